Context: an optimization exercise on an open-source flow, tuned for a short achievable clock period, few clock cycles and low power. The choices shown serve that exercise and are no tape-out recipe. RTL that was checked went through simulation tests only; none was proved equivalent to the original. Runs are listed by start time; runs that overlapped did not see each other's results, and the first one shown may already differ from the original design. Some runs may be left out. An edit can pass the tests and still lose a function that they never use. The RTL of runs 7 and 8 was laid out without a check of its function. Power is estimated from default activity; no workload was simulated.

$ cat config.mk
export PLATFORM = sky130hd
export DESIGN_NAME = mips
export DESIGN_NICKNAME = mips
export VERILOG_FILES = /design/flow/design.v
export SDC_FILE = /design/flow/constraint.sdc
export NUM_CORES = 4
export LEC_CHECK = 0
export CAP_MARGIN = 20
export CORE_MARGIN = 2
export CORE_UTILIZATION = 40
export SLEW_MARGIN = 20
$ cat constraint.sdc
create_clock -name core_clock -period 10.0 [get_ports {clk}]
set_input_delay 2.0000 -clock core_clock [delete_from_list [all_inputs] [get_ports {clk}]]
set_output_delay 2.0000 -clock core_clock [all_outputs]
set_load 0.01 [all_outputs]
$ cat design.v
module mips(input  logic       clk, reset,
            input  logic [7:0] memdata,
            output logic [7:0] adr,
            output logic       memread, memwrite,
            output logic [7:0] writedata);
  logic       alusrca, iord, memtoreg, hit, cachewrite, morc, morw, pcen, regdst;
  logic       regwrite, zero;
  logic [2:0] alucontrol;
  logic [1:0] alusrcb;
  logic [5:0] funct;
  logic [3:0] irwrite;
  logic [7:0] cachedata, dpdata, cacheout;
  logic [5:0] op;
  logic [1:0] pcsrc;
  cache cache_0(.address(adr), .clk(clk), .reset(reset), .data_in(cachedata),
                .we(cachewrite), .data_out(cacheout), .hit(hit));
  controller_plabased controll_0(clk, reset, hit, op, funct, zero, memread, memwrite,
                    cachewrite, morc, morw,
                    alusrca, memtoreg, iord, pcen, regwrite, regdst,
                    pcsrc, alusrcb, alucontrol, irwrite);
  datapath0 #(8, 3)
            dp(clk, reset, dpdata, alusrca, memtoreg, iord, pcen,
               regwrite, regdst, pcsrc, alusrcb, irwrite, alucontrol,
               zero, op, funct, adr, writedata);
  mux2 #(8) cachemux(memdata, writedata, morw, cachedata);
  mux2 #(8) dpmux(memdata, cacheout, morc, dpdata);
endmodule
module controller_plabased(input  logic       clk, reset, hit,
                           input  logic [5:0] op,
                           input  logic [5:0] funct,
                           input  logic       zero,
                           output logic       memread, memwrite, cachewrite, morc, morw, alusrca,
                           output logic       memtoreg, iord, pcen,
                           output logic       regwrite, regdst,
                           output logic [1:0] pcsrc, alusrcb,
                           output logic [2:0] alucontrol,
                           output logic [3:0] irwrite);
  logic            pcwrite, branch;
  logic     [1:0]  aluop;
  logic     [10:0] in;
  logic            cw, cr;
  logic     [26:0] out;
  logic     [4:0]  state;
  logic     [4:0]  nextstate;
  always_ff @(posedge clk)
     if(reset) state <= 5'b00000;
     else      state <= nextstate;
  assign in = {op,state};
  assign {aluop, branch, pcwrite, irwrite, alusrcb, pcsrc, regdst, regwrite,
          iord, memtoreg, alusrca, memwrite, memread, nextstate, cw, cr, morw} = out;
  assign cachewrite = cw | (cr & ~hit);
  assign morc       = cr & hit;
  aludec  ac(aluop, funct, alucontrol);
  assign pcen = pcwrite | (branch & zero);  
  always_comb
    casez(in)
      11'b??????00000: out = 27'b000000000000000000010000000;
      11'b??????10000: out = 27'b000100010100000000100001010;
      11'b??????00001: out = 27'b000000000000000000010001000;
      11'b??????10001: out = 27'b000100100100000000100010010;
      11'b??????00010: out = 27'b000000000000000000010010000;
      11'b??????10010: out = 27'b000101000100000000100011010;
      11'b??????00011: out = 27'b000000000000000000010011000;
      11'b??????10011: out = 27'b000110000100000000100100010;
      11'b10000000100: out = 27'b000000001100000000000101000;
      11'b10100000100: out = 27'b000000001100000000000101000;
      11'b00000000100: out = 27'b000000001100000000001001000;
      11'b00010000100: out = 27'b000000001100000000001011000;
      11'b00001000100: out = 27'b000000001100000000001100000;
      11'b10000000101: out = 27'b000000001000000010000110000;
      11'b10100000101: out = 27'b000000001000000010001000000;
      11'b??????00110: out = 27'b000000001000000010010110000;
      11'b??????10110: out = 27'b000000000000001000100111010;
      11'b??????00111: out = 27'b000000000000010100000000000;
      11'b??????01000: out = 27'b000000000000001001000000101;
      11'b??????01001: out = 27'b100000000000000010001010000;
      11'b??????01010: out = 27'b000000000000110000000000000;
      11'b??????01011: out = 27'b011000000001000010000000000;
      11'b??????01100: out = 27'b000100000010000000000000000;
      default:          out = 27'b000000000000000000000000000;
    endcase
endmodule
module aludec(input  logic [1:0] aluop,
              input  logic [5:0] funct,
              output logic [2:0] alucontrol);
  localparam logic [5:0] ADD = 6'b100000,
                         SUB = 6'b100010,
                         AND = 6'b100100,
                         OR  = 6'b100101,
                         SLT = 6'b101010;
  always_comb
    case (aluop)
      2'b00: alucontrol = 3'b010;   
      2'b01: alucontrol = 3'b110;   
      default: case(funct)       
                 ADD: alucontrol = 3'b010;
                 SUB: alucontrol = 3'b110;
                 AND: alucontrol = 3'b000;
                 OR:  alucontrol = 3'b001;
                 SLT: alucontrol = 3'b111;
                 default:   alucontrol = 3'b101;  
               endcase
    endcase
endmodule
module datapath0 #(parameter WIDTH = 8, REGBITS = 3)
                 (input  logic             clk, reset,
                  input  logic [WIDTH-1:0] memdata,
                  input  logic             alusrca, memtoreg, iord,
                  input  logic             pcen, regwrite, regdst,
                  input  logic [1:0]       pcsrc, alusrcb,
                  input  logic [3:0]       irwrite,
                  input  logic [2:0]       alucontrol,
                  output logic             zero,
                  output logic [5:0]       op,
                  output logic [5:0]       funct,
                  output logic [WIDTH-1:0] adr, writedata);
  logic [REGBITS-1:0] ra1, ra2, wa;
  logic [WIDTH-1:0]   pc, nextpc, data, rd1, rd2, wd, a, srca,
                      srcb, aluresult, aluout, immx4;
  logic [31:0]        instr;
  localparam logic [WIDTH-1:0] CONST_ONE = 1;
  assign op = instr[31:26];
  assign funct = instr[5:0];
  assign immx4 = {instr[WIDTH-3:0],2'b00};
  assign ra1 = instr[REGBITS+20:21];
  assign ra2 = instr[REGBITS+15:16];
  mux2       #(REGBITS) regmux(instr[REGBITS+15:16],
                               instr[REGBITS+10:11], regdst, wa);
  flopen     #(8)      ir0(clk, irwrite[0], memdata[7:0], instr[7:0]);
  flopen     #(8)      ir1(clk, irwrite[1], memdata[7:0], instr[15:8]);
  flopen     #(8)      ir2(clk, irwrite[2], memdata[7:0], instr[23:16]);
  flopen     #(8)      ir3(clk, irwrite[3], memdata[7:0], instr[31:24]);
  flopenr    #(WIDTH)  pcreg(clk, reset, pcen, nextpc, pc);
  flop       #(WIDTH)  datareg(clk, memdata, data);
  flop       #(WIDTH)  areg(clk, rd1, a);
  flop       #(WIDTH)  wrdreg(clk, rd2, writedata);
  flop       #(WIDTH)  resreg(clk, aluresult, aluout);
  mux2       #(WIDTH)  adrmux(pc, aluout, iord, adr);
  mux2       #(WIDTH)  src1mux(pc, a, alusrca, srca);
  mux4       #(WIDTH)  src2mux(writedata, CONST_ONE, instr[WIDTH-1:0],
                               immx4, alusrcb, srcb);
  mux3       #(WIDTH)  pcmux(aluresult, aluout, immx4,
                             pcsrc, nextpc);
  mux2       #(WIDTH)  wdmux(aluout, data, memtoreg, wd);
  regfile    #(WIDTH,REGBITS) rf(clk, regwrite, ra1, ra2,
                                 wa, wd, rd1, rd2);
  alu        #(WIDTH) alunit(srca, srcb, alucontrol, aluresult, zero);
endmodule
module alu #(parameter WIDTH = 8)
            (input  logic [WIDTH-1:0] a, b,
             input  logic [2:0]       alucontrol,
             output logic [WIDTH-1:0] result,
             output logic             zero);
  logic [WIDTH-1:0] b2, andresult, orresult, sumresult, sltresult;
  andN    andblock(a, b, andresult);
  orN     orblock(a, b, orresult);
  condinv binv(b, alucontrol[2], b2);
  adder   addblock(a, b2, alucontrol[2], sumresult);
  assign sltresult = {{(WIDTH-1){1'b0}}, sumresult[WIDTH-1]};
  mux4 resultmux(andresult, orresult, sumresult, sltresult, alucontrol[1:0], result);
  zerodetect #(WIDTH) zd(result, zero);
endmodule
module regfile #(parameter WIDTH = 8, REGBITS = 3)
                (input  logic               clk,
                 input  logic               regwrite,
                 input  logic [REGBITS-1:0] ra1, ra2, wa,
                 input  logic [WIDTH-1:0]   wd,
                 output logic [WIDTH-1:0]   rd1, rd2);
   logic [WIDTH-1:0] RAM [2**REGBITS-1:0];
  always @(posedge clk)
    if (regwrite) RAM[wa] <= wd;
  assign rd1 = (ra1 != 0) ? RAM[ra1] : 0;
  assign rd2 = (ra2 != 0) ? RAM[ra2] : 0;
endmodule
module zerodetect #(parameter WIDTH = 8)
                   (input  logic [WIDTH-1:0] a,
                    output logic             y);
   assign y = (a==0);
endmodule
module flop #(parameter WIDTH = 8)
             (input  logic             clk,
              input  logic [WIDTH-1:0] d,
              output logic [WIDTH-1:0] q);
  always_ff @(posedge clk)
    q <= d;
endmodule
module flopen #(parameter WIDTH = 8)
               (input  logic             clk, en,
                input  logic [WIDTH-1:0] d,
                output logic [WIDTH-1:0] q);
  always_ff @(posedge clk)
    if (en) q <= d;
endmodule
module flopenr #(parameter WIDTH = 8)
                (input  logic             clk, reset, en,
                 input  logic [WIDTH-1:0] d,
                 output logic [WIDTH-1:0] q);
  always_ff @(posedge clk)
    if      (reset) q <= 0;
    else if (en)    q <= d;
endmodule
module mux2 #(parameter WIDTH = 8)
             (input  logic [WIDTH-1:0] d0, d1,
              input  logic             s,
              output logic [WIDTH-1:0] y);
  assign y = s ? d1 : d0;
endmodule
module mux3 #(parameter WIDTH = 8)
             (input  logic [WIDTH-1:0] d0, d1, d2,
              input  logic [1:0]       s,
              output logic [WIDTH-1:0] y);
  always_comb
    casez (s)
      2'b00:   y = d0;
      2'b01:   y = d1;
      default: y = d2;
    endcase
endmodule
module mux4 #(parameter WIDTH = 8)
             (input  logic [WIDTH-1:0] d0, d1, d2, d3,
              input  logic [1:0]       s,
              output logic [WIDTH-1:0] y);
  always_comb
    case (s)
      2'b00: y = d0;
      2'b01: y = d1;
      2'b10: y = d2;
      2'b11: y = d3;
    endcase
endmodule
module andN #(parameter WIDTH = 8)
             (input  logic [WIDTH-1:0] a, b,
              output logic [WIDTH-1:0] y);
  assign y = a & b;
endmodule
module orN #(parameter WIDTH = 8)
            (input  logic [WIDTH-1:0] a, b,
             output logic [WIDTH-1:0] y);
  assign y = a | b;
endmodule
module inv #(parameter WIDTH = 8)
            (input  logic [WIDTH-1:0] a,
             output logic [WIDTH-1:0] y);
  assign y = ~a;
endmodule
module condinv #(parameter WIDTH = 8)
                (input  logic [WIDTH-1:0] a,
                 input  logic             invert,
                 output logic [WIDTH-1:0] y);
  logic [WIDTH-1:0] ab;
  inv  inverter(a, ab);
  mux2 invmux(a, ab, invert, y);
endmodule
module adder #(parameter WIDTH = 8)
              (input  logic [WIDTH-1:0] a, b,
               input  logic             cin,
               output logic [WIDTH-1:0] y);
  assign y = a + b + cin;
endmodule
module cache(input  logic [7:0] address,
             input  logic       clk, reset,
             input  logic [7:0] data_in,
             input  logic       we,
             output logic [7:0] data_out,
             output logic       hit);
  logic [15:0] wl;
  logic [3:0]  tag_out;
  logic        valid_out, tag_match;
  decoder dec(address[3:0], wl);
  sram sram_0(clk, reset, we, wl, we, address[7:4], data_in, tag_out, data_out, valid_out);
  assign tag_match = (address[7:4] == tag_out);
  assign hit = valid_out & tag_match;
endmodule
module sram(clk, reset, we, wl, valid_in, tag_in, data_in, tag_out, data_out, valid_out);
	input logic clk;
	input logic reset;
	input logic we;
	input logic valid_in;
	input logic [15:0] wl;
	input logic [3:0] tag_in;
	input logic [7:0] data_in;
	output logic [3:0] tag_out;
	output logic [7:0] data_out;
	output logic valid_out;
	logic [7:0] ramD[15:0];
	logic [3:0] ramT[15:0];
	logic [15:0] ramV;
	logic [3:0] addr;
	encoder enc(wl, addr);
	always @ (posedge clk)
	begin
		if (we)
		begin
			ramT[addr] <= tag_in;
			ramD[addr] <= data_in;
		end
	end
	always @ (posedge clk)
	begin
		if (reset)
			ramV <= 16'b0;
		else if (we)
			ramV[addr] <= valid_in;
	end
	assign	tag_out = ramT[addr];
	assign	data_out = ramD[addr];
	assign 	valid_out = ramV[addr];
endmodule
module encoder(input logic [15:0] in, output logic [3:0] out);
	always_comb
	  casez (in)
		  16'b0000000000000001 : out = 0;
		  16'b0000000000000010 : out = 1;
		  16'b0000000000000100 : out = 2;
		  16'b0000000000001000 : out = 3;
		  16'b0000000000010000 : out = 4;
		  16'b0000000000100000 : out = 5;
		  16'b0000000001000000 : out = 6;
		  16'b0000000010000000 : out = 7;
		  16'b0000000100000000 : out = 8;
		  16'b0000001000000000 : out = 9;
		  16'b0000010000000000 : out = 10;
		  16'b0000100000000000 : out = 11;
		  16'b0001000000000000 : out = 12;
		  16'b0010000000000000 : out = 13;
		  16'b0100000000000000 : out = 14;
		  16'b1000000000000000 : out = 15;
	  default: out = 4'b0;
	  endcase
endmodule
module decoder(input logic [3:0] in, output logic [15:0] out);
	always_comb
	  case (in)
		  0 : out = 16'b0000000000000001;
		  1 : out = 16'b0000000000000010;
		  2 : out = 16'b0000000000000100;
		  3 : out = 16'b0000000000001000;
		  4 : out = 16'b0000000000010000;
		  5 : out = 16'b0000000000100000;
		  6 : out = 16'b0000000001000000;
		  7 : out = 16'b0000000010000000;
		  8 : out = 16'b0000000100000000;
		  9 : out = 16'b0000001000000000;
		  10 : out = 16'b0000010000000000;
		  11 : out = 16'b0000100000000000;
		  12 : out = 16'b0001000000000000;
		  13 : out = 16'b0010000000000000;
		  14 : out = 16'b0100000000000000;
		  15 : out = 16'b1000000000000000;
	  endcase
endmodule
$ cat run.sh
#!/bin/bash
# synth_recipe.tcl (not shown) runs the flow's synth.tcl, then flattens the netlist and writes it again
# the make line also repeats each setting of config.mk as NAME=value (left out here)
make -C /OpenROAD-flow-scripts/flow DESIGN_CONFIG=/design/flow/config.mk WORK_HOME=/design/flow/orfs CLKGATE_MAP_FILE= SYNTH_SCRIPT=/design/flow/synth_recipe.tcl finish
==> metrics.md, run 1 <==
| Metric | Value |
|---|---|
| Final instance count without filler cells | `1710` |
| Number of antenna violations at the first check in global routing | `0` |
| Commonest non-fill, non-tap cell in the layout | `sky130_fd_sc_hd__edfxtp_1` |
| Worst-case vdd ir drop | `~110 µV` |
| Setup slack of the worst register-to-register path | `4.35 ns` |
| Crit path max-delay family | `simple AND/OR/NAND/NOR gates` |
| Count of flip-flops with a built-in enable after synthesis | `273` |
| Maximum fanout along the worst path | `38` |
| Max-Cap Viols | `0` |
| Via count of the first global-routing pass | `approximately 9700` |
| Number of placement rows | `between 70 and 80` |
| Transition time of the tightest slew-check pin | `1.10 ns` |
| Adder-cell share of the synthesized area | `between 1 and 1.5%` |
| Setup Fix Bufs, Post-CTS | `0` |
| Reported leakage power | `0.00585 µW` |
| Synthesis-to-layout area growth | `12.2%` |
| Total Routing Usage GR | `roughly a fifth` |
| Library cell appearing most often on the critical path | `sky130_fd_sc_hd__buf_4` |
| Power density of the placed cells | `around 190 nW/µm²` |
| Net count after synthesis | `between 1000 and 1500` |
| Max-slew violations | `0` |
| Sinks on Clock Net | `about 330` |
| Count of synthesis-stage warnings from yosys | `12` |
| Number of storage elements in the synthesis netlist | `334` |
| Largest net degree at the start of global routing | `between 40 and 50` |
| Die Outline Area | `40200 µm²` |
| Cell total after placement | `approximately 1600` |
| Fmax | `~180 MHz` |
| Critical path's largest stage delay | `0.68 ns` |
| Number of top-level pins | `28` |
| Synthesized instance count | `between 1000 and 1500` |
| Dominant combinational cell family by area after synthesis | `multiplexers` |
| Count of nets left with antenna violations after detail routing | `0` |
| Sequential element share of the synthesized area | `between 60 and 70%` |
| Final critical-path required period | `roughly 5.6 ns` |
| Fraction of final layout cells with drive strength greater than 1 | `~16%` |
| Die width | `200 µm` |
| CP Launch Point | `controll_0.state[3]` |
| CP Launch Type | `register` |
| Clock input transition at the sequential cells of the worst setup and hold paths | `~0.06 ns` |
| Fin crit share | `56.5%` |
| Class of the tightest hold or removal check | `register to register` |
| Number of distinct library cells after synthesis | `83` |
| Final count of negative-setup-slack endpoints | `0` |
| Number of buffers created by CTS | `37` |
| Number of antenna repair diodes | `0` |
| Core Region | `approximately 38000 µm²` |
| Net count, final | `between 1000 and 1500` |
| Final weighted congestion of routability-driven global placement | `approximately 0.91` |
| Clock tree root driver cell | `sky130_fd_sc_hd__clkbuf_16` |
| Share of the synthesized area in the top cell type | `a little over half` |
| Worst-path cell with the longest stage delay | `sky130_fd_sc_hd__and3_1` |
| CP Data Arrival Time | `approximately 5.8 ns` |
| Pre-antenna DRT Iters | `5` |
| Multiplexer share of the synthesized area | `roughly 13%` |
| Relative slew slack | `about a quarter` |
| Fraction of the mapped netlist area in compound gates | `roughly 11%` |
| 1st-iter DRT viols | `between 900 and 1000` |
| Yosys top cell by area | `sky130_fd_sc_hd__edfxtp_1` |
| Post-cts hold buffer count | `0` |
| Effective utilization at floorplan | `about two fifths` |
| Core Util, Final | `45.8%` |
| Final setup skew | `0.0158 ns` |
| Async SR Flop Fraction | `0%` |
| Routed vias | `between 9000 and 10000` |
| CP Data Required Time | `10.15 ns` |
| Final wirelength | `39200 µm` |
| Synth top area cells | `sky130_fd_sc_hd__edfxtp_1 53%, sky130_fd_sc_hd__dfxtp_1 7.9%, sky130_fd_sc_hd__mux4_2 7.6%` |
| GRT Residual Overflow | `0` |
| Setup repair after global routing missed its margin | `false` |
| Crit path kind | `register to register` |
| Kind of end point of the critical path | `register` |
| Vias per Instance | `5.81` |
| Average cell area after synthesis | `~13 µm²` |
| Fill count | `about 3400` |
| Max Root-Sink Buffers | `3` |
| Critical path buffer and inverter count | `3` |
| Number of levels the H-tree was split into | `2` |
| Result of the run | `finished clean` |
| CTS tree | `done` |
| Buffers added on ports | `27` |
| Overall die height | `approximately 200 µm` |
| Clk latency of the worst-skew pair | `about 0.53 ns` |
| Wire length of the first global-routing pass | `59400 µm` |
| Count of unresolved DRC violations after routing | `0` |
| Combined area of all synthesized cells | `between 15000 and 20000 µm²` |
| # resized after CTS | `0` |
| CP cell instances | `or4b_1, a21oi_4, mux2i_4, buf_4, inv_2, buf_4, nor2_1, o21ai_0, and4_1, a31oi_1, xnor2_1, o31ai_1, nand2_1, and3_1` |
| Fraction of the mapped netlist area in simple logic gates | `between 10% and 20%` |
| Most used cells in the layout excluding fill and tap cells | `273 x sky130_fd_sc_hd__edfxtp_1, 127 x sky130_fd_sc_hd__nand2_1, 69 x sky130_fd_sc_hd__nor2_1, 61 x sky130_fd_sc_hd__dfxtp_1, 52 x sky130_fd_sc_hd__mux4_2` |
| Worst Hold Launch | `cache_0.sram_0.ramV[0]` |
| Final Hold Violating Endpoints | `0` |
| Area share of xor/xnor cells in the synthesized design | `1.19%` |
| Primary FF master, synth | `sky130_fd_sc_hd__edfxtp_1` |
| Startpoint of the worst-slack reg-to-reg timing path | `controll_0.state[3]` |
| DR WL/cell | `between 20 and 25 µm` |
| Setup TNS | `0 ns` |
| HPWL after detailed placement | `between 20000 and 30000 µm` |
==> stage by stage <==
step	power (µW)	instance area, µm²	hold slack, ns	worst slack, ns
5_1_grt	3370	17300	0.502	3.93
2_1_floorplan	1870	15400	0.437	5.59
6_report	3250	17300	0.476	4.35
3_3_place_gp	2000	16200	0.465	4.43
3_5_place_dp	2000	16200	0.459	4.38
4_1_cts	3270	17300	0.481	4.37
==> path summary, 6_finish.rpt <==
path	end	cells after the start
max	cache_0.sram_0.ramD[13][2]	14
min	cache_0.sram_0.ramV[0]	1
max reg2reg	cache_0.sram_0.ramD[13][2]	14
min reg2reg	cache_0.sram_0.ramV[0]	1
==> layout make-up <==
type / instances / area, µm² / share of cell area [%]
clock buffer: 47 / 1010 / 5.82
clock inverter: 16 / 118 / 0.679
inverter: 28 / 105 / 0.607
multi-input combinational: 731 / 5650 / 32.6
sequential: 334 / 9420 / 54.4
tap: 511 / 639 / 3.69
timing repair buffer: 43 / 390 / 2.25
==> per-layer routing <==
layer,track usage [%],up-vias,share of wire [%],routed length (µm)
met5,0,-,0,0
met4,6.72,0,2.9,1150
met3,3.78,89,7.3,2840
met2,30.0,388,45,17800
met1,27.2,4935,44,17400
li1,-,4527,-,-
==> power breakdown <==
group / internal, µW / switching (µW) / total, µW
logic: 134 / 229 / 363
clock network: 739 / 538 / 1280
registers: 1560 / 51.6 / 1610
==> state kept, by name, summed over array words and instances (netlist names) <==
register and cells:
dp.rf.RAM 58, controll_0.state 5, cache_0.sram_0.ramV 16, dp.ir3.q 6, dp.ir0.q 8, dp.resreg.q 8
dp.datareg.q 8, cache_0.sram_0.ramD 128, cache_0.sram_0.ramT 64, dp.pcreg.q 8, dp.ir1.q 3, dp.wrdreg.q 8
dp.ir2.q 6, dp.areg.q 8
==> synth_stat cells, types with 19 or more instances <==
| cell | n |
|---|---|
| sky130_fd_sc_hd__edfxtp_1 | 273 |
| sky130_fd_sc_hd__nand2_1 | 127 |
| sky130_fd_sc_hd__nor2_1 | 69 |
| sky130_fd_sc_hd__dfxtp_1 | 61 |
| sky130_fd_sc_hd__mux4_2 | 52 |
| sky130_fd_sc_hd__a21oi_1 | 46 |
| sky130_fd_sc_hd__mux2_2 | 40 |
| sky130_fd_sc_hd__o21ai_0 | 39 |
| sky130_fd_sc_hd__a22oi_1 | 36 |
| sky130_fd_sc_hd__clkbuf_1 | 35 |
| sky130_fd_sc_hd__and3_1 | 33 |
| sky130_fd_sc_hd__mux2i_1 | 30 |
| sky130_fd_sc_hd__inv_1 | 27 |
| sky130_fd_sc_hd__nand3_1 | 22 |
| sky130_fd_sc_hd__nor3_1 | 19 |
==> kinds of logic after synthesis <==
kind of cell,after synthesis
AO/OA/AOI/OAI,236
multiplexers,124
buffers and inverters,90
adder cells (fa/ha/maj),14
XOR/XNOR,21
flip-flops,334
AND/OR/NAND/NOR,336
==> run 2, diff against run 1 <==
==> design.v (replaced) <==
module mips(input  logic       clk, reset,
            input  logic [7:0] memdata,
            output logic [7:0] adr,
            output logic       memread, memwrite,
            output logic [7:0] writedata);
  localparam logic [2:0] S_F3 = 3'd0,   
                         S_F0 = 3'd1,   
                         S_F2 = 3'd2,   
                         S_F1 = 3'd3,   
                         S_X  = 3'd4,   
                         S_L  = 3'd5,   
                         S_W  = 3'd6;   
  logic [2:0] state;
  logic [5:0] pc;           
  logic [2:0] kind;         
  logic [7:0] t;            
  logic [2:0] rs, rt;
  logic [7:0] rf [7:1];
  logic is_j, is_r, is_beq, is_sb;
  assign is_j   = kind[1] & kind[0];
  assign is_r   = ~kind[2] & ~kind[0];
  assign is_beq = ~kind[1] & kind[0];
  assign is_sb  = kind[2] & kind[1];
  logic [2:0] nkind;        
  assign nkind = {memdata[7], memdata[5] | memdata[3], memdata[4] | memdata[3]};
  logic [7:0] ra, rb;
  assign ra = (rs == 3'd0) ? 8'd0 : rf[rs];
  assign rb = (rt == 3'd0) ? 8'd0 : rf[rt];
  logic       sub;
  logic [7:0] bsrc, sum, aluout;
  assign sub  = (state == S_F1) & t[1];
  assign bsrc = (state == S_F1) ? (rb ^ {8{sub}}) : t;
  assign sum  = ra + bsrc + {7'd0, sub};
  always_comb
    if (t[2]) aluout = t[0] ? (ra | rb) : (ra & rb);
    else if (t[3]) aluout = {7'd0, sum[7]};
    else aluout = sum;
  logic       eq;
  assign eq = (ra == rb);
  logic [5:0] pc1, target;
  assign pc1    = pc + 6'd1;
  assign target = pc + t[5:0];
  assign memread   = 1'b1;
  assign writedata = t;
  logic       we;
  logic [2:0] wa;
  logic [7:0] wd;
  always_comb begin
    we = 1'b0; wa = rt; wd = memdata;
    if (state == S_F1) begin we = 1'b1; wa = memdata[5:3]; wd = aluout; end
    if (state == S_L)  begin we = 1'b1; wa = rt;           wd = memdata; end
  end
  always_ff @(posedge clk)
    for (int i = 1; i < 8; i++)
      if (we && wa == i[2:0]) rf[i] <= wd;
  always_ff @(posedge clk) begin
    if (reset) begin
      state    <= S_F3;
      pc       <= 6'd0;
      adr      <= 8'h03;
      memwrite <= 1'b0;
    end else begin
      memwrite <= 1'b0;
      case (state)
        S_F3: begin
          kind  <= nkind;
          adr   <= {pc, 2'b00};
          state <= S_F0;
        end
        S_F0: begin
          t <= memdata;
          if (is_j) begin
            pc    <= memdata[5:0];
            adr   <= {memdata[5:0], 2'b11};
            state <= S_F3;
          end else begin
            adr   <= {pc, 2'b10};
            state <= S_F2;
          end
        end
        S_F2: begin
          rs <= memdata[7:5];
          rt <= memdata[2:0];
          if (is_r) begin
            adr   <= {pc, 2'b01};
            state <= S_F1;
          end else begin
            pc    <= pc1;
            adr   <= {pc1, 2'b11};
            state <= S_X;
          end
        end
        S_F1: begin
          pc    <= pc1;
          adr   <= {pc1, 2'b11};
          state <= S_F3;
        end
        S_X: begin
          kind <= nkind;
          if (is_beq) begin
            if (eq) begin
              pc    <= target;
              adr   <= {target, 2'b11};
              state <= S_F3;
            end else begin
              adr   <= {pc, 2'b00};
              state <= S_F0;
            end
          end else begin
            adr <= sum;
            if (is_sb) begin
              t        <= rb;
              memwrite <= 1'b1;
              state    <= S_W;
            end else
              state <= S_L;
          end
        end
        default: begin   
          adr   <= {pc, 2'b00};
          state <= S_F0;
        end
      endcase
    end
  end
endmodule
==> metrics.md, run 2 <==
| Metric | Value |
|---|---|
| Setup Fix Bufs, Post-CTS | `0` |
| Share of the synthesized area in the top cell type | `between 30 and 40%` |
| Number of buffers created by CTS | `9` |
| # resized after CTS | `0` |
| GRT Residual Overflow | `0` |
| Fmax | `214 MHz` |
| Top register by number of flip-flops | `rf` |
| Count of unresolved DRC violations after routing | `0` |
| Reported leakage power | `roughly 0.0024 µW` |
| Routed vias | `between 4000 and 5000` |
| Registers with the highest flip-flop counts | `rf: 56 flops, adr: 8 flops, t: 8 flops` |
| Commonest non-fill, non-tap cell in the layout | `sky130_fd_sc_hd__edfxtp_1` |
| Core Region | `about 14000 µm²` |
| Number of levels the H-tree was split into | `3` |
| Setup repair after global routing missed its margin | `false` |
| Area of the multi-input gates | `3020 µm²` |
| Async SR Flop Fraction | `0%` |
| Kind of end point of the critical path | `register` |
| Setup slack of the worst register-to-register path | `5.33 ns` |
| Count of synthesis-stage warnings from yosys | `10` |
| Result of the run | `finished clean` |
| Fraction of final layout cells with drive strength greater than 1 | `under 10%` |
| Final wirelength | `16000 µm` |
| Vias per Instance | `5.97` |
| CP Data Arrival Time | `about 4.8 ns` |
| Storage element area | `roughly 2600 µm²` |
| Number of placement rows | `between 40 and 50` |
| Synthesis-to-layout area growth | `11.7%` |
| Number of flip-flops in the largest register | `56` |
| CP Data Required Time | `~10 ns` |
| Final instance count without filler cells | `between 700 and 800` |
| 1st-iter DRT viols | `617` |
| Yosys top cell by area | `sky130_fd_sc_hd__edfxtp_1` |
| Buffers added on ports | `26` |
| Number of antenna repair diodes | `0` |
| Crit path kind | `register to register` |
| Clock tree root driver cell | `sky130_fd_sc_hd__clkbuf_16` |
| HPWL after detailed placement | `between 10000 and 15000 µm` |
| Number of storage elements in the synthesis netlist | `91` |
| Final weighted congestion of routability-driven global placement | `0.872` |
| Overall die height | `about 120 µm` |
| Net count after synthesis | `620` |
| Effective utilization at floorplan | `between 40 and 50%` |
| Relative slew slack | `between 30% and 40%` |
| Max-Cap Viols | `0` |
| Post-cts hold buffer count | `0` |
| Synth top cells by count | `73 x sky130_fd_sc_hd__edfxtp_1, 57 x sky130_fd_sc_hd__nor2_1, 47 x sky130_fd_sc_hd__nand2_1, 34 x sky130_fd_sc_hd__a21oi_1, 30 x sky130_fd_sc_hd__o21ai_1` |
| Final critical-path required period | `4.67 ns` |
| Class of the tightest hold or removal check | `register to register` |
| Die Outline Area | `15600 µm²` |
| Most common cell in the netlist | `sky130_fd_sc_hd__edfxtp_1` |
| Number of distinct library cells after synthesis | `60` |
| Final Hold Violating Endpoints | `0` |
| Synth top area cells | `sky130_fd_sc_hd__edfxtp_1 38%, sky130_fd_sc_hd__dfxtp_1 6.2%, sky130_fd_sc_hd__ha_1 6.0%` |
| Die width | `125 µm` |
| Average cell area after synthesis | `between 10 and 15 µm²` |
| Most used cells in the layout excluding fill and tap cells | `73 x sky130_fd_sc_hd__edfxtp_1, 57 x sky130_fd_sc_hd__nor2_1, 47 x sky130_fd_sc_hd__nand2_1, 34 x sky130_fd_sc_hd__a21oi_1, 30 x sky130_fd_sc_hd__o21ai_1` |
| Net count, final | `627` |
| Fill count | `1349` |
| Setup TNS | `0 ns` |
| Transition time of the tightest slew-check pin | `~0.98 ns` |
| Clock input transition at the sequential cells of the worst setup and hold paths | `about 0.07 ns` |
| Via count of the first global-routing pass | `between 4000 and 5000` |
| Pre-antenna DRT Iters | `5` |
| Sinks on Clock Net | `between 90 and 100` |
| Final count of negative-setup-slack endpoints | `0` |
| Combined area of all synthesized cells | `roughly 5800 µm²` |
| Primary FF master, synth | `sky130_fd_sc_hd__edfxtp_1` |
| Largest net degree at the start of global routing | `33` |
| CP Launch Type | `register` |
| Sequential element share of the synthesized area | `approximately 44%` |
| Power density of the placed cells | `138 nW/µm²` |
| Count of flip-flops with a built-in enable after synthesis | `between 70 and 80` |
| CTS tree | `done` |
| Wire length of the first global-routing pass | `between 20000 and 30000 µm` |
| Final setup skew | `0.0115 ns` |
| Cell total after placement | `roughly 760` |
| Max-slew violations | `0` |
| Fin crit share | `a little under half` |
| Number of antenna violations at the first check in global routing | `0` |
| DR WL/cell | `between 20 and 25 µm` |
| Number of top-level pins | `28` |
| Clk latency of the worst-skew pair | `between 0.3 and 0.4 ns` |
| Worst-case vdd ir drop | `roughly 110 µV` |
| Count of nets left with antenna violations after detail routing | `0` |
| Synthesized instance count | `around 580` |
| Total Routing Usage GR | `~21%` |
| Maximum fanout along the worst path | `20` |
| Max Root-Sink Buffers | `2` |
## run 2: cell types whose count changed after synthesis, sizes merged, moves of 12 or more
cell    before  now
mux2        40    9
mux4        52   11
ha          11   28
and3        33    2
nand3       22    7
clkbuf      36   21
nor2        70   58
nand2      127   47
dfxtp       61   18
a22oi       36   13
edfxtp     273   73
o31ai       14    1
a32oi       13    0
## run 2: layout make-up
| cell class | instances | area share (%) |
|---|---|---|
| Sequential cell | 91 | 39.1 |
| Inverter | 30 | 1.73 |
| Timing Repair Buffer | 32 | 4.99 |
| Multi-Input combinational cell | 422 | 46.2 |
| Clock buffer | 9 | 3.45 |
| Tap cell | 184 | 3.53 |
| Clock inverter | 7 | 0.978 |
## run 2: power breakdown
group	internal [µW]	switching, µW
Sequential	420	17.9
Combinational	52.4	69.4
Clock	176	168
Total	648	256
## run 2: path summary, 6_finish.rpt
check	startpoint	end	cells past startpoint
worst max-delay path	rt[2]	rf[4][7]	12
worst min-delay path	pc[2]	pc[2]	2
worst max register to register	rt[2]	rf[4][7]	12
worst min register to register	pc[2]	pc[2]	2
## run 2: worst max-delay path, cell delays in order (launching register included)
cell and delay, ns:
sky130_fd_sc_hd__edfxtp_1 0.90, sky130_fd_sc_hd__mux4_2 0.61, sky130_fd_sc_hd__o21ai_1 0.42, sky130_fd_sc_hd__nor2_1 0.10
sky130_fd_sc_hd__xor2_1 0.25, sky130_fd_sc_hd__ha_1 0.29, sky130_fd_sc_hd__nor2b_1 0.13, sky130_fd_sc_hd__o21a_1 0.18
sky130_fd_sc_hd__a311o_1 0.39, sky130_fd_sc_hd__a31oi_2 0.30, sky130_fd_sc_hd__xnor2_2 0.15, sky130_fd_sc_hd__xnor2_1 0.14
sky130_fd_sc_hd__o21ai_1 0.52
## run 2: cells by family after synthesis
| group | share of synthesized area (%) |
|---|---|
| mux | 9.57 |
| compound gates | 17.7 |
| flops | 43.7 |
| buf+inv | 4.71 |
| xor+xnor | 3.55 |
| fa+ha+maj | 7.02 |
| other cells | 0.0642 |
| simple gates | 13.7 |
## run 2: per-layer routing
metal  vias up  global-route usage [%]  part of all wire (%)
li1       2148                       -                     -
met1      2232                    29.1                    45
met2       208                    32.1                    46
met3        36                    4.25                   6.8
met4         0                    7.65                   2.9
met5         -                       0                     0
## run 2: per-stage QoR
stage	hold slack (ns)	utilization (%)	total power, µW	setup WS (ns)	instance area, µm²
2_1_floorplan	0.533	-	521	6.50	5840
3_3_place_gp	0.582	43.0	564	5.48	6210
3_5_place_dp	0.593	43.0	565	5.41	6210
4_1_cts	0.599	45.0	905	5.35	6500
5_1_grt	0.640	45.2	935	5.06	6530
6_report	0.606	45.2	904	5.33	6530
Testbench counts for the RTL of run 2, summed over its fixed seeds: cycles 137,961.
==> run 3, diff against run 2 <==
--- a/config.mk
+++ b/config.mk
@@ -8,4 +8,7 @@
 export CAP_MARGIN = 20
 export CORE_MARGIN = 2
-export CORE_UTILIZATION = 40
+export CORE_UTILIZATION = 70
+export CTS_BUF_LIST = sky130_fd_sc_hd__clkbuf_8
+export CTS_CLUSTER_DIAMETER = 500
+export CTS_CLUSTER_SIZE = 100
 export SLEW_MARGIN = 20
==> metrics.md, run 3 <==
| Metric | Value |
|---|---|
| Top register by number of flip-flops | `rf` |
| Core Util, Final | `between 70 and 80%` |
| # resized after CTS | `0` |
| Most used cells in the layout excluding fill and tap cells | `73 x sky130_fd_sc_hd__edfxtp_1, 57 x sky130_fd_sc_hd__nor2_1, 47 x sky130_fd_sc_hd__nand2_1, 34 x sky130_fd_sc_hd__a21oi_1, 30 x sky130_fd_sc_hd__o21ai_1` |
| Synthesis-to-layout area growth | `8.52%` |
| Number of antenna violations at the first check in global routing | `0` |
| Adder-cell share of the synthesized area | `under 10%` |
| Number of placement rows | `33` |
| Pre-antenna DRT Iters | `5` |
| HPWL after detailed placement | `~11000 µm` |
| CP Launch Type | `register` |
| Area of the multi-input gates | `3020 µm²` |
| Wire length on met1 | `about 5800 µm` |
| Transition time of the tightest slew-check pin | `around 1 ns` |
| Net count, final | `roughly 630` |
| Result of the run | `finished clean` |
| PnR worst setup slack | `around 5.4 ns` |
| Setup Fix Bufs, Post-CTS | `0` |
| Reported leakage power | `approximately 0.0024 µW` |
| Net count after synthesis | `between 600 and 700` |
| Kind of end point of the critical path | `register` |
| Number of antenna repair diodes | `0` |
| Routed wl met3 | `between 1000 and 1500 µm` |
| Synthesized instance count | `between 500 and 600` |
| Count of flip-flops with a built-in enable after synthesis | `73` |
| Highest metal used | `met4` |
| Maximum fanout along the worst path | `19` |
| Final setup skew | `~0.016 ns` |
| Buffers added on ports | `26` |
| Synth top area cells | `sky130_fd_sc_hd__edfxtp_1 38%, sky130_fd_sc_hd__dfxtp_1 6.2%, sky130_fd_sc_hd__ha_1 6.0%` |
| Number of distinct library cells after synthesis | `60` |
| Clock tree root driver cell | `sky130_fd_sc_hd__clkbuf_8` |
| CP Data Required Time | `a little over 10 ns` |
| Count of nets left with antenna violations after detail routing | `0` |
| Fraction of final layout cells with drive strength greater than 1 | `under 10%` |
| Design area | `between 6000 and 7000 µm²` |
| DR WL/cell | `around 23 µm` |
| Largest net degree at the start of global routing | `33` |
| Fin crit share | `roughly 46%` |
| Final weighted congestion of routability-driven global placement | `~0.95` |
| Number of buffers created by CTS | `9` |
| Setup repair after global routing missed its margin | `false` |
| Area share of xor/xnor cells in the synthesized design | `about 3.6%` |
| Number of flip-flops in the largest register | `56` |
| Worst-case vdd ir drop | `~120 µV` |
| Clock network power share | `between 30% and 40%` |
| Fmax | `approximately 220 MHz` |
| Share of the synthesized area in the top cell type | `about 38%` |
| Core Region | `around 8100 µm²` |
| Final Hold Violating Endpoints | `0` |
| Number of top-level pins | `28` |
| Wire length of the first global-routing pass | `roughly 24000 µm` |
| Internal power | `roughly 610 µW` |
| Registers with the highest flip-flop counts | `rf: 56 flops, adr: 8 flops, t: 8 flops` |
| Overall die height | `approximately 95 µm` |
| Number of storage elements in the synthesis netlist | `91` |
| Primary FF master, synth | `sky130_fd_sc_hd__edfxtp_1` |
| Fill count | `~520` |
| Clk latency of the worst-skew pair | `0.38 ns` |
| Fraction of the mapped netlist area in simple logic gates | `approximately 14%` |
| Vias per Instance | `6.86` |
| Die Outline Area | `9090 µm²` |
| Dominant combinational cell family by area after synthesis | `compound AO/OA/AOI/OAI gates` |
| Reg power frac | `approximately half` |
| Max-Cap Viols | `0` |
| Final wirelength | `between 15000 and 20000 µm` |
| Setup TNS | `0 ns` |
| Multiplexer share of the synthesized area | `roughly a tenth` |
| Count of synthesis-stage warnings from yosys | `10` |
| Fraction of the mapped netlist area in compound gates | `17.7%` |
| Clock input transition at the sequential cells of the worst setup and hold paths | `roughly 0.10 ns` |
| Most common cell in the netlist | `sky130_fd_sc_hd__edfxtp_1` |
| Max-slew violations | `0` |
| Crit path kind | `register to register` |
| Final critical-path required period | `between 4 and 5 ns` |
| Sequential element share of the synthesized area | `43.7%` |
| Sinks on Clock Net | `between 90 and 100` |
| Placed Instance Area | `6100 µm²` |
| CP Data Arrival Time | `roughly 4.7 ns` |
| Average cell area after synthesis | `10.1 µm²` |
| Via count of the first global-routing pass | `around 4500` |
| Routed vias | `4769` |
| Die width | `approximately 95 µm` |
| Storage element area | `2550 µm²` |
| Combined area of all synthesized cells | `roughly 6000 µm²` |
| Max Root-Sink Buffers | `2` |
| Relative slew slack | `about a third` |
| Psw | `about 230 µW` |
| Share of power burned in combinational logic | `between 10% and 20%` |
| Pre-CTS setup slack | `5.58 ns` |
| Class of the tightest hold or removal check | `register to register` |
| Total Routing Usage GR | `about 37%` |
| Power density of the placed cells | `133 nW/µm²` |
| 1st-iter DRT viols | `426` |
| Yosys top cell by area | `sky130_fd_sc_hd__edfxtp_1` |
| WL met2 | `about 7900 µm` |
| Post-cts hold buffer count | `0` |
| Effective utilization at floorplan | `71.8%` |
| Commonest non-fill, non-tap cell in the layout | `sky130_fd_sc_hd__edfxtp_1` |
| Share of total power consumed by net switching | `a little over a quarter` |
| Synth top cells by count | `73 x sky130_fd_sc_hd__edfxtp_1, 57 x sky130_fd_sc_hd__nor2_1, 47 x sky130_fd_sc_hd__nand2_1, 34 x sky130_fd_sc_hd__a21oi_1, 30 x sky130_fd_sc_hd__o21ai_1` |
| GRT Residual Overflow | `0` |
| Final count of negative-setup-slack endpoints | `0` |
| Async SR Flop Fraction | `0%` |
| CTS tree | `done` |
| Count of unresolved DRC violations after routing | `0` |
| Number of levels the H-tree was split into | `3` |
==> run 3: cell counts after synthesis <==
No cell type changed its count.
==> run 3: routing by layer <==
layer / track usage [%] / up-vias
met5: 0 / -
met2: 61.8 / 298
met4: 21.6 / 0
met1: 44.6 / 2260
met3: 5.45 / 69
li1: - / 2142
==> run 3: power groups by stage <==
stage / combinational, µW / clock [µW] / sequential (µW)
floorplan: 82.7 / 0 / 439
finish: 123 / 285 / 436
global route: 133 / 299 / 438
CTS: 121 / 285 / 436
global placement: 118 / 0 / 444
detailed placement: 120 / 0 / 445
==> run 3: critical path, cell delays in order, from the launching register on <==
cell	delay, ns
sky130_fd_sc_hd__edfxtp_1	0.92
sky130_fd_sc_hd__inv_2	0.22
sky130_fd_sc_hd__nor2_1	0.30
sky130_fd_sc_hd__a22oi_1	0.13
sky130_fd_sc_hd__a211oi_1	0.27
sky130_fd_sc_hd__nor2_1	0.17
sky130_fd_sc_hd__xor2_1	0.17
sky130_fd_sc_hd__o21ai_1	0.16
sky130_fd_sc_hd__ha_1	0.30
sky130_fd_sc_hd__a21oi_1	0.15
sky130_fd_sc_hd__nor2b_1	0.06
sky130_fd_sc_hd__a311o_1	0.35
sky130_fd_sc_hd__a31oi_2	0.29
sky130_fd_sc_hd__xnor2_2	0.15
sky130_fd_sc_hd__xnor2_1	0.15
sky130_fd_sc_hd__o21ai_1	0.49
==> run 3: cells by family after synthesis <==
family / count (synthesis)
simple gates: 169
compound gates: 158
flops: 91
buf+inv: 66
mux: 41
fa+ha+maj: 31
xor+xnor: 22
other cells: 1
==> run 3: worst paths after layout <==
path / start / to / slack [ns] / depth (start not counted)
worst max register to register: rt[1] / rf[4][0] / 5.44 / 15
worst min-delay path: pc[5] / pc[5] / 0.63 / 2
worst min register to register: pc[5] / pc[5] / 0.63 / 2
worst max-delay path: rt[1] / rf[4][0] / 5.44 / 15
==> run 3: through the flow <==
stage          hold slack (ns)  instances  total power (µW)
2_1_floorplan            0.533        579               521
3_5_place_dp             0.602        678               564
6_report                 0.630        695               845
4_1_cts                  0.622        694               842
3_3_place_gp             0.592        678               562
5_1_grt                  0.656        695               870
==> run 3: area by class of cell <==
cell class	count	share of cell area, %
inverters	30	1.78
multi-input cells	422	47.6
well taps	105	2.07
clock buffers	9	1.95
repair buffers	31	4.81
flip-flops and latches	91	40.3
clock inverters	7	1.58
==> run 4, diff against run 3 <==
--- a/config.mk
+++ b/config.mk
@@ -8,6 +8,5 @@
 export CAP_MARGIN = 20
 export CORE_MARGIN = 2
-export CORE_UTILIZATION = 70
-export CTS_BUF_LIST = sky130_fd_sc_hd__clkbuf_8
+export CORE_UTILIZATION = 40
 export CTS_CLUSTER_DIAMETER = 500
 export CTS_CLUSTER_SIZE = 100
==> metrics.md, run 4 <==
| Metric | Value |
|---|---|
| Result of the run | `finished clean` |
| Sequential element share of the synthesized area | `a little over two fifths` |
| Max-slew violations | `0` |
| # resized after CTS | `0` |
| Final instance count without filler cells | `between 700 and 800` |
| Number of buffers created by CTS | `9` |
| Reported leakage power | `roughly 0.0024 µW` |
| HPWL after detailed placement | `11200 µm` |
| Async SR Flop Fraction | `0%` |
| Final setup skew | `0.0115 ns` |
| Critical register-to-register path endpoint | `rf[4][7]` |
| Startpoint of the worst-slack reg-to-reg timing path | `rt[2]` |
| Die Outline Area | `between 15000 and 20000 µm²` |
| Synthesis-to-layout area growth | `11.7%` |
| Kind of end point of the critical path | `register` |
| Buffers added on ports | `26` |
| Worst Hold Launch | `pc[2]` |
| Pre-antenna DRT Iters | `5` |
| Relative slew slack | `34.3%` |
| Overall die height | `between 100 and 150 µm` |
| Power density of the placed cells | `~140 nW/µm²` |
| Synth top area cells | `sky130_fd_sc_hd__edfxtp_1 38%, sky130_fd_sc_hd__dfxtp_1 6.2%, sky130_fd_sc_hd__ha_1 6.0%` |
| Sinks on Clock Net | `around 90` |
| Clock tree root driver cell | `sky130_fd_sc_hd__clkbuf_16` |
| Post-cts hold buffer count | `0` |
| CP Launch Type | `register` |
| Number of top-level pins | `28` |
| Die width | `125 µm` |
| Maximum fanout along the worst path | `20` |
| Average cell area after synthesis | `10.1 µm²` |
| Wire length of the first global-routing pass | `25200 µm` |
| Setup repair after global routing missed its margin | `false` |
| Count of unresolved DRC violations after routing | `0` |
| Fmax | `about 210 MHz` |
| CP Data Required Time | `around 10 ns` |
| Setup TNS | `0 ns` |
| Net count, final | `627` |
| Core Util, Final | `a little under half` |
| PnR worst setup slack | `approximately 5.3 ns` |
| Count of nets left with antenna violations after detail routing | `0` |
| CTS tree | `done` |
| Pre-CTS setup slack | `between 5 and 6 ns` |
| CP Data Arrival Time | `around 4.8 ns` |
| Final critical-path required period | `4.67 ns` |
| Setup Fix Bufs, Post-CTS | `0` |
| Post-Route Hold Slack | `around 0.61 ns` |
| Number of distinct library cells after synthesis | `60` |
| Number of levels the H-tree was split into | `3` |
| Max-Cap Viols | `0` |
| Number of storage elements in the synthesis netlist | `91` |
| Effective utilization at floorplan | `40.5%` |
| Combined area of all synthesized cells | `between 5000 and 6000 µm²` |
| Synth top cells by count | `73 x sky130_fd_sc_hd__edfxtp_1, 57 x sky130_fd_sc_hd__nor2_1, 47 x sky130_fd_sc_hd__nand2_1, 34 x sky130_fd_sc_hd__a21oi_1, 30 x sky130_fd_sc_hd__o21ai_1` |
| Path depth of the worst reg2reg path | `12` |
| Synthesized instance count | `about 580` |
| Core Region | `roughly 14000 µm²` |
| Crit path kind | `register to register` |
| Net count after synthesis | `between 600 and 700` |
| Total Routing Usage GR | `20.8%` |
| Via count of the first global-routing pass | `about 4400` |
| Count of synthesis-stage warnings from yosys | `10` |
| Hold Path Stages | `2` |
| Routed vias | `between 4000 and 5000` |
| Setup slack of the worst register-to-register path | `5.33 ns` |
| Fraction of final layout cells with drive strength greater than 1 | `a little under a tenth` |
| Number of antenna violations at the first check in global routing | `0` |
| Fin crit share | `46.7%` |
| Final Hold Violating Endpoints | `0` |
| Largest net degree at the start of global routing | `33` |
| Max Root-Sink Buffers | `2` |
| Most common cell in the netlist | `sky130_fd_sc_hd__edfxtp_1` |
| Commonest non-fill, non-tap cell in the layout | `sky130_fd_sc_hd__edfxtp_1` |
| Vias per Instance | `between 5 and 6` |
| Class of the tightest hold or removal check | `register to register` |
| DR WL/cell | `approximately 21 µm` |
| Worst-case vdd ir drop | `about 110 µV` |
| Most used cells in the layout excluding fill and tap cells | `73 x sky130_fd_sc_hd__edfxtp_1, 57 x sky130_fd_sc_hd__nor2_1, 47 x sky130_fd_sc_hd__nand2_1, 34 x sky130_fd_sc_hd__a21oi_1, 30 x sky130_fd_sc_hd__o21ai_1` |
| Transition time of the tightest slew-check pin | `~0.98 ns` |
| Count of flip-flops with a built-in enable after synthesis | `73` |
| Share of the synthesized area in the top cell type | `a little under two fifths` |
| Final count of negative-setup-slack endpoints | `0` |
| 1st-iter DRT viols | `between 600 and 700` |
| Number of flip-flops in the largest register | `56` |
| Registers with the highest flip-flop counts | `rf: 56 flops, adr: 8 flops, t: 8 flops` |
| Top register by number of flip-flops | `rf` |
| Number of placement rows | `44` |
| Clk latency of the worst-skew pair | `0.36 ns` |
| Cell total after placement | `between 700 and 800` |
| Number of antenna repair diodes | `0` |
| Final wirelength | `approximately 16000 µm` |
| Worst Hold Endpoint | `pc[2]` |
| GRT Residual Overflow | `0` |
| Final weighted congestion of routability-driven global placement | `0.872` |
| Primary FF master, synth | `sky130_fd_sc_hd__edfxtp_1` |
| Clock input transition at the sequential cells of the worst setup and hold paths | `~0.07 ns` |
| Yosys top cell by area | `sky130_fd_sc_hd__edfxtp_1` |
## run 4: cell count changes in the layout (fill, tap and decap cells not counted)
cell | previous run | this run
sky130_fd_sc_hd__buf_8 | 1 | 0
sky130_fd_sc_hd__clkinvlp_4 | 1 | 0
sky130_fd_sc_hd__buf_16 | 0 | 1
sky130_fd_sc_hd__clkbuf_16 | 0 | 9
sky130_fd_sc_hd__buf_4 | 4 | 5
sky130_fd_sc_hd__inv_6 | 1 | 3
sky130_fd_sc_hd__bufinv_16 | 2 | 0
sky130_fd_sc_hd__clkbuf_8 | 9 | 0
sky130_fd_sc_hd__clkinv_4 | 1 | 0
sky130_fd_sc_hd__inv_8 | 1 | 3
## run 4: metal layers
metal / part of all wire, % / vias up / global-route usage (%)
li1: - / 2148 / -
met1: 45 / 2232 / 29.1
met2: 46 / 208 / 32.1
met3: 6.8 / 36 / 4.25
met4: 2.9 / 0 / 7.65
met5: 0 / - / 0
## run 4: worst max-delay path, cell delays in order (launching register included)
cell,delay [ns]
sky130_fd_sc_hd__edfxtp_1,0.90
sky130_fd_sc_hd__mux4_2,0.61
sky130_fd_sc_hd__o21ai_1,0.42
sky130_fd_sc_hd__nor2_1,0.10
sky130_fd_sc_hd__xor2_1,0.25
sky130_fd_sc_hd__ha_1,0.29
sky130_fd_sc_hd__nor2b_1,0.13
sky130_fd_sc_hd__o21a_1,0.18
sky130_fd_sc_hd__a311o_1,0.39
sky130_fd_sc_hd__a31oi_2,0.30
sky130_fd_sc_hd__xnor2_2,0.15
sky130_fd_sc_hd__xnor2_1,0.14
sky130_fd_sc_hd__o21ai_1,0.52
## run 4: cell type report
class	instances	area, µm²
Inverter	30	113
Multi-Input combinational cell	422	3020
Sequential cell	91	2550
Clock inverter	7	63.8
Tap cell	184	230
Fill cell	1349	7900
Clock buffer	9	225
Timing Repair Buffer	32	325
## run 4: power breakdown
part           total, µW  internal, µW  switching (µW)
clock                344           176             168
sequential           437           420            17.9
combinational        122          52.4            69.4
## run 4: worst max path at each step
stage          start  endpoint  depth (start not counted)
6_report       rt[2]  rf[4][7]                         12
5_1_grt        rt[2]  rf[2][7]                         12
4_1_cts        rt[1]  rf[2][7]                         13
3_5_place_dp   rt[2]  rf[6][7]                         12
3_3_place_gp   rt[2]  rf[5][7]                         12
2_1_floorplan  rt[1]  rf[1][6]                         16
## run 4: cells by family after synthesis
group / after synthesis / synth area share [%]
adders and majority gates: 31 / 7.02
buffers and inverters: 66 / 4.71
other: 1 / 0.0642
muxes: 41 / 9.57
xor gates and xnor gates: 22 / 3.55
DFF: 91 / 43.7
AOI/OAI and AO/OA: 158 / 17.7
and+or+nand+nor: 169 / 13.7
## run 4: stage by stage
| stage | power, µW | instance area [µm²] |
|---|---|---|
| 3_3_place_gp | 564 | 6210 |
| 4_1_cts | 905 | 6500 |
| 2_1_floorplan | 521 | 5840 |
| 5_1_grt | 935 | 6530 |
| 3_5_place_dp | 565 | 6210 |
| 6_report | 904 | 6530 |
==> run 5, diff against run 4 <==
==> flow/run.sh (new file) <==
#!/bin/bash
set -euo pipefail
export CTS_ARGS="-sink_clustering_enable -repair_clock_nets -dont_use_dummy_load -buf_list sky130_fd_sc_hd__clkbuf_8"
bash standard.sh SETUP_SLACK_MARGIN=6.5 finish > standard_make.log 2>&1
==> standard.sh (new file) <==
#!/bin/bash
# synth_recipe.tcl (not shown) runs the flow's synth.tcl, then flattens the netlist and writes it again
# the make line also repeats each setting of config.mk as NAME=value (left out here)
make -C /OpenROAD-flow-scripts/flow DESIGN_CONFIG=/design/flow/config.mk WORK_HOME=/design/flow/orfs CLKGATE_MAP_FILE= SYNTH_SCRIPT=/design/flow/synth_recipe.tcl "${@:-finish}"
--- a/config.mk
+++ b/config.mk
@@ -8,6 +8,4 @@
 export CAP_MARGIN = 20
 export CORE_MARGIN = 2
-export CORE_UTILIZATION = 40
-export CTS_CLUSTER_DIAMETER = 500
-export CTS_CLUSTER_SIZE = 100
+export CORE_UTILIZATION = 60
 export SLEW_MARGIN = 20
removed: run.sh
==> metrics.md, run 5 <==
| Metric | Value |
|---|---|
| Transition time of the tightest slew-check pin | `slightly below 1 ns` |
| Clock tree root driver cell | `sky130_fd_sc_hd__clkbuf_8` |
| Clk latency of the worst-skew pair | `about 0.37 ns` |
| Pre-antenna DRT Iters | `5` |
| Most common cell in the netlist | `sky130_fd_sc_hd__edfxtp_1` |
| Design area | `around 7000 µm²` |
| Final weighted congestion of routability-driven global placement | `0.904` |
| Placed Instance Area | `~6100 µm²` |
| Fraction of final layout cells with drive strength greater than 1 | `a little under a quarter` |
| Setup repair after global routing missed its margin | `true` |
| Final setup skew | `0.0169 ns` |
| Number of levels the H-tree was split into | `3` |
| Net count, final | `about 670` |
| Primary FF master, synth | `sky130_fd_sc_hd__edfxtp_1` |
| Synthesized instance count | `between 500 and 600` |
| Number of top-level pins | `28` |
| Overall die height | `around 100 µm` |
| Sequential element share of the synthesized area | `a little over two fifths` |
| Number of storage elements in the synthesis netlist | `91` |
| Count of flip-flops with a built-in enable after synthesis | `73` |
| Count of unresolved DRC violations after routing | `0` |
| Maximum fanout along the worst path | `7` |
| Combined area of all synthesized cells | `just under 6000 µm²` |
| Final Hold Violating Endpoints | `0` |
| CP Data Arrival Time | `around 3.7 ns` |
| Max-Cap Viols | `0` |
| Share of total power consumed by net switching | `approximately 28%` |
| Final count of negative-setup-slack endpoints | `0` |
| Kind of end point of the critical path | `register` |
| CTS tree | `done` |
| Final wirelength | `roughly 17000 µm` |
| Post-cts hold buffer count | `0` |
| CP cell instances | `buf_6, mux2_4, a221o_1, o21ai_4, nor2_2, xor2_2, ha_1, nor2b_1, o21a_1, a311o_1, a31oi_4, xnor2_2, xnor2_2, buf_6, o21ai_4` |
| Sinks on Clock Net | `just over 90` |
| Clock input transition at the sequential cells of the worst setup and hold paths | `0.09 ns` |
| Most used cells in the layout excluding fill and tap cells | `73 x sky130_fd_sc_hd__edfxtp_1, 46 x sky130_fd_sc_hd__nand2_1, 40 x sky130_fd_sc_hd__nor2_1, 33 x sky130_fd_sc_hd__buf_4, 29 x sky130_fd_sc_hd__a21oi_1` |
| Async SR Flop Fraction | `0%` |
| Synthesis-to-layout area growth | `19.2%` |
| Share of the synthesized area in the top cell type | `37.5%` |
| Effective utilization at floorplan | `about three fifths` |
| Fmax | `276 MHz` |
| Number of flip-flops in the largest register | `56` |
| Via count of the first global-routing pass | `between 4000 and 5000` |
| Psw | `214 µW` |
| Average cell area after synthesis | `roughly 10 µm²` |
| Number of antenna violations at the first check in global routing | `0` |
| Worst-path cell with the longest stage delay | `sky130_fd_sc_hd__edfxtp_1` |
| Number of distinct library cells after synthesis | `60` |
| Total Power Consumption | `~780 µW` |
| DR WL/cell | `roughly 22 µm` |
| Yosys top cell by area | `sky130_fd_sc_hd__edfxtp_1` |
| Power density of the placed cells | `approximately 110 nW/µm²` |
| Die Outline Area | `approximately 11000 µm²` |
| Fin crit share | `between 30% and 40%` |
| Number of placement rows | `36` |
| HPWL after detailed placement | `10700 µm` |
| Synth top area cells | `sky130_fd_sc_hd__edfxtp_1 38%, sky130_fd_sc_hd__dfxtp_1 6.2%, sky130_fd_sc_hd__ha_1 6.0%` |
| Clock network power share | `approximately a quarter` |
| Synth top cells by count | `73 x sky130_fd_sc_hd__edfxtp_1, 57 x sky130_fd_sc_hd__nor2_1, 47 x sky130_fd_sc_hd__nand2_1, 34 x sky130_fd_sc_hd__a21oi_1, 30 x sky130_fd_sc_hd__o21ai_1` |
| Internal power | `approximately 560 µW` |
| GRT Residual Overflow | `0` |
| Max Root-Sink Buffers | `2` |
| Net count after synthesis | `620` |
| Commonest non-fill, non-tap cell in the layout | `sky130_fd_sc_hd__edfxtp_1` |
| Max-slew violations | `0` |
| Final critical-path required period | `between 3 and 4 ns` |
| Count of nets left with antenna violations after detail routing | `0` |
| Largest net degree at the start of global routing | `33` |
| Routed vias | `about 5000` |
| Wire length of the first global-routing pass | `about 25000 µm` |
| Share of power burned in combinational logic | `18.7%` |
| Number of buffers created by CTS | `9` |
| Relative slew slack | `35.2%` |
| Setup TNS | `0 ns` |
| Die width | `103 µm` |
| Fill count | `672` |
| Critical path's largest stage delay | `~0.53 ns` |
| Buffers added on ports | `26` |
| Class of the tightest hold or removal check | `register to register` |
| Registers with the highest flip-flop counts | `rf: 56 flops, adr: 8 flops, t: 8 flops` |
| Number of antenna repair diodes | `0` |
| Result of the run | `finished clean` |
| CP Launch Type | `register` |
| Worst-case vdd ir drop | `90.2 µV` |
| Count of synthesis-stage warnings from yosys | `10` |
| 1st-iter DRT viols | `330` |
| Top register by number of flip-flops | `rf` |
| Vias per Instance | `around 6.6` |
| Reported leakage power | `~0.0026 µW` |
| Reg power frac | `between 50% and 60%` |
| Core Region | `9590 µm²` |
| CP Data Required Time | `10.09 ns` |
| Crit path kind | `register to register` |
| Total Routing Usage GR | `between 30% and 40%` |
[run 5: cell counts after synthesis]
No cell type changed its count.
[run 5: cells by family (layout without fill, tap and decap cells)]
group                    count (synthesis)  in the layout  synth area share (%)
AND/OR/NAND/NOR                        169            169                  13.7
AO/OA/AOI/OAI                          158            158                  17.7
flip-flops                              91             91                  43.7
buffers and inverters                   66            110                  4.71
multiplexers                            41             41                  9.57
adder cells (fa/ha/maj)                 31             31                  7.02
XOR/XNOR                                22             22                  3.55
other                                    1              1                0.0642
[run 5: metrics by stage]
stage          hold slack (ns)  setup WS, ns  std cells  util (%)
6_report                 0.622          6.37        756      72.6
3_3_place_gp             0.601          5.62        704      63.8
5_1_grt                  0.651          6.28        756      72.6
4_1_cts                  0.614          6.26        748      69.8
2_1_floorplan            0.533          6.50        579         -
3_5_place_dp             0.600          5.52        704      63.8
[run 5: final timing paths]
| kind | end | slack [ns] | cells past startpoint | start |
|---|---|---|---|---|
| worst max-delay path | rf[4][0] | 6.37 | 15 | rt[1] |
| worst min-delay path | pc[2] | 0.62 | 2 | pc[2] |
| worst max register to register | rf[4][0] | 6.37 | 15 | rt[1] |
| worst min register to register | pc[2] | 0.62 | 2 | pc[2] |
[run 5: area by class of cell]
class / instances / area, µm² / area share, %
Sequential cell: 91 / 2560 / 36.7
Tap cell: 133 / 166 / 2.39
Timing Repair Buffer: 71 / 672 / 9.65
Clock buffer: 9 / 124 / 1.78
Inverter: 30 / 115 / 1.65
Multi-Input combinational cell: 422 / 3330 / 47.8
[run 5: repair_timing]
item,4_1_cts,5_1_grt
pin swaps,12,14
gates resized for setup,34,47
buffers inserted,35,8
endpoints found under the setup margin,134,126
[run 5: critical path: cells and delay by family, from the launching register on]
family,cells,cell delay (ns)
AO/OA/AOI/OAI,6,1.25
flip-flops,1,0.53
XOR/XNOR,3,0.45
buffers and inverters,2,0.34
multiplexers,1,0.29
adder cells (fa/ha/maj),1,0.28
AND/OR/NAND/NOR,2,0.20
[run 5: power groups by stage]
stage,sequential (µW),clock [µW],combinational (µW)
after detailed placement,445,0,119
after floorplan,439,0,82.7
after global routing,434,216,157
after global placement,444,0,117
after CTS,432,205,137
final,433,200,146
[run 5: layer usage]
layer | GRT usage, % | wire [µm]
met5 | 0 | 0
met2 | 53.6 | 8300
met1 | 41.6 | 6440
met3 | 5.63 | 1350
met4 | 15.1 | 617
==> run 6, diff against run 5 <==
==> flow/run.sh (replaced) <==
#!/bin/bash
set -euo pipefail
export CTS_ARGS="-sink_clustering_enable -repair_clock_nets -dont_use_dummy_load -buf_list sky130_fd_sc_hd__clkbuf_8"
bash standard.sh SETUP_SLACK_MARGIN=7.5 finish > standard_make.log 2>&1
==> metrics.md, run 6 <==
| Metric | Value |
|---|---|
| Clock tree root driver cell | `sky130_fd_sc_hd__clkbuf_8` |
| Largest net degree at the start of global routing | `33` |
| Max-slew violations | `0` |
| Final weighted congestion of routability-driven global placement | `~0.99` |
| Cell total after placement | `slightly above 700` |
| Worst-path cell with the longest stage delay | `sky130_fd_sc_hd__edfxtp_1` |
| Die Outline Area | `approximately 11000 µm²` |
| Number of placement rows | `36` |
| Number of distinct library cells after synthesis | `60` |
| Via count of the first global-routing pass | `between 4000 and 5000` |
| Path depth of the worst reg2reg path | `16` |
| Fill count | `~590` |
| Top register by number of flip-flops | `rf` |
| Critical path's largest stage delay | `~0.57 ns` |
| Synth top cells by count | `73 x sky130_fd_sc_hd__edfxtp_1, 57 x sky130_fd_sc_hd__nor2_1, 47 x sky130_fd_sc_hd__nand2_1, 34 x sky130_fd_sc_hd__a21oi_1, 30 x sky130_fd_sc_hd__o21ai_1` |
| Total Routing Usage GR | `between 30% and 40%` |
| Registers with the highest flip-flop counts | `rf: 56 flops, adr: 8 flops, t: 8 flops` |
| DR WL/cell | `approximately 23 µm` |
| Net count after synthesis | `620` |
| Wire length of the first global-routing pass | `roughly 26000 µm` |
| Fmax | `approximately 270 MHz` |
| Synthesized instance count | `about 580` |
| Final instance count without filler cells | `around 800` |
| Synthesis-to-layout area growth | `30.6%` |
| Number of flip-flops in the largest register | `56` |
| Clk latency of the worst-skew pair | `approximately 0.38 ns` |
| Synth top area cells | `sky130_fd_sc_hd__edfxtp_1 38%, sky130_fd_sc_hd__dfxtp_1 6.2%, sky130_fd_sc_hd__ha_1 6.0%` |
| Primary FF master, synth | `sky130_fd_sc_hd__edfxtp_1` |
| Count of nets left with antenna violations after detail routing | `0` |
| CTS tree | `done` |
| CP cell instances | `buf_6, buf_4, nor2_4, a221o_1, o21ai_4, nor2_2, xor2_2, ha_1, nor2b_1, o21a_1, a311o_1, a31oi_4, xnor2_2, xnor2_2, buf_6, o21ai_4` |
| GRT Residual Overflow | `0` |
| Count of synthesis-stage warnings from yosys | `10` |
| Max Root-Sink Buffers | `2` |
| Maximum fanout along the worst path | `7` |
| Die width | `between 100 and 150 µm` |
| Number of antenna repair diodes | `0` |
| Most common cell in the netlist | `sky130_fd_sc_hd__edfxtp_1` |
| Sinks on Clock Net | `between 90 and 100` |
| Fraction of final layout cells with drive strength greater than 1 | `between 30% and 40%` |
| Effective utilization at floorplan | `between 60% and 70%` |
| Net count, final | `a little over 700` |
| Core Region | `9590 µm²` |
| Power density of the placed cells | `105 nW/µm²` |
| Async SR Flop Fraction | `0%` |
| Clock input transition at the sequential cells of the worst setup and hold paths | `about 0.090 ns` |
| Number of buffers created by CTS | `9` |
| CP Data Required Time | `between 10 and 15 ns` |
| Number of levels the H-tree was split into | `3` |
| Sequential element share of the synthesized area | `around 44%` |
| Relative slew slack | `between 30% and 40%` |
| Kind of end point of the critical path | `register` |
| Fin crit share | `between 30% and 40%` |
| Combined area of all synthesized cells | `approximately 5800 µm²` |
| Setup TNS | `0 ns` |
| Buffers added on ports | `26` |
| Pre-antenna DRT Iters | `5` |
| Number of top-level pins | `28` |
| Most used cells in the layout excluding fill and tap cells | `73 x sky130_fd_sc_hd__edfxtp_1, 56 x sky130_fd_sc_hd__buf_4, 41 x sky130_fd_sc_hd__nand2_1, 36 x sky130_fd_sc_hd__nor2_1, 27 x sky130_fd_sc_hd__a21oi_1` |
| Number of antenna violations at the first check in global routing | `0` |
| Final count of negative-setup-slack endpoints | `0` |
| Crit path kind | `register to register` |
| Max-Cap Viols | `0` |
| Result of the run | `finished clean` |
| Number of storage elements in the synthesis netlist | `91` |
| Overall die height | `between 100 and 150 µm` |
| Count of unresolved DRC violations after routing | `0` |
| Commonest non-fill, non-tap cell in the layout | `sky130_fd_sc_hd__edfxtp_1` |
| Worst-case vdd ir drop | `79.7 µV` |
| Final Hold Violating Endpoints | `0` |
| CP Launch Type | `register` |
| Class of the tightest hold or removal check | `register to register` |
| Final wirelength | `around 19000 µm` |
| Vias per Instance | `6.50` |
| Average cell area after synthesis | `a little over 10 µm²` |
| Final setup skew | `between 0.03 and 0.04 ns` |
| Share of the synthesized area in the top cell type | `between 30% and 40%` |
| Count of flip-flops with a built-in enable after synthesis | `73` |
| HPWL after detailed placement | `approximately 11000 µm` |
| Routed vias | `just over 5000` |
| Area of the multi-input gates | `about 3600 µm²` |
| Final critical-path required period | `3.66 ns` |
| Setup repair after global routing missed its margin | `true` |
| Reported leakage power | `between 0.002 and 0.003 µW` |
| Hold Path Stages | `2` |
| Storage element area | `2560 µm²` |
| Yosys top cell by area | `sky130_fd_sc_hd__edfxtp_1` |
| 1st-iter DRT viols | `549` |
| CP Data Arrival Time | `about 3.8 ns` |
| Transition time of the tightest slew-check pin | `between 0.9 and 1 ns` |
run 6: cell types whose count changed in the layout (fill, tap and decap cells not counted), sizes merged:
cell	change
bufbuf	+1
buf	+59
clkdlybuf4s50	-25
dlygate4sd2	+4
run 6: repair_timing:
action                                  4_1_cts  5_1_grt
gates resized for setup                     155       60
gates cloned                                  1        0
buffers inserted                             52       26
hold buffers                                  0        0
pin swaps                                    18       32
endpoints found under the setup margin      177      150
run 6: routing by layer:
layer,up-vias,track usage [%],routed length (µm)
li1,2296,-,-
met5,-,0,0
met2,326,58.0,9150
met4,0,19.4,1020
met3,82,5.63,1680
met1,2467,41.5,6740
run 6: critical path, delay by kind of cell, from the launching register on:
kind,cells,cell delay (ns)
flops,1,0.57
compound gates,6,1.13
fa+ha+maj,1,0.26
buf+inv,3,0.50
simple gates,3,0.39
xor+xnor,3,0.51
run 6: kinds of logic after synthesis:
group	Yosys count	synth area share, %
other	1	0.0642
buffers and inverters	66	4.71
AND/OR/NAND/NOR	169	13.7
flip-flops	91	43.7
XOR/XNOR	22	3.55
adder cells (fa/ha/maj)	31	7.02
AO/OA/AOI/OAI	158	17.7
multiplexers	41	9.57
run 6: area by class of cell:
class                      instances  share of cell area (%)
multi-input combinational        422                    46.9
tap                              133                    2.18
clock buffer                       9                    1.62
timing repair buffer             110                    14.2
sequential                        91                    33.5
inverter                          30                    1.54
run 6: path summary, 6_finish.rpt:
path	start	endpoint	slack, ns
setup / recovery	rt[2]	rf[1][0]	6.34
hold / removal	pc[5]	pc[5]	0.61
setup reg to reg	rt[2]	rf[1][0]	6.34
hold reg to reg	pc[5]	pc[5]	0.61
run 6: metrics by stage:
step                setup slack, ns  area [µm²]  hold WS [ns]  power, µW  util, %
global placement               5.90        6320         0.590        568     65.9
detailed placement             5.86        6320         0.596        571     65.9
CTS                            6.45        7150         0.605        781     74.5
finish                         6.34        7630         0.613        801     79.5
floorplan                      6.75        6130         0.531        530        -
global route                   6.20        7630         0.649        825     79.5
run 6: power by group:
part | leakage (µW) | internal [µW] | switching (µW)
Sequential | 0.000808 | 420 | 15.3
Combinational | 0.00210 | 73.4 | 90.3
Clock | 0.0000647 | 80.9 | 121
Total | 0.00297 | 574 | 227
==> run 7, diff against run 6 <==
--- a/design.v
+++ b/design.v
@@ -27,9 +27,25 @@
   assign ra = (rs == 3'd0) ? 8'd0 : rf[rs];
   assign rb = (rt == 3'd0) ? 8'd0 : rf[rt];
+  function automatic logic [7:0] add8(input logic [7:0] a, b, input logic cin);
+    logic [7:0] p, g, gg, pp, gn, pn;
+    p = a ^ b;
+    g = a & b;
+    gg = {g[7:1], g[0] | (p[0] & cin)};
+    pp = p;
+    for (int d = 1; d < 8; d = d * 2) begin
+      gn = gg; pn = pp;
+      for (int i = d; i < 8; i++) begin
+        gn[i] = gg[i] | (pp[i] & gg[i-d]);
+        pn[i] = pp[i] & pp[i-d];
+      end
+      gg = gn; pp = pn;
+    end
+    add8 = p ^ {gg[6:0], cin};
+  endfunction
   logic       sub;
   logic [7:0] bsrc, sum, aluout;
   assign sub  = (state == S_F1) & t[1];
   assign bsrc = (state == S_F1) ? (rb ^ {8{sub}}) : t;
-  assign sum  = ra + bsrc + {7'd0, sub};
+  assign sum  = add8(ra, bsrc, sub);
   always_comb
     if (t[2]) aluout = t[0] ? (ra | rb) : (ra & rb);
==> flow/run.sh (replaced) <==
#!/bin/bash
set -euo pipefail
export CTS_ARGS="-sink_clustering_enable -repair_clock_nets -dont_use_dummy_load -buf_list sky130_fd_sc_hd__clkbuf_8"
bash standard.sh SETUP_SLACK_MARGIN=7.2 finish > standard_make.log 2>&1
==> metrics.md, run 7 <==
| Metric | Value |
|---|---|
| CP Launch Type | `register` |
| Most used cells in the layout excluding fill and tap cells | `73 x sky130_fd_sc_hd__edfxtp_1, 50 x sky130_fd_sc_hd__buf_4, 45 x sky130_fd_sc_hd__nand2_1, 29 x sky130_fd_sc_hd__nor2_1, 27 x sky130_fd_sc_hd__inv_1` |
| Number of levels the H-tree was split into | `3` |
| Clock input transition at the sequential cells of the worst setup and hold paths | `about 0.09 ns` |
| Number of distinct library cells after synthesis | `slightly below 70` |
| Worst Hold Launch | `pc[5]` |
| Net count after synthesis | `594` |
| Fraction of final layout cells with drive strength greater than 1 | `a little over a third` |
| Reported leakage power | `around 0.0028 µW` |
| Via count of the first global-routing pass | `4819` |
| Path depth of the worst reg2reg path | `13` |
| Final instance count without filler cells | `742` |
| Number of antenna repair diodes | `0` |
| Setup repair after global routing missed its margin | `true` |
| Fmax | `roughly 270 MHz` |
| Number of placement rows | `35` |
| Transition time of the tightest slew-check pin | `~0.87 ns` |
| Net count, final | `just under 700` |
| Number of flip-flops in the largest register | `between 50 and 60` |
| Die width | `101 µm` |
| Relative slew slack | `between 40% and 50%` |
| Clk latency of the worst-skew pair | `roughly 0.36 ns` |
| Final weighted congestion of routability-driven global placement | `roughly 0.94` |
| PnR worst setup slack | `~6.3 ns` |
| CP Data Required Time | `between 10 and 15 ns` |
| Top register by number of flip-flops | `rf` |
| Synthesized instance count | `about 550` |
| Share of the synthesized area in the top cell type | `38.7%` |
| Commonest non-fill, non-tap cell in the layout | `sky130_fd_sc_hd__edfxtp_1` |
| Number of antenna violations at the first check in global routing | `0` |
| Kind of end point of the critical path | `register` |
| Async SR Flop Fraction | `0%` |
| Setup slack of the worst register-to-register path | `roughly 6.3 ns` |
| CP Data Arrival Time | `roughly 3.8 ns` |
| Count of nets left with antenna violations after detail routing | `0` |
| Final wirelength | `between 15000 and 20000 µm` |
| Setup TNS | `0 ns` |
| Count of synthesis-stage warnings from yosys | `10` |
| Pre-CTS setup slack | `around 5.7 ns` |
| Max-Cap Viols | `0` |
| Combined area of all synthesized cells | `around 5700 µm²` |
| Largest net degree at the start of global routing | `33` |
| Average cell area after synthesis | `10.2 µm²` |
| HPWL after detailed placement | `about 11000 µm` |
| Synth top cells by count | `73 x sky130_fd_sc_hd__edfxtp_1, 50 x sky130_fd_sc_hd__nand2_1, 45 x sky130_fd_sc_hd__a21oi_1, 42 x sky130_fd_sc_hd__nor2_1, 36 x sky130_fd_sc_hd__o21ai_0` |
| Clock tree root driver cell | `sky130_fd_sc_hd__clkbuf_8` |
| Primary FF master, synth | `sky130_fd_sc_hd__edfxtp_1` |
| Die Outline Area | `10200 µm²` |
| Sinks on Clock Net | `between 90 and 100` |
| Final critical-path required period | `3.70 ns` |
| Synthesis-to-layout area growth | `28.7%` |
| Fin crit share | `between 30% and 40%` |
| Vias per Instance | `slightly below 7` |
| Synth top area cells | `sky130_fd_sc_hd__edfxtp_1 39%, sky130_fd_sc_hd__dfxtp_1 6.4%, sky130_fd_sc_hd__ha_1 6.2%` |
| Overall die height | `around 100 µm` |
| Wire length of the first global-routing pass | `between 20000 and 30000 µm` |
| Most common cell in the netlist | `sky130_fd_sc_hd__edfxtp_1` |
| Final Hold Violating Endpoints | `0` |
| Worst Hold Endpoint | `pc[5]` |
| Worst-case vdd ir drop | `approximately 89 µV` |
| Startpoint of the worst-slack reg-to-reg timing path | `rt[0]` |
| Core Region | `a little over 9000 µm²` |
| Buffers added on ports | `26` |
| Registers with the highest flip-flop counts | `rf: 56 flops, adr: 8 flops, t: 8 flops` |
| Cell total after placement | `~660` |
| Number of storage elements in the synthesis netlist | `91` |
| Yosys top cell by area | `sky130_fd_sc_hd__edfxtp_1` |
| GRT Residual Overflow | `0` |
| Total Routing Usage GR | `between 30% and 40%` |
| Result of the run | `finished clean` |
| Final setup skew | `a little under 0.02 ns` |
| Effective utilization at floorplan | `~60%` |
| 1st-iter DRT viols | `391` |
| Power density of the placed cells | `101 nW/µm²` |
| Max-slew violations | `0` |
| CTS tree | `done` |
| Class of the tightest hold or removal check | `register to register` |
| Maximum fanout along the worst path | `11` |
| Pre-antenna DRT Iters | `6` |
| Number of buffers created by CTS | `9` |
| Critical register-to-register path endpoint | `rf[6][0]` |
| Sequential element share of the synthesized area | `between 40% and 50%` |
| Number of top-level pins | `28` |
| Count of unresolved DRC violations after routing | `0` |
| Count of flip-flops with a built-in enable after synthesis | `73` |
| Routed vias | `approximately 5000` |
| Max Root-Sink Buffers | `2` |
| Crit path kind | `register to register` |
| Final count of negative-setup-slack endpoints | `0` |
| DR WL/cell | `approximately 24 µm` |
| Hold Path Stages | `2` |
[run 7: area by class of cell]
type / instances / area, µm²
Clock buffer: 9 / 124
Inverter: 29 / 109
Sequential cell: 91 / 2560
Tap cell: 111 / 139
Fill cell: 535 / 1910
Multi-Input combinational cell: 404 / 3410
Timing Repair Buffer: 98 / 948
[run 7: worst max-delay path, cell delays in order (launching register included)]
cell                       delay (ns)
sky130_fd_sc_hd__edfxtp_1        0.42
sky130_fd_sc_hd__buf_12          0.18
sky130_fd_sc_hd__mux4_2          0.51
sky130_fd_sc_hd__a21oi_2         0.34
sky130_fd_sc_hd__xor2_1          0.18
sky130_fd_sc_hd__o21ai_0         0.10
sky130_fd_sc_hd__ha_1            0.41
sky130_fd_sc_hd__o21a_1          0.23
sky130_fd_sc_hd__o211ai_1        0.25
sky130_fd_sc_hd__o21ai_1         0.16
sky130_fd_sc_hd__xnor2_2         0.23
sky130_fd_sc_hd__xnor2_2         0.16
sky130_fd_sc_hd__buf_6           0.16
sky130_fd_sc_hd__o21ai_4         0.09
[run 7: worst max path at each step]
stage / start / end / slack, ns / depth (start not counted)
after floorplan: rt[2] / rf[1][6] / 6.71 / 13
final: rt[0] / rf[6][0] / 6.30 / 13
after detailed placement: rt[1] / rf[1][1] / 5.73 / 10
after CTS: rt[2] / rf[1][6] / 6.42 / 12
after global routing: rt[0] / rf[4][0] / 6.22 / 13
after global placement: rt[1] / rf[6][1] / 5.80 / 10
[run 7: cell families (layout without fill, tap and decap cells)]
| family | count (synthesis) | after routing | synth area share (%) |
|---|---|---|---|
| muxes | 38 | 38 | 8.38 |
| xor gates and xnor gates | 20 | 20 | 3.09 |
| AOI/OAI and AO/OA | 164 | 164 | 18.8 |
| buffers and inverters | 58 | 136 | 4.40 |
| and+or+nand+nor | 150 | 150 | 12.9 |
| DFF | 91 | 91 | 45.1 |
| other | 1 | 1 | 0.0662 |
| adders and majority gates | 31 | 31 | 7.25 |
[run 7: metrics by stage]
| stage | area [µm²] | hold slack, ns | total power (µW) | util (%) |
|---|---|---|---|---|
| after floorplan | 5860 | 0.473 | 487 | - |
| after global placement | 6090 | 0.499 | 513 | 66.2 |
| after detailed placement | 6090 | 0.506 | 515 | 66.2 |
| after CTS | 6880 | 0.522 | 717 | 74.9 |
| after global routing | 7290 | 0.552 | 760 | 79.2 |
| final | 7290 | 0.530 | 737 | 79.2 |
[run 7: power breakdown]
group / switching (µW) / leakage, µW / internal (µW)
sequential: 7.77 / 0.000808 / 415
clock: 122 / 0.0000647 / 81.1
combinational: 63.7 / 0.00196 / 47.6
total: 193 / 0.00284 / 544
[run 7: routing by layer]
metal | vias to the layer above | GRT usage, % | wire [µm]
met4 | 0 | 17.7 | 1080
met3 | 92 | 5.45 | 1430
met2 | 319 | 57.5 | 8380
met1 | 2392 | 43.4 | 6730
met5 | - | 0 | 0
li1 | 2216 | - | -
[run 7: timing repair]
item | CTS | global route
cloned | 2 | 0
setup endpoints to repair | 168 | 150
setup buffers | 47 | 20
resized for setup | 145 | 61
hold buffers | 0 | 0
pin swaps | 16 | 33
==> run 8, diff against run 7 <==
--- a/design.v
+++ b/design.v
@@ -67,7 +67,10 @@
     if (state == S_L)  begin we = 1'b1; wa = rt;           wd = memdata; end
   end
+  logic [7:1] wsel;
+  always_comb
+    for (int i = 1; i < 8; i++) wsel[i] = we & (wa == i[2:0]);
   always_ff @(posedge clk)
     for (int i = 1; i < 8; i++)
-      if (we && wa == i[2:0]) rf[i] <= wd;
+      rf[i] <= (wd & {8{wsel[i]}}) | (rf[i] & {8{~wsel[i]}});
   always_ff @(posedge clk) begin
     if (reset) begin
==> metrics.md, run 8 <==
| Metric | Value |
|---|---|
| Result of the run | `finished clean` |
| Worst Hold Launch | `pc[5]` |
| Reported leakage power | `between 0.002 and 0.003 µW` |
| CP Launch Type | `register` |
| Sequential element share of the synthesized area | `between 40% and 50%` |
| PnR worst setup slack | `around 6.2 ns` |
| Storage element area | `2560 µm²` |
| Setup slack of the worst register-to-register path | `between 6 and 7 ns` |
| DR WL/cell | `23.7 µm` |
| Sinks on Clock Net | `slightly above 90` |
| Yosys top cell by area | `sky130_fd_sc_hd__edfxtp_1` |
| Overall die height | `between 100 and 150 µm` |
| Number of top-level pins | `28` |
| Number of antenna violations at the first check in global routing | `0` |
| CP Data Arrival Time | `slightly below 4 ns` |
| Clock input transition at the sequential cells of the worst setup and hold paths | `~0.080 ns` |
| Max-Cap Viols | `0` |
| Primary FF master, synth | `sky130_fd_sc_hd__edfxtp_1` |
| Setup TNS | `0 ns` |
| Count of flip-flops with a built-in enable after synthesis | `73` |
| Synthesized instance count | `580` |
| Synth top cells by count | `73 x sky130_fd_sc_hd__edfxtp_1, 49 x sky130_fd_sc_hd__nand2_1, 46 x sky130_fd_sc_hd__o21ai_0, 44 x sky130_fd_sc_hd__nor2_1, 34 x sky130_fd_sc_hd__a21oi_1` |
| Count of unresolved DRC violations after routing | `0` |
| Path depth of the worst reg2reg path | `14` |
| Area share of xor/xnor cells in the synthesized design | `about 3.6%` |
| Vias per Instance | `between 6 and 7` |
| Startpoint of the worst-slack reg-to-reg timing path | `rt[1]` |
| CP cell instances | `buf_12, mux2_2, a221o_1, o21ai_4, xor2_1, o21ai_2, fa_2, fa_2, a21o_1, a21oi_2, o21ai_1, xor2_1, a221oi_2, nor2_4` |
| Relative slew slack | `between 30% and 40%` |
| Core Util, Final | `around three quarters` |
| HPWL after detailed placement | `about 11000 µm` |
| Max Root-Sink Buffers | `2` |
| Final setup skew | `0.0209 ns` |
| Number of placement rows | `35` |
| Fraction of the mapped netlist area in compound gates | `a little under a fifth` |
| Crit path max-delay family | `compound AO/OA/AOI/OAI gates` |
| Commonest non-fill, non-tap cell in the layout | `sky130_fd_sc_hd__edfxtp_1` |
| Synthesis-to-layout area growth | `23.3%` |
| Critical path's largest stage delay | `between 0.4 and 0.5 ns` |
| Placed Instance Area | `6230 µm²` |
| Combined area of all synthesized cells | `a little under 6000 µm²` |
| Async SR Flop Fraction | `0%` |
| Net count after synthesis | `621` |
| Power density of the placed cells | `approximately 110 nW/µm²` |
| Core Region | `approximately 9300 µm²` |
| CP Data Required Time | `roughly 10 ns` |
| Final count of negative-setup-slack endpoints | `0` |
| Fmax | `between 200 and 300 MHz` |
| Crit path kind | `register to register` |
| Fraction of the mapped netlist area in simple logic gates | `between 10% and 20%` |
| Critical path buffer and inverter count | `1` |
| Clk latency of the worst-skew pair | `0.38 ns` |
| Cell total after placement | `~700` |
| Worst-case vdd ir drop | `143 µV` |
| Total number of cells along the worst setup path | `14` |
| CP Launch Point | `rt[1]` |
| Final instance count without filler cells | `between 700 and 800` |
| Class of the tightest hold or removal check | `register to register` |
| Number of buffers created by CTS | `9` |
| Pre-antenna DRT Iters | `5` |
| Maximum fanout along the worst path | `7` |
| CTS tree | `done` |
| Transition time of the tightest slew-check pin | `0.998 ns` |
| Wire length of the first global-routing pass | `26300 µm` |
| Synth top area cells | `sky130_fd_sc_hd__edfxtp_1 38%, sky130_fd_sc_hd__dfxtp_1 6.2%, sky130_fd_sc_hd__ha_1 6.0%` |
| Area of the multi-input gates | `roughly 3400 µm²` |
| Number of antenna repair diodes | `0` |
| Final Hold Violating Endpoints | `0` |
| Most common cell in the netlist | `sky130_fd_sc_hd__edfxtp_1` |
| Die Outline Area | `10500 µm²` |
| Clock tree root driver cell | `sky130_fd_sc_hd__clkbuf_8` |
| Multiplexer share of the synthesized area | `8.68%` |
| Fill count | `620` |
| Kind of end point of the critical path | `register` |
| Setup repair after global routing missed its margin | `true` |
| Most used cells in the layout excluding fill and tap cells | `73 x sky130_fd_sc_hd__edfxtp_1, 47 x sky130_fd_sc_hd__buf_4, 42 x sky130_fd_sc_hd__nand2_1, 32 x sky130_fd_sc_hd__o21ai_0, 31 x sky130_fd_sc_hd__inv_1` |
| Final wirelength | `18100 µm` |
| Number of distinct library cells after synthesis | `56` |
| Post-cts hold buffer count | `0` |
| Die width | `between 100 and 150 µm` |
| Number of storage elements in the synthesis netlist | `91` |
| Largest net degree at the start of global routing | `33` |
| Fin crit share | `approximately 38%` |
| Pre-CTS setup slack | `between 5 and 6 ns` |
| Fraction of final layout cells with drive strength greater than 1 | `~30%` |
| Final critical-path required period | `roughly 3.8 ns` |
| Dominant combinational cell family by area after synthesis | `compound AO/OA/AOI/OAI gates` |
| Count of synthesis-stage warnings from yosys | `10` |
| Share of the synthesized area in the top cell type | `a little under two fifths` |
| Final weighted congestion of routability-driven global placement | `0.928` |
| Net count, final | `approximately 680` |
| Worst-path cell with the longest stage delay | `sky130_fd_sc_hd__edfxtp_1` |
| Average cell area after synthesis | `between 10 and 15 µm²` |
| Via count of the first global-routing pass | `approximately 4800` |
| Buffers added on ports | `26` |
| 1st-iter DRT viols | `around 380` |
| Total Routing Usage GR | `about a third` |
| Routed vias | `5115` |
| Number of levels the H-tree was split into | `3` |
| GRT Residual Overflow | `0` |
| Count of nets left with antenna violations after detail routing | `0` |
| Effective utilization at floorplan | `a little over three fifths` |
| Design area | `just over 7000 µm²` |
| Adder-cell share of the synthesized area | `under 10%` |
| Max-slew violations | `0` |
==> run 8: layout make-up <==
cell class	count	area share [%]
sequential	91	35.7
multi-input combinational	420	47.6
inverter	32	1.67
tap	129	2.25
clock buffer	9	1.73
timing repair buffer	84	11.1
==> run 8: stage by stage <==
stage | hold WS, ns | power, µW
finish | 0.580 | 789
floorplan | 0.506 | 527
CTS | 0.562 | 774
global route | 0.597 | 815
global placement | 0.534 | 569
detailed placement | 0.551 | 571
==> run 8: kinds of logic after synthesis <==
group	after synthesis
buf+inv	69
flops	91
fa+ha+maj	31
other cells	1
simple gates	160
mux	38
compound gates	166
xor+xnor	24
==> run 8: worst min path at each step <==
stage                   to  slack (ns)  depth (start not counted)
global placement     pc[5]        0.53                          2
detailed placement   pc[5]        0.55                          2
finish               pc[5]        0.58                          2
CTS                  pc[5]        0.56                          2
floorplan           adr[6]        0.51                          2
global route         pc[5]        0.60                          2
==> run 8: worst min-delay path, cell delays in order, from the launching register on <==
cell and delay, ns:
sky130_fd_sc_hd__dfxtp_1 0.37, sky130_fd_sc_hd__o21ai_0 0.10, sky130_fd_sc_hd__a21oi_1 0.07
==> run 8: timing repair <==
item,in CTS,in global routing
cloned,1,1
resized for setup,152,33
endpoints found under the hold margin,0,0
buffers inserted,43,10
setup endpoints to repair,171,136
pin swaps,27,14
==> run 8: power by group <==
part / total, µW / leakage (µW) / switching (µW) / internal [µW]
Clock: 196 / 0.0000647 / 116 / 80.7
Sequential: 436 / 0.000808 / 16.0 / 420
Combinational: 156 / 0.00189 / 93.2 / 63.2
Total: 789 / 0.00277 / 225 / 564
==> run 8: routing by layer <==
| metal | routed length [µm] | track usage (%) | vias to the layer above |
|---|---|---|---|
| li1 | - | - | 2265 |
| met1 | 6660 | 41.6 | 2447 |
| met5 | 0 | 0 | - |
| met3 | 1520 | 7.86 | 91 |
| met4 | 1080 | 16.6 | 0 |
| met2 | 8890 | 58.6 | 312 |

==> afterwards: timing with drivers on the ports <==
In the flow no input, the clock included, has a driving cell. The finished layouts below were timed again as built, in two steps. Step 1 assumes that a clkbuf_16 drives the clock port and a buf_2 every other input. Step 2, shift: input delay + t, output delay - t, t = (earliest + latest rising clock arrival at the registers) / 2. This alone moves slack from input paths to output paths. Slacks: no drivers / after step 1 / after step 2; pairs: no drivers / after step 1.
run | t (ns) | setup WS [ns] | worst setup path after step 2 | clock arrival spread, ns | worst register clock-pin slew, ns
run 1 | 0.575 | 4.353 / 4.338 / 4.353 | register to register | 0.016 / 0.016 | 0.06 / 0.06
run 2 | 0.394 | 5.326 / 5.326 / 5.326 | register to register | 0.011 / 0.011 | 0.08 / 0.08
run 3 | 0.411 | 5.436 / 5.436 / 5.436 | register to register | 0.016 / 0.016 | 0.11 / 0.11
run 4 | 0.394 | 5.326 / 5.326 / 5.326 | register to register | 0.011 / 0.011 | 0.08 / 0.08
run 5 | 0.396 | 6.375 / 6.375 / 6.039 | input to register | 0.018 / 0.017 | 0.09 / 0.09
run 6 | 0.398 | 6.339 / 6.339 / 6.339 | register to register | 0.033 / 0.033 | 0.10 / 0.10
run 7 | 0.383 | 6.295 / 6.295 / 6.295 | register to register | 0.019 / 0.020 | 0.09 / 0.09
run 8 | 0.400 | 6.204 / 6.204 / 6.204 | register to register | 0.021 / 0.021 | 0.09 / 0.09
After both steps setup and hold are still met in every run listed. The setup slack of run 5, which loses most, moves by 0.000 ns with the drivers and by -0.336 ns with both steps.
